Source: an optimization exercise on an open RTL-to-GDS flow (aim: small area). Production flows keep margins and buffers that such runs may drop. Function was checked by simulation only, so behaviour that the tests miss may differ from the original. Runs are listed by start time; runs that overlapped did not see each other's results, and the first one shown may already differ from the original design. Not every run is shown, and edits may drop behaviour that the tests do not exercise. The clock port is modelled as an ideal driver; clocking choices that lean on that would not hold on a real chip.

**flow/design.v**
```verilog
`default_nettype none
module adc_row_col_decoder(
    input  wire[9:0] data_in,
    input  wire row_mode,
    input  wire col_mode,
    output wire[15:0] row_out_n,
    output wire[15:0] rowon_out_n,
    output wire[15:0] rowoff_out_n,
    output wire[31:0] col_out_n,
    output wire[31:0] col_out,
    output wire[2:0]  bincap_out_n,
    output wire       c0p_out_n,
    output wire       c0n_out_n
	);
genvar i;
wire[2:0] bincap_w = data_in[2:0];
wire[3:0] col_intermediate_w = data_in[6:3];
wire[2:0] row_intermediate_w = data_in[9:7];
wire row_direction_RL = row_intermediate_w[0] ;  
wire[15:0] row_bottotop_n = ~(16'h0001<<row_intermediate_w);
wire[15:0] rowon_bottotop_n = (16'hFFFF<<row_intermediate_w);
wire [15:0] row_midtoside_n;
wire [15:0] rowon_midtoside_n;
generate
  for (i=0;i<8;i=i+1) begin
    assign row_midtoside_n[8+i] = row_bottotop_n[2*i];
    assign row_midtoside_n[7-i] = row_bottotop_n[2*i+1];
    assign rowon_midtoside_n[8+i] = rowon_bottotop_n[2*i];
    assign rowon_midtoside_n[7-i] = rowon_bottotop_n[2*i+1];
  end
endgenerate
assign row_out_n = row_mode ? row_midtoside_n : row_bottotop_n ;
assign rowon_out_n = row_mode ? rowon_midtoside_n : rowon_bottotop_n ;
wire is_first_row = ~row_out_n[0];
wire[32:0] col_shift  = (33'h1FFFFFFFE)<<col_intermediate_w;
wire[32:0] col_shift_inv;
generate
  for (i=0;i<33;i=i+1) begin
    assign col_shift_inv[i] = col_shift[32-i];
  end
endgenerate
wire zeroes = row_mode == 1'b1 | (row_mode==1'b0 & col_mode==1'b1 & is_first_row );
wire[31:0] col_even_n = zeroes ? col_shift[32:1] : col_shift[31:0];
wire[31:0] col_odd_n  = zeroes ? col_shift_inv[31:0] :
                                 col_shift_inv[32:1] ;
wire[31:0] col_sidetoside_n = row_direction_RL ? col_odd_n : col_even_n;
wire[31:0] col_midtoside_n;
generate
  for (i=0;i<16;i=i+1) begin
    assign col_midtoside_n[16+i] = col_even_n[2*i];
    assign col_midtoside_n[15-i] = col_even_n[2*i+1];
  end
endgenerate
assign col_out_n = col_mode ? col_midtoside_n : col_sidetoside_n;
assign col_out = ~col_out_n;                            
assign bincap_out_n = ~bincap_w;
assign rowoff_out_n = ~(row_out_n&rowon_out_n);
assign c0p_out_n = 1'b0;
assign c0n_out_n = 1'b1;
endmodule
`default_nettype none
module adc_control_nonbinary #(
    parameter MATRIX_BITS = 10,
    parameter NONBINARY_REDUNDANCY = 3
)(
   input wire clk,
   input wire rst_n,
   input wire comparator_in,
   input wire [2:0] avg_control_in,
   output wire sample_out,
   output wire sample_out_n,
   output wire enable_loop_out,
   output wire conv_finished_strobe_out,
   output wire [MATRIX_BITS-1:0] pswitch_out,
   output wire [MATRIX_BITS-1:0] nswitch_out,
   output reg [MATRIX_BITS-1:0] result_out
);
   reg [MATRIX_BITS + NONBINARY_REDUNDANCY + 1 : 0] shift_register_r;
   reg [MATRIX_BITS-1:0] data_register_r;
   reg [4:0] average_counter_r;
   reg [4:0] average_sum_r;
   reg [2:0] sampled_avg_control_r;
   reg conv_finished_r;
   wire [MATRIX_BITS-1:0] next_result_w;
   wire [4:0] next_average_counter_w;
   wire [4:0] next_average_sum_w;
   wire [2:0] next_sampled_avg_control_w;
   wire [MATRIX_BITS + NONBINARY_REDUNDANCY + 1 : 0] next_shift_register_w;
   wire [MATRIX_BITS-1:0] next_data_register_w;
   wire lsb_region_w = (shift_register_r[2] | shift_register_r[3] | shift_register_r[4]);
   wire is_averaging_w = (lsb_region_w && (average_counter_r < average_count_limit_w));
   wire [4:0] average_count_limit_w;
   wire averaged_comparator_in_w;
   wire is_holding_result_w = shift_register_r[1];
   wire is_sampling_w       = shift_register_r[0];
   wire result_ready_w      = (shift_register_r[2] == 1'b1) && ~is_averaging_w;
   wire result_strobe_w     = (shift_register_r[1] == 1'b1) && ~is_averaging_w;
   always @(posedge clk or negedge rst_n) begin
      if (!rst_n) begin
         result_out            <= {MATRIX_BITS{1'b0}};
         shift_register_r      <= {{(MATRIX_BITS+NONBINARY_REDUNDANCY+1){1'b0}}, 1'b1};
         sampled_avg_control_r <= 3'b000;
         average_counter_r     <= 5'd1;
         average_sum_r         <= 5'd0;
         data_register_r       <= 10'd512;   
         conv_finished_r       <= 1'b0;
      end else begin
         result_out            <= next_result_w;
         shift_register_r      <= next_shift_register_w;
         sampled_avg_control_r <= next_sampled_avg_control_w;
         average_counter_r     <= next_average_counter_w;
         average_sum_r         <= next_average_sum_w;
         data_register_r       <= next_data_register_w;
         conv_finished_r       <= result_strobe_w;  
      end
   end
   assign sample_out               = is_sampling_w;
   assign sample_out_n             = ~is_sampling_w;
   assign enable_loop_out          = ~is_sampling_w;
   assign conv_finished_strobe_out = conv_finished_r;
   assign pswitch_out              = ~data_register_r;
   assign nswitch_out              = data_register_r;
   assign next_shift_register_w = is_averaging_w ? shift_register_r :
                                  {shift_register_r[0], shift_register_r[MATRIX_BITS+NONBINARY_REDUNDANCY+1:1]};
   assign next_sampled_avg_control_w = is_sampling_w ? avg_control_in : sampled_avg_control_r;
   wire [MATRIX_BITS-1:0] nonbinary_value_w;
   assign nonbinary_value_w =
        (shift_register_r == 15'd8192) ? 10'd201 :   
        (shift_register_r == 15'd4096) ? 10'd121 :   
        (shift_register_r == 15'd2048) ? 10'd74  :   
        (shift_register_r == 15'd1024) ? 10'd45  :   
        (shift_register_r == 15'd512 ) ? 10'd27  :   
        (shift_register_r == 15'd256 ) ? 10'd17  :   
        (shift_register_r == 15'd128 ) ? 10'd10  :   
        (shift_register_r == 15'd64  ) ? 10'd6   :   
        (shift_register_r == 15'd32  ) ? 10'd4   :   
        (shift_register_r == 15'd16  ) ? 10'd2   :   
        (shift_register_r == 15'd8   ) ? 10'd1   :   
        (shift_register_r == 15'd4   ) ? 10'd1   :   
        (shift_register_r == 15'd2   ) ? 10'd1   :   
        (shift_register_r == 15'd1   ) ? 10'd1   :   
        10'd0;
   wire [MATRIX_BITS-1:0] sar_up   = data_register_r + nonbinary_value_w;
   wire [MATRIX_BITS-1:0] sar_down = data_register_r - nonbinary_value_w;
   assign next_data_register_w = is_sampling_w | is_holding_result_w | result_ready_w ? 10'd512 :
                                 is_averaging_w ? data_register_r :
                                 averaged_comparator_in_w ? sar_up : sar_down;
   assign next_result_w = result_ready_w ?
                         (averaged_comparator_in_w ? data_register_r : data_register_r - 1) :
                         result_out;
   assign next_average_counter_w = is_averaging_w ? average_counter_r + 1 : 5'd1;
   assign next_average_sum_w     = is_averaging_w ? average_sum_r + {4'b0, comparator_in} : {4'b0, comparator_in};
   assign averaged_comparator_in_w = (~lsb_region_w) ? comparator_in :
                                     is_averaging_w ? 1'b0 :
                                     (average_count_limit_w == 5'd3)  ? average_sum_r[1] :
                                     (average_count_limit_w == 5'd7)  ? average_sum_r[2] :
                                     (average_count_limit_w == 5'd15) ? average_sum_r[3] :
                                     (average_count_limit_w == 5'd31) ? average_sum_r[4] :
                                     comparator_in;
   assign average_count_limit_w = (sampled_avg_control_r == 3'b001) ? 5'd3  :
                                  (sampled_avg_control_r == 3'b010) ? 5'd7  :
                                  (sampled_avg_control_r == 3'b011) ? 5'd15 :
                                  (sampled_avg_control_r == 3'b100) ? 5'd31 :
                                  5'd1;
endmodule   
`default_nettype none
module adc_osr (
   input wire clk,
   input wire rst_n,
   input wire data_valid_strobe,
   input wire [2:0] osr_mode_in,
   input wire [9:0] data_in,
   output wire [15:0] data_out,
   output wire conversion_finished_osr_out
   );
   reg  [19:0] result_r;
   reg  [2:0]  osr_mode_r;
   reg  [8:0]  sample_count_r;
   reg  [15:0] output_r;
   reg         osr_valid_r;
   wire [19:0] next_result_w;
   wire [2:0]  next_osr_mode_w;
   wire [8:0]  next_sample_count_w;
   wire [15:0] next_output_w;
   assign conversion_finished_osr_out = osr_valid_r;
   always @(posedge clk, negedge rst_n) begin
      if (rst_n == 1'b0) begin
         result_r          <= 20'd0;
         osr_mode_r        <=  3'd0;
         sample_count_r    <=  9'd1;
         output_r          <=  16'd0;
         osr_valid_r       <=  1'b0;
      end
      else begin
         osr_valid_r     <= data_valid_strobe & is_last_sample;
         if (data_valid_strobe) begin
            result_r        <= next_result_w;
            osr_mode_r      <= next_osr_mode_w;
            sample_count_r  <= next_sample_count_w;
            output_r        <= next_output_w;
         end
      end
   end
   wire bypass_oversampling = ~(osr_mode_in[0] | osr_mode_in[1] | osr_mode_in==3'b100);
   wire is_first_sample = bypass_oversampling | (sample_count_r == 9'd1);
   wire is_last_sample  = bypass_oversampling | ((sample_count_r == osr_count_limit_w)&&(~is_first_sample));
   assign next_result_w        = is_first_sample ? {10'd0,data_in} : 
                                                   {10'd0,data_in} + result_r;
   assign next_osr_mode_w      = is_first_sample ? osr_mode_in : osr_mode_r;
   assign next_sample_count_w  = is_last_sample ? 1 : sample_count_r + 1;
    assign data_out = output_r;
    assign next_output_w = bypass_oversampling    ? {next_result_w[9:0],6'b0} :
                       ~is_last_sample        ? output_r :
                       (osr_mode_r == 3'b001) ? {next_result_w[11:1],5'b0} :
                       (osr_mode_r == 3'b010) ? {next_result_w[13:2],4'b0} :
                       (osr_mode_r == 3'b011) ? {next_result_w[15:3],3'b0} :
                       (osr_mode_r == 3'b100) ? {next_result_w[17:4],2'b0} :
                       16'd0;
    wire [8:0] osr_count_limit_w = (osr_mode_r == 3'b001) ? 9'd4   :
                                   (osr_mode_r == 3'b010) ? 9'd16  :
                                   (osr_mode_r == 3'b011) ? 9'd64  :
                                   (osr_mode_r == 3'b100) ? 9'd256 :
                                   9'd1;
endmodule
`default_nettype none
module adc_core_digital(
    input  wire        a_rst_n,              
    input  wire [9:0]  a_config_1_in,        
    input  wire [9:0]  a_config_2_in,        
    input  wire        a_comparator_in,      
    input  wire        a_clk_dig_in,         
    output wire [15:0] a_result_out,         
    output wire        a_conv_finished_osr_out,
    output wire        a_enable_loop_out,    
    output wire        a_sample_matrix_out,      
    output wire        a_sample_matrix_out_n,    
    output wire        a_sample_switch_out,      
    output wire        a_sample_switch_out_n,    
    output wire [9:0]  a_pmatrix_row_out_n,      
    output wire [9:0]  a_pmatrix_rowon_out_n,    
    output wire [9:0]  a_pmatrix_rowoff_out_n,   
    output wire [12:0] a_pmatrix_col_out_n,      
    output wire [12:0] a_pmatrix_col_out,        
    output wire [2:0]  a_pmatrix_bincap_out_n,   
    output wire        a_pmatrix_c0_out_n,       
    output wire [9:0]  a_nmatrix_row_out_n,      
    output wire [9:0]  a_nmatrix_rowon_out_n,    
    output wire [9:0]  a_nmatrix_rowoff_out_n,   
    output wire [12:0] a_nmatrix_col_out_n,      
    output wire [12:0] a_nmatrix_col_out,        
    output wire [2:0]  a_nmatrix_bincap_out_n,   
    output wire        a_nmatrix_c0_out_n        
);
wire [9:0] result_cnb;
wire [9:0] pswitch_cnb;
wire [9:0] nswitch_cnb;
wire       conv_finished_cnb_n;
wire       a_sample_cnb_n;
wire       a_sample_cnb;
wire       _unused_ok_pin1, _unused_ok_pin2;     
wire [2:0] avg_control_w = a_config_1_in[2:0];      
wire [2:0] osr_mode_w    = a_config_1_in[5:3];      
wire       row_mode_w    = a_config_1_in[6];        
wire       col_mode_w    = a_config_1_in[7];        
assign a_sample_switch_out   = a_sample_cnb;
assign a_sample_switch_out_n = a_sample_cnb_n;
assign a_sample_matrix_out   = a_sample_cnb;
assign a_sample_matrix_out_n = a_sample_cnb_n;
adc_control_nonbinary cnb (
   .clk(a_clk_dig_in),
   .rst_n(a_rst_n),
   .comparator_in(a_comparator_in),
   .avg_control_in(avg_control_w),
   .sample_out(a_sample_cnb),
   .sample_out_n(a_sample_cnb_n),
   .enable_loop_out(a_enable_loop_out),
   .conv_finished_strobe_out(conv_finished_cnb_n),
   .pswitch_out(pswitch_cnb),
   .nswitch_out(nswitch_cnb),
   .result_out(result_cnb)
);
adc_row_col_decoder pdc (
   .data_in(pswitch_cnb),
   .row_mode(row_mode_w),
   .col_mode(col_mode_w),
   .row_out_n(a_pmatrix_row_out_n),
   .rowon_out_n(a_pmatrix_rowon_out_n),
   .rowoff_out_n(a_pmatrix_rowoff_out_n),
   .col_out_n(a_pmatrix_col_out_n),
   .col_out(a_pmatrix_col_out),
   .bincap_out_n(a_pmatrix_bincap_out_n),
   .c0p_out_n(a_pmatrix_c0_out_n),
   .c0n_out_n(_unused_ok_pin1)
);
adc_row_col_decoder ndc (
   .data_in(nswitch_cnb),
   .row_mode(row_mode_w),
   .col_mode(col_mode_w),
   .row_out_n(a_nmatrix_row_out_n),
   .rowon_out_n(a_nmatrix_rowon_out_n),
   .rowoff_out_n(a_nmatrix_rowoff_out_n),
   .col_out_n(a_nmatrix_col_out_n),
   .col_out(a_nmatrix_col_out),
   .bincap_out_n(a_nmatrix_bincap_out_n),
   .c0p_out_n(_unused_ok_pin2),
   .c0n_out_n(a_nmatrix_c0_out_n)
);
adc_osr osr (
   .clk(a_clk_dig_in),
   .rst_n(a_rst_n),
   .data_valid_strobe(conv_finished_cnb_n),
   .osr_mode_in(osr_mode_w),
   .data_in(result_cnb),
   .data_out(a_result_out),
   .conversion_finished_osr_out(a_conv_finished_osr_out)
);
wire [1:0]  _unused_ok_1 = a_config_1_in[9:8];    
wire [9:0]  _unused_ok_2 = a_config_2_in[9:0];    
endmodule
```
**flow/run.sh**
```bash
#!/bin/bash
# synth_recipe.tcl (not shown) runs the flow's synth.tcl, then flattens the netlist and writes it again
# the make line also repeats each setting of config.mk as NAME=value (left out here)
make -C /OpenROAD-flow-scripts/flow DESIGN_CONFIG=/design/flow/config.mk WORK_HOME=/design/flow/orfs CLKGATE_MAP_FILE= SYNTH_SCRIPT=/design/flow/synth_recipe.tcl finish
```
**flow/config.mk**
```make
export PLATFORM = sky130hd
export DESIGN_NAME = adc_core_digital
export DESIGN_NICKNAME = adc_core_digital
export VERILOG_FILES = /design/flow/design.v
export SDC_FILE = /design/flow/constraint.sdc
export NUM_CORES = 4
export LEC_CHECK = 0
export CAP_MARGIN = 20
export CORE_MARGIN = 2
export CORE_UTILIZATION = 40
export SLEW_MARGIN = 20
```
**flow/constraint.sdc**
```tcl
create_clock -name core_clock -period 10.0 [get_ports {a_clk_dig_in}]
set_input_delay 2.0000 -clock core_clock [delete_from_list [all_inputs] [get_ports {a_clk_dig_in}]]
set_output_delay 2.0000 -clock core_clock [all_outputs]
set_load 0.01 [all_outputs]
```
==> impl_results.md, run 1 <==
* CTS tree: built
* Main synth FF type: dfrtp_1
* Detail Placement HPWL at between 15000 and 20000 µm
* Root Driver: clkbuf_16
* Critical Path Source: a_config_1_in[7]
* # diodes at 0
* Final RePlAce weighted congestion at 0.892
* Most Crowded Layer GR: met2
* Drt first pass iters at 5
* Yosys reg bits at 94
* WL final at between 20000 and 25000 µm
* Worst Skew at roughly 0.012 ns
* H-Tree Level Count at 3
* Via count at approximately 7500
* Slowest stage delay, CP at about 0.71 ns
* First-pass GRT wire length at between 30000 and 40000 µm
* Share of cells above drive strength 1 at just under 7%
* Warnings, synthesis at 12
* Min-delay src: cnb.average_counter_r[0]
* Largest family of logic cells by synthesized area: simple AND/OR/NAND/NOR gates
* Fin. max-slew vios at 0
* Area grow syn2layout at 22.0%
* Syn avg cell area at roughly 7.8 µm²
* Compound-Gate Fraction of Synth Area at around 20%
* Die height at around 140 µm
* # hold bufs at CTS at 0
* Setup bufs post-CTS at 0
* Worst reg-to-reg setup slack at around 5.2 ns
* Grt met2 use at around 36%
* Commonest non-fill, non-tap cell in the layout: clkdlybuf4s50_1
* Clock Pin Slew Worst Setup and Hold Paths at about 0.07 ns
* Crit path launch type: primary input
* Synthesized area at about 0.008 mm²
* Critical path type: in -> out
* Crit path required time at roughly 8.0 ns
* Status: complete, no violations
* Sink Count at 94
* CP arrival at ~4.6 ns
* Largest net degree at the start of global routing at 64
* Adder-cell share of the synthesized area at 5.34%
* Max-cap viol count at 0
* Maximum fanout along the worst path at 19
* Post-route minimum period at about 6.5 ns
* Full die area at roughly 0.021 mm²
* RSZ-0062 raised after global routing: no
* CTS Buf Count at 9
* Sequential share of the synthesized area at a little under a third
* Initial antenna violation count at 0
* Crit-path cells: clkdlybuf4s50_1 -> a21o_1 -> or3_1 -> nand2_1 -> a21oi_1 -> a311o_1 -> inv_1 -> clkdlybuf4s50_1
* Clock Latency Late Sink at roughly 0.36 ns
* Port bufs at roughly 150
* Hold Path Class: reg -> reg
* Critical path's most frequent cell: clkdlybuf4s50_1
* Worst-Margin Slew at slightly below 1 ns
* Crit path max-delay cell type: clkdlybuf4s50_1
* Post-Synth XOR/XNOR Area at 5.07%
* Synth Area in Simple Gates at approximately a quarter
* Crit path capture type: output port
* DIE WIDTH at between 100 and 150 µm
* Synth Instances at 1002
* Initial drt markers at between 400 and 500
* Slew headroom at a little over a third
* GR Util met3 at just over 4%
* Post-CTS resize count at 0
* Max clock buf depth at 2
* Core outline area at about 0.019 mm²
* Synth cell types at 83
* Ys async rst share at 100%
* R2r startpoint: cnb.shift_register_r[2]
* Avg WL per Cell at 16.2 µm
* Setup-failing EPs final at 0
* Final setup TNS at 0 ns
* Post-route ant nets at 0
* GRT Resource Usage Total at a little over a fifth
* Fin crit share at between 60% and 70%
* I/O pins at 165
* Vias in the first global route at between 6000 and 7000
* M1 GR Usage at between 20% and 30%
* Hold Violations, Final at 0
* Drt via density at about 5.5
* Mux cell area share after synthesis at just over 3%
* Achievable clock frequency at between 0.15 and 0.2 GHz
* GRT overflow at 0
* Fin nets at 1146
* FP Rows at 51
* Commonest cells after routing, fill and taps aside: 147 x clkdlybuf4s50_1, 131 x nand2_1, 111 x nor2_1
* Residual DRC count at 0
* Initial core utilization at about two fifths
* Number of flops mapped to enable cells by yosys at 0
registers in the layout, summed over array words and instances, names as in the netlist:
name,flops
cnb.average_counter_r,5
cnb.average_sum_r,5
cnb.conv_finished_r,1
cnb.data_register_r,10
cnb.result_out,10
cnb.sampled_avg_control_r,3
cnb.shift_register_r,15
osr.osr_mode_r,3
osr.osr_valid_r,1
osr.output_r,14
osr.result_r,18
osr.sample_count_r,9
cell families after synthesis:
logic type | Yosys count
other | 2
xor gates and xnor gates | 45
muxes | 21
buffers and inverters | 141
adders and majority gates | 32
DFF | 94
and+or+nand+nor | 422
AOI/OAI and AO/OA | 245
routing by layer:
layer  vias up  share of wire (%)
met5         -                  0
met3        25                5.9
met1      3496                 45
met2       226                 47
met4         0                1.5
li1       3711                  -
path summary, 6_finish.rpt:
kind                                       endpoint  cells after the start
setup / recovery              a_pmatrix_col_out[11]                      8
hold / removal             cnb.average_counter_r[0]                      1
setup reg to reg             cnb.data_register_r[9]                     17
hold reg to reg            cnb.average_counter_r[0]                      1
max in group asynchronous   cnb.shift_register_r[3]                      2
min in group asynchronous          osr.result_r[14]                      1
worst max-delay path, delay by kind of cell:
| kind | cells | cell delay (ns) |
|---|---|---|
| compound gates | 3 | 0.81 |
| buf+inv | 3 | 1.29 |
| simple gates | 2 | 0.44 |
through the flow:
stage | cell area, µm² | util (%) | hold slack [ns] | cells | setup WS (ns)
2_1_floorplan | 7790 | - | 0.438 | 1004 | 4.68
6_report | 9490 | 49.3 | 0.468 | 1361 | 3.45
4_1_cts | 9490 | 49.3 | 0.469 | 1361 | 3.46
3_5_place_dp | 9190 | 47.7 | 0.452 | 1345 | 3.47
3_3_place_gp | 9190 | 47.7 | 0.449 | 1345 | 3.42
5_1_grt | 9490 | 49.3 | 0.484 | 1361 | 3.30
cells in the mapped netlist, types with 14 or more instances:
library cell  count  area, µm²
and3_1           14       87.6
nor2_1          111        417
nor3_1           24        120
a21oi_1          52        260
nand2_1         131        492
o21ai_0          69        345
xor2_1           28        245
dfrtp_1          90       2250
ha_1             30        375
clkbuf_1         48        180
inv_1            56        210
xnor2_1          17        149
nand3_1          29        145
final cells by class:
cell class / count / area [µm²]
Timing Repair Buffer: 158 / 1550
Multi-Input combinational cell: 769 / 4720
Inverter: 59 / 221
Sequential cell: 94 / 2360
Clock buffer: 9 / 225
Clock inverter: 7 / 81.3
Tap cell: 265 / 332
Fill cell: 1947 / 9780
Power of run 1 is not shown: the default activity estimate is doubtful for this run.
==> inputs of run 2 (changes only) <==
==> flow/design.v (replaced) <==
`default_nettype none
module adc_row_col_decoder (
   input  wire [9:0]  data_in,
   input  wire        row_mode,
   input  wire        col_mode,
   output wire [9:0]  row_out_n,
   output wire [9:0]  rowon_out_n,
   output wire [9:0]  rowoff_out_n,
   output wire [12:0] col_out_n,
   output wire [12:0] col_out,
   output wire [2:0]  bincap_out_n
);
   wire [2:0] r = data_in[9:7];
   wire [3:0] c = data_in[6:3];
   wire rm = row_mode;
   wire cm = col_mode;
   genvar k;
   generate
      for (k = 0; k < 4; k = k + 1) begin : g_row_lo
         assign row_out_n[k]    = rm | (r != k);
         assign rowon_out_n[k]  = rm | (r <= k);
         assign rowoff_out_n[k] = ~rm & (r >= k);
      end
      for (k = 4; k < 8; k = k + 1) begin : g_row_hi
         assign row_out_n[k]    = rm ? (r != 15 - 2*k) : (r != k);
         assign rowon_out_n[k]  = rm ? (r <= 15 - 2*k) : (r <= k);
         assign rowoff_out_n[k] = rm ? (r >= 15 - 2*k) : (r >= k);
      end
   endgenerate
   assign row_out_n[8]    = ~rm | (r != 3'd0);
   assign row_out_n[9]    = ~rm | (r != 3'd2);
   assign rowon_out_n[8]  = ~rm | (r == 3'd0);
   assign rowon_out_n[9]  = ~rm | (r <= 3'd2);
   assign rowoff_out_n[8] = rm;
   assign rowoff_out_n[9] = rm & (r >= 3'd2);
   wire zeroes = rm | (cm & (r == 3'd0));
   generate
      for (k = 0; k < 13; k = k + 1) begin : g_col
         if (k < 8) begin : g_side
            assign col_out_n[k] = cm | data_in[7] | (c < k) | (zeroes & (c == k));
         end else begin : g_mid
            assign col_out_n[k] = cm ? ((c < 31 - 2*k) | (zeroes & (c == 31 - 2*k)))
                                     : (data_in[7] | (c < k) | (zeroes & (c == k)));
         end
      end
   endgenerate
   assign col_out      = ~col_out_n;
   assign bincap_out_n = ~data_in[2:0];
endmodule
`default_nettype none
module adc_control_nonbinary (
   input  wire       clk,
   input  wire       rst_n,
   input  wire       comparator_in,
   input  wire [2:0] avg_control_in,
   output wire       sample_out,
   output wire       sample_out_n,
   output wire       enable_loop_out,
   output reg        conv_finished_strobe_out,
   output reg  [9:0] data_out,
   output reg  [9:0] result_out
);
   function [3:0] enc;
      input integer step;
      reg [3:0] s;
      integer i;
      begin
         s = 4'b0001;
         if (step != 0)
            for (i = 0; i < 15 - step; i = i + 1)
               s = {s[2:0], s[3] ^ s[2]};
         enc = s;
      end
   endfunction
   reg [3:0] state_r;
   reg [4:0] avg_cnt_r;
   reg [4:0] avg_sum_r;
   reg [2:0] avg_ctl_r;
   wire s_sample = (state_r == enc(0));
   wire s_hold   = (state_r == enc(1));
   wire s_ready  = (state_r == enc(2));
   wire s_lsb    = s_ready | (state_r == enc(3)) | (state_r == enc(4));
   wire m1 = (avg_ctl_r == 3'd1) | (avg_ctl_r == 3'd2) | (avg_ctl_r == 3'd3) | (avg_ctl_r == 3'd4);
   wire m2 = (avg_ctl_r == 3'd2) | (avg_ctl_r == 3'd3) | (avg_ctl_r == 3'd4);
   wire m3 = (avg_ctl_r == 3'd3) | (avg_ctl_r == 3'd4);
   wire m4 = (avg_ctl_r == 3'd4);
   wire avg_done = avg_cnt_r[0] & (avg_cnt_r[1] | ~m1) & (avg_cnt_r[2] | ~m2) &
                   (avg_cnt_r[3] | ~m3) & (avg_cnt_r[4] | ~m4);
   wire averaging = s_lsb & ~avg_done;
   wire majority = m4 ? avg_sum_r[4] : m3 ? avg_sum_r[3] : m2 ? avg_sum_r[2] :
                   m1 ? avg_sum_r[1] : comparator_in;
   wire decision = s_lsb ? majority : comparator_in;
   reg [7:0] w_up, w_dn;
   always @(*) begin
      w_up = 8'd0;
      w_dn = 8'd0;
      case (state_r)
         enc(13): begin w_up = 8'd201; w_dn = 8'd201; end
         enc(12): begin w_up = 8'd121; w_dn = 8'd121; end
         enc(11): begin w_up = 8'd74;  w_dn = 8'd74;  end
         enc(10): begin w_up = 8'd45;  w_dn = 8'd45;  end
         enc(9):  begin w_up = 8'd27;  w_dn = 8'd27;  end
         enc(8):  begin w_up = 8'd17;  w_dn = 8'd17;  end
         enc(7):  begin w_up = 8'd10;  w_dn = 8'd10;  end
         enc(6):  begin w_up = 8'd6;   w_dn = 8'd6;   end
         enc(5):  begin w_up = 8'd4;   w_dn = 8'd4;   end
         enc(4):  begin w_up = 8'd2;   w_dn = 8'd2;   end
         enc(3):  begin w_up = 8'd1;   w_dn = 8'd1;   end
         enc(2):  begin w_up = 8'd0;   w_dn = 8'd1;   end
         default: begin w_up = 8'd0;   w_dn = 8'd0;   end
      endcase
   end
   wire [9:0]  addend = decision ? {2'b00, w_up} : {2'b11, ~w_dn};
   wire [10:0] sum_w  = {data_out, 1'b1} + {addend, ~decision};
   wire [9:0]  step_w = sum_w[10:1];
   assign sample_out      = s_sample;
   assign sample_out_n    = ~s_sample;
   assign enable_loop_out = ~s_sample;
   always @(posedge clk or negedge rst_n) begin
      if (!rst_n) begin
         state_r                  <= enc(0);
         data_out                 <= 10'd512;
         conv_finished_strobe_out <= 1'b0;
      end else begin
         conv_finished_strobe_out <= s_hold;
         if (!averaging) begin
            state_r  <= {state_r[2:0], state_r[3] ^ state_r[2]};
            data_out <= (s_sample | s_hold | s_ready) ? 10'd512 : step_w;
         end
      end
   end
   always @(posedge clk) begin
      if (s_ready & ~averaging)
         result_out <= step_w;
      if (s_sample)
         avg_ctl_r <= avg_control_in;
      avg_cnt_r <= averaging ? avg_cnt_r + 5'd1 : 5'd1;
      avg_sum_r <= averaging ? avg_sum_r + {4'b0, comparator_in} : {4'b0, comparator_in};
   end
endmodule
`default_nettype none
module adc_osr (
   input  wire        clk,
   input  wire        rst_n,
   input  wire        data_valid_strobe,
   input  wire [2:0]  osr_mode_in,
   input  wire [9:0]  data_in,
   output wire [15:0] data_out,
   output reg         conversion_finished_osr_out
);
   reg [17:0] acc_r;
   reg [2:0]  mode_r;
   reg [8:0]  cnt_r;      
   reg [15:2] out_r;
   wire bypass = (osr_mode_in == 3'd0);
   wire first  = (cnt_r == 9'd0);
   wire hit    = ((mode_r == 3'd1) & (cnt_r == 9'd3)) |
                 ((mode_r == 3'd2) & (cnt_r == 9'd15)) |
                 ((mode_r == 3'd3) & (cnt_r == 9'd63)) |
                 ((mode_r == 3'd4) & (cnt_r == 9'd255));
   wire last   = bypass | hit;
   wire [17:0] sum_w = (first ? 18'd0 : acc_r) + {8'd0, data_in};
   reg [15:2] osr_w;
   always @(*) begin
      case (mode_r[1:0])
         2'b01:   osr_w = {sum_w[11:1], 3'b0};
         2'b10:   osr_w = {sum_w[13:2], 2'b0};
         2'b11:   osr_w = {sum_w[15:3], 1'b0};
         default: osr_w = sum_w[17:4];
      endcase
   end
   assign data_out = {out_r, 2'b00};
   always @(posedge clk or negedge rst_n) begin
      if (!rst_n) begin
         cnt_r                       <= 9'd0;
         out_r                       <= 14'd0;
         conversion_finished_osr_out <= 1'b0;
      end else begin
         conversion_finished_osr_out <= data_valid_strobe & last;
         if (data_valid_strobe) begin
            cnt_r <= last ? 9'd0 : cnt_r + 9'd1;
            if (bypass)
               out_r <= {data_in, 4'b0};
            else if (hit)
               out_r <= osr_w;
         end
      end
   end
   always @(posedge clk) begin
      if (data_valid_strobe) begin
         acc_r <= sum_w;
         if (first)
            mode_r <= osr_mode_in;
      end
   end
endmodule
`default_nettype none
module adc_core_digital(
    input  wire        a_rst_n,
    input  wire [9:0]  a_config_1_in,
    input  wire [9:0]  a_config_2_in,
    input  wire        a_comparator_in,
    input  wire        a_clk_dig_in,
    output wire [15:0] a_result_out,
    output wire        a_conv_finished_osr_out,
    output wire        a_enable_loop_out,
    output wire        a_sample_matrix_out,
    output wire        a_sample_matrix_out_n,
    output wire        a_sample_switch_out,
    output wire        a_sample_switch_out_n,
    output wire [9:0]  a_pmatrix_row_out_n,
    output wire [9:0]  a_pmatrix_rowon_out_n,
    output wire [9:0]  a_pmatrix_rowoff_out_n,
    output wire [12:0] a_pmatrix_col_out_n,
    output wire [12:0] a_pmatrix_col_out,
    output wire [2:0]  a_pmatrix_bincap_out_n,
    output wire        a_pmatrix_c0_out_n,
    output wire [9:0]  a_nmatrix_row_out_n,
    output wire [9:0]  a_nmatrix_rowon_out_n,
    output wire [9:0]  a_nmatrix_rowoff_out_n,
    output wire [12:0] a_nmatrix_col_out_n,
    output wire [12:0] a_nmatrix_col_out,
    output wire [2:0]  a_nmatrix_bincap_out_n,
    output wire        a_nmatrix_c0_out_n
);
wire [9:0] result_cnb;
wire [9:0] dac_code;
wire       conv_finished_cnb;
wire       sample_cnb;
wire       sample_cnb_n;
assign a_sample_switch_out   = sample_cnb;
assign a_sample_switch_out_n = sample_cnb_n;
assign a_sample_matrix_out   = sample_cnb;
assign a_sample_matrix_out_n = sample_cnb_n;
adc_control_nonbinary cnb (
   .clk(a_clk_dig_in),
   .rst_n(a_rst_n),
   .comparator_in(a_comparator_in),
   .avg_control_in(a_config_1_in[2:0]),
   .sample_out(sample_cnb),
   .sample_out_n(sample_cnb_n),
   .enable_loop_out(a_enable_loop_out),
   .conv_finished_strobe_out(conv_finished_cnb),
   .data_out(dac_code),
   .result_out(result_cnb)
);
adc_row_col_decoder pdc (
   .data_in(~dac_code),
   .row_mode(a_config_1_in[6]),
   .col_mode(a_config_1_in[7]),
   .row_out_n(a_pmatrix_row_out_n),
   .rowon_out_n(a_pmatrix_rowon_out_n),
   .rowoff_out_n(a_pmatrix_rowoff_out_n),
   .col_out_n(a_pmatrix_col_out_n),
   .col_out(a_pmatrix_col_out),
   .bincap_out_n(a_pmatrix_bincap_out_n)
);
adc_row_col_decoder ndc (
   .data_in(dac_code),
   .row_mode(a_config_1_in[6]),
   .col_mode(a_config_1_in[7]),
   .row_out_n(a_nmatrix_row_out_n),
   .rowon_out_n(a_nmatrix_rowon_out_n),
   .rowoff_out_n(a_nmatrix_rowoff_out_n),
   .col_out_n(a_nmatrix_col_out_n),
   .col_out(a_nmatrix_col_out),
   .bincap_out_n(a_nmatrix_bincap_out_n)
);
assign a_pmatrix_c0_out_n = 1'b0;
assign a_nmatrix_c0_out_n = 1'b1;
adc_osr osr (
   .clk(a_clk_dig_in),
   .rst_n(a_rst_n),
   .data_valid_strobe(conv_finished_cnb),
   .osr_mode_in(a_config_1_in[5:3]),
   .data_in(result_cnb),
   .data_out(a_result_out),
   .conversion_finished_osr_out(a_conv_finished_osr_out)
);
wire [1:0] _unused_ok_1 = a_config_1_in[9:8];
wire [9:0] _unused_ok_2 = a_config_2_in[9:0];
endmodule
==> impl_results.md, run 2 <==
* Status: complete, no violations (unchanged)
* Commonest cells after routing, fill and taps aside: 147 x clkdlybuf4s50_1, 110 x nand2_1, 70 x inv_1 (was 147 x clkdlybuf4s50_1, 131 x nand2_1, 111 x nor2_1)
* Yosys reg bits at 83 (was 94)
* Detail Placement HPWL at 13800 µm (was 16100 µm)
* Max reg flops at 18 (unchanged)
* Fin crit share at 67.6% (was 65.5%)
* Post-synth top cells: 110 x nand2_1, 70 x inv_1, 67 x nor2_1, 60 x o21ai_0, 39 x a21oi_1 (was 131 x nand2_1, 111 x nor2_1, 90 x dfrtp_1, 69 x o21ai_0, 56 x inv_1)
* # hold bufs at CTS at 0 (unchanged)
* Initial antenna violation count at 0 (unchanged)
* Post-CTS resize count at 0 (unchanged)
* Worst Skew at 0.00914 ns (was 0.0116 ns)
* Clock Latency Late Sink at 0.35 ns (was 0.36 ns)
* Crit path required time at 8.00 ns (about the same)
* RSZ-0062 raised after global routing: no (unchanged)
* Largest reg by FF count: osr.acc_r (was osr.result_r)
* Avg WL per Cell at 16.9 µm (was 16.2 µm)
* DIE WIDTH at 129 µm (was 143 µm)
* Die height at 129 µm (was 143 µm)
* Crit-path cells: clkdlybuf4s50_1 -> inv_1 -> o21ai_0 -> o21a_1 -> nand2_1 -> a32oi_1 -> clkdlybuf4s50_1 (was clkdlybuf4s50_1 -> a21o_1 -> or3_1 -> nand2_1 -> a21oi_1 -> a311o_1 -> inv_1 -> clkdlybuf4s50_1)
* Syn avg cell area at 8.07 µm² (was 7.76 µm²)
* Fin. max-slew vios at 0 (unchanged)
* Final setup TNS at 0 ns (unchanged)
* Crit path max-delay cell type: clkdlybuf4s50_1 (unchanged)
* # diodes at 0 (unchanged)
* Hold Violations, Final at 0 (unchanged)
* Largest net degree at the start of global routing at 40 (was 64)
* CP delay by family, top: buffers and inverters (unchanged)
* Critical path type: in -> out (unchanged)
* GRT overflow at 0 (unchanged)
* Yosys top cell by area: edfxtp_1 (was dfrtp_1)
* Setup bufs post-CTS at 0 (unchanged)
* Slew headroom at 45.8% (was 35.5%)
* Initial drt markers at 364 (was 475)
* Setup-failing EPs final at 0 (unchanged)
* CTS Buf Count at 9 (unchanged)
* Crit path capture type: output port (unchanged)
* Full die area at 0.0166 mm² (was 0.0206 mm²)
* Sequential share of the synthesized area at 35.4% (was 30.3%)
* Post-synth top area share at 16.4% (was 28.9%)
* Clock Pin Slew Worst Setup and Hold Paths at 0.06 ns (was 0.07 ns)
* Via count at 5957 (was 7458)
* Core outline area at 0.0152 mm² (was 0.0193 mm²)
* Initial core utilization at 40.9% (was 40.4%)
* Main synth FF type: dfrtp_1 (unchanged)
* Most common cell in the netlist: nand2_1 (unchanged)
* Root Driver: clkbuf_16 (unchanged)
* Final core utilization at 53.1% (was 49.3%)
* Commonest non-fill, non-tap cell in the layout: clkdlybuf4s50_1 (unchanged)
* Worst-Margin Slew at 0.813 ns (was 0.967 ns)
* Residual DRC count at 0 (unchanged)
* Drt first pass iters at 5 (unchanged)
* FF+latch area at 0.00220 mm² (was 0.00236 mm²)
* I/O pins at 165 (unchanged)
* GRT Resource Usage Total at 22.3% (was 21.4%)
* FP Rows at 45 (was 51)
* Fin nets at 950 (was 1146)
* Synth Instances at 771 (was 1002)
* CTS tree: built (unchanged)
* Filler cells at 1454 (was 1947)
* Ys async rst share at 47.0% (was 100%)
* Synthesized area at 0.00622 mm² (was 0.00778 mm²)
* GR Util met3 at 4.57% (was 4.13%)
* Max clock buf depth at 2 (unchanged)
* Multi-input logic area at 0.00353 mm² (was 0.00472 mm²)
* M1 GR Usage at 27.4% (was 28.4%)
* Sink Count at 83 (was 94)
* CP arrival at 4.76 ns (was 4.55 ns)
* Critical path's most frequent cell: clkdlybuf4s50_1 (unchanged)
* First-pass GRT wire length at 29400 µm (was 35600 µm)
* Grt met2 use at 38.5% (was 35.5%)
* Area grow syn2layout at 29.7% (was 22.0%)
* Number of flops mapped to enable cells by yosys at 34 (was 0)
* Post-route ant nets at 0 (unchanged)
* Final RePlAce weighted congestion at 0.861 (was 0.892)
* Bufs and invs on worst path at 3 (unchanged)
* Synth cell types at 71 (was 83)
* H-Tree Level Count at 3 (unchanged)
* Drt via density at 5.50 (was 5.48)
* Warnings, synthesis at 2 (was 12)
* WL final at 18400 µm (was 22100 µm)
* Post-route minimum period at 6.76 ns (was 6.55 ns)
* Dominant cells by area after synthesis: edfxtp_1 16%, dfrtp_1 15%, ha_1 6.8% (was dfrtp_1 29%, nand2_1 6.3%, nor2_1 5.4%)
* Most Crowded Layer GR: met2 (unchanged)
* Hold Path Class: reg -> reg (unchanged)
* Slowest stage delay, CP at 0.78 ns (was 0.71 ns)
* Achievable clock frequency at 0.148 GHz (was 0.153 GHz)
* Maximum fanout along the worst path at 14 (was 19)
* Port bufs at 148 (unchanged)
* Top flop regs: osr.acc_r: 18 flops, osr.out_r: 14 flops (was osr.result_r: 18 flops, cnb.shift_register_r: 15 flops, osr.output_r: 14 flops)
* Max-cap viol count at 0 (unchanged)
* Share of cells above drive strength 1 at 4.58% (was 6.84%)
* Vias in the first global route at 5816 (was 6938)
* Crit path launch type: primary input (unchanged)
## run 2: changes by cell type after synthesis, moves of 13 or more
cell      previous run  this run
xor2_1              28        15
dfrtp_1             90        37
nor2_1             111        67
clkbuf_1            48        31
edfxtp_1             0        34
a21oi_1             52        39
inv_1               56        70
nand2_1            131       110
## run 2: path summary, 6_finish.rpt
check	depth (start not counted)	end	start	slack [ns]
worst max-delay path	7	a_pmatrix_col_out_n[11]	a_config_1_in[7]	3.24
worst min-delay path	1	cnb.avg_cnt_r[0]	cnb.avg_cnt_r[0]	0.43
worst max register to register	13	osr.out_r[13]	osr.cnt_r[4]	5.41
worst min register to register	1	cnb.avg_cnt_r[0]	cnb.avg_cnt_r[0]	0.43
max in group asynchronous	1	cnb.data_out[7]	a_rst_n	7.95
min in group asynchronous	1	cnb.state_r[3]	a_rst_n	1.65
## run 2: kinds of logic (layout without fill, tap and decap cells)
group / count (synthesis) / after routing / synth area share, %
simple gates: 306 / 306 / 23.4
buf+inv: 120 / 243 / 8.07
xor+xnor: 36 / 36 / 5.07
compound gates: 179 / 179 / 19.0
flops: 83 / 83 / 35.4
other cells: 2 / 4 / 0.121
mux: 9 / 9 / 1.49
fa+ha+maj: 36 / 36 / 7.48
## run 2: layout make-up
class | count | share of cell area, %
multi-input combinational | 570 | 43.7
sequential | 83 | 27.3
timing repair buffer | 154 | 18.9
inverter | 73 | 3.40
tap | 188 | 2.92
clock buffer | 11 | 2.88
clock inverter | 5 | 0.961
## run 2: per-layer routing
layer,part of all wire (%),wire (µm)
met1,43,7850
met2,50,9110
met3,5.0,924
met4,2.6,469
met5,0,0
## run 2: metrics by stage
stage | std cells | setup slack, ns | hold slack (ns) | instance area, µm²
detailed placement | 1068 | 3.34 | 0.417 | 7760
finish | 1084 | 3.24 | 0.430 | 8070
CTS | 1084 | 3.34 | 0.431 | 8070
global placement | 1068 | 3.39 | 0.406 | 7760
floorplan | 773 | 4.83 | 0.389 | 6230
global route | 1084 | 3.07 | 0.443 | 8070
Power of run 2 is not shown: the default activity estimate is doubtful for this run.
==> inputs of run 3 (changes only) <==
==> flow/flow/run.sh (new file) <==
#!/bin/bash
# The standard layout (standard.sh) with these changes:
#  - synthesis: synth_recipe.tcl unchanged, except that ABC maps the logic with an
#    area-oriented script (flow/area.abc); registers are mapped before ABC as usual,
#  - port buffers made of the smallest buffer cell,
#  - a small clock tree without dummy loads,
#  - area recovery (downsizing) on paths with slack after CTS (then legalized again).
set -e
HERE=$(pwd)
{
  echo 'proc abc {args} { set i [lsearch $args -script]; if {$i >= 0} { lset args [expr {$i + 1}] $::env(MY_ABC_SCRIPT) }; yosys abc {*}$args }'
  cat synth_recipe.tcl
} > my_synth.tcl
sed "s#SYNTH_SCRIPT=[^ ]*#SYNTH_SCRIPT=$HERE/my_synth.tcl#" standard.sh > my_standard.sh
grep -q "SYNTH_SCRIPT=$HERE/my_synth.tcl" my_standard.sh
export MY_ABC_SCRIPT=$HERE/flow/area.abc
export BUFFER_PORTS_ARGS="-buffer_cell sky130_fd_sc_hd__buf_1"
export CTS_ARGS="-sink_clustering_enable -repair_clock_nets -dont_use_dummy_load -buf_list sky130_fd_sc_hd__clkbuf_8"
export POST_CTS_TCL=$HERE/flow/recover.tcl
bash my_standard.sh > standard.log 2>&1
==> flow/flow/area.abc (new file) <==
&get -n
&st
&dch
&nf -R 1000
&put
==> flow/flow/recover.tcl (new file) <==
# downsize cells on paths with slack to recover area, fix any slew/cap this
# caused, and legalize the placement again
estimate_parasitics -placement
repair_timing -recover_power 100
repair_design
detailed_placement
check_placement -verbose
==> flow/standard.sh (new file) <==
#!/bin/bash
# synth_recipe.tcl (not shown) runs the flow's synth.tcl, then flattens the netlist and writes it again
# the make line also repeats each setting of config.mk as NAME=value (left out here)
make -C /OpenROAD-flow-scripts/flow DESIGN_CONFIG=/design/flow/config.mk WORK_HOME=/design/flow/orfs CLKGATE_MAP_FILE= SYNTH_SCRIPT=/design/flow/synth_recipe.tcl "${@:-finish}"
removed: flow/run.sh
==> impl_results.md, run 3 <==
* CTS tree: built (unchanged)
* Yosys reg bits at 83 (unchanged)
* Hold Violations, Final at 0 (unchanged)
* Main synth FF type: dfrtp_1 (unchanged)
* GR Util met3 at 3.65% (was 4.57%)
* Fin crit share at 63.3% (was 67.6%)
* Setup-failing EPs final at 0 (unchanged)
* WL final at 14100 µm (was 18400 µm)
* # diodes at 0 (unchanged)
* Sequential share of the synthesized area at 39.5% (was 35.4%)
* Dominant cells by area after synthesis: edfxtp_1 18%, dfrtp_1 17%, ha_1 7.6% (was edfxtp_1 16%, dfrtp_1 15%, ha_1 6.8%)
* Synth Area in Simple Gates at 20.3% (was 23.4%)
* Largest family of logic cells by synthesized area: simple AND/OR/NAND/NOR gates (unchanged)
* Crit path capture type: output port (unchanged)
* Initial antenna violation count at 0 (unchanged)
* Port bufs at 148 (unchanged)
* Crit path launch type: primary input (unchanged)
* Adder-cell share of the synthesized area at 8.36% (was 7.48%)
* Sink Count at 83 (unchanged)
* Status: complete, no violations (unchanged)
* Worst Reg-to-Reg Cells at 19 (was 13)
* Hold Path Class: reg -> reg (unchanged)
* Min-delay src: cnb.avg_cnt_r[0] (unchanged)
* Worst Skew at 0.0233 ns (was 0.00914 ns)
* Vias in the first global route at 4993 (was 5816)
* Initial drt markers at 519 (was 364)
* FP Rows at 43 (was 45)
* Critical path's most frequent cell: buf_1 (was clkdlybuf4s50_1)
* Syn avg cell area at 8.45 µm² (was 8.07 µm²)
* Fin nets at 872 (was 950)
* Worst reg-to-reg setup slack at 4.85 ns (was 5.41 ns)
* Achievable clock frequency at 0.158 GHz (was 0.148 GHz)
* Post-Synth XOR/XNOR Area at 7.08% (was 5.07%)
* Hold Path Sink: cnb.avg_cnt_r[0] (unchanged)
* Hold path cells at 1 (unchanged)
* Post-synth top cells: 107 x nand2_1, 64 x clkinv_1, 60 x nor2_1, 46 x o21ai_0, 43 x a21oi_1 (was 110 x nand2_1, 70 x inv_1, 67 x nor2_1, 60 x o21ai_0, 39 x a21oi_1)
* Clock Pin Slew Worst Setup and Hold Paths at 0.07 ns (was 0.06 ns)
* Mux cell area share after synthesis at 0.180% (was 1.49%)
* Synthesized area at 0.00557 mm² (was 0.00622 mm²)
* Ys async rst share at 47.0% (unchanged)
* M1 GR Usage at 24.7% (was 27.4%)
* Max-cap viol count at 0 (unchanged)
* Initial core utilization at 40.6% (was 40.9%)
* Fin. max-slew vios at 0 (unchanged)
* Commonest non-fill, non-tap cell in the layout: buf_1 (was clkdlybuf4s50_1)
* Share of cells above drive strength 1 at 1.60% (was 4.58%)
* First-pass GRT wire length at 23100 µm (was 29400 µm)
* Drt first pass iters at 6 (was 5)
* Reg2reg end: osr.out_r[13] (unchanged)
* Via count at 5315 (was 5957)
* Crit-path cells: buf_1 -> clkbuf_1 -> a21oi_1 -> nor2_1 -> o21ai_0 -> a32oi_1 -> clkinv_1 -> buf_1 (was clkdlybuf4s50_1 -> inv_1 -> o21ai_0 -> o21a_1 -> nand2_1 -> a32oi_1 -> clkdlybuf4s50_1)
* GRT overflow at 0 (unchanged)
* Yosys top cell by area: edfxtp_1 (unchanged)
* RSZ-0062 raised after global routing: no (unchanged)
* Post-route ant nets at 0 (unchanged)
* Slowest stage delay, CP at 0.64 ns (was 0.78 ns)
* I/O pins at 165 (unchanged)
* Number of flops mapped to enable cells by yosys at 34 (unchanged)
* Maximum fanout along the worst path at 22 (was 14)
* Largest reg by FF count: osr.acc_r (unchanged)
* Detail Placement HPWL at 10700 µm (was 13800 µm)
* Clock Latency Late Sink at 0.36 ns (was 0.35 ns)
* R2r startpoint: osr.cnt_r[4] (unchanged)
* GRT Resource Usage Total at 19.3% (was 22.3%)
* Synth cell types at 45 (was 71)
* Area grow syn2layout at 15.5% (was 29.7%)
* Most Crowded Layer GR: met2 (unchanged)
* Residual DRC count at 0 (unchanged)
* Grt met2 use at 33.2% (was 38.5%)
* CP arrival at 4.33 ns (was 4.76 ns)
* Synth Instances at 659 (was 771)
* Die height at 122 µm (was 129 µm)
* Largest net degree at the start of global routing at 34 (was 40)
* Compound-Gate Fraction of Synth Area at 18.3% (was 19.0%)
* Post-route minimum period at 6.33 ns (was 6.76 ns)
* Crit path max-delay cell type: clkbuf_1 (was clkdlybuf4s50_1)
* Most common cell in the netlist: nand2_1 (unchanged)
* Post-synth top area share at 18.3% (was 16.4%)
* Commonest cells after routing, fill and taps aside: 147 x buf_1, 107 x nand2_1, 64 x clkinv_1 (was 147 x clkdlybuf4s50_1, 110 x nand2_1, 70 x inv_1)
* Top flop regs: osr.acc_r: 18 flops, osr.out_r: 14 flops (unchanged)
* Drt via density at 5.36 (was 5.50)
* Max reg flops at 18 (unchanged)
* Warnings, synthesis at 2 (unchanged)
* DIE WIDTH at 122 µm (was 129 µm)
* Crit path required time at 8.00 ns (about the same)
* Avg WL per Cell at 14.3 µm (was 16.9 µm)
* Critical path type: in -> out (unchanged)
* Final setup TNS at 0 ns (unchanged)
* Worst-Margin Slew at 0.918 ns (was 0.813 ns)
* Core outline area at 0.0137 mm² (was 0.0152 mm²)
* Full die area at 0.0149 mm² (was 0.0166 mm²)
* Slew headroom at 38.8% (was 45.8%)
* Final RePlAce weighted congestion at 0.917 (was 0.861)
run 3: cell types whose count changed in the layout (fill, tap and decap cells not counted), sizes merged, moves of 9 or more:
| cell | change |
|---|---|
| nand2b | -13 |
| xor2 | +11 |
| buf | +141 |
| a222oi | +9 |
| clkinv | +60 |
| o21ai | -16 |
| inv | -72 |
| clkdlybuf4s50 | -147 |
run 3: how the worst max path moves through the flow:
stage,end,slack (ns),startpoint,depth (start not counted)
6_report,a_pmatrix_col_out[12],3.67,a_config_1_in[6],8
5_1_grt,a_pmatrix_col_out[11],3.32,a_config_1_in[6],8
3_5_place_dp,a_pmatrix_col_out[11],4.03,a_config_1_in[7],7
3_3_place_gp,a_nmatrix_col_out[10],4.00,a_config_1_in[7],7
2_1_floorplan,cnb.data_out[9],4.63,a_comparator_in,16
run 3: cell type report:
| type | count | area (µm²) |
|---|---|---|
| repair buffers | 154 | 597 |
| flip-flops and latches | 83 | 2200 |
| multi-input cells | 501 | 3040 |
| fillers | 1345 | 7290 |
| well taps | 180 | 225 |
| inverters | 64 | 240 |
| clock buffers | 9 | 124 |
run 3: per-stage QoR:
stage	utilization, %	cell area (µm²)	worst slack, ns	hold WS (ns)	std cells
6_report	46.8	6430	3.67	0.426	991
5_1_grt	46.8	6430	3.32	0.441	991
2_1_floorplan	-	5570	4.63	0.388	661
3_5_place_dp	45.9	6300	4.03	0.409	981
3_3_place_gp	45.9	6300	4.00	0.407	981
run 3: logic make-up after synthesis:
kind of cell | Yosys count
DFF | 83
xor gates and xnor gates | 45
and+or+nand+nor | 254
muxes | 1
AOI/OAI and AO/OA | 161
adders and majority gates | 36
other | 2
buffers and inverters | 77
run 3: routing by layer:
metal,wire (µm),up-vias
li1,-,2611
met1,6170,2485
met2,6930,204
met3,840,15
met4,189,0
met5,0,-
run 3: worst max-delay path, delay by kind of cell:
family          cells  cell delay, ns
simple gates        1            0.63
buf+inv             4            0.93
compound gates      3            0.75
Power of run 3 is not shown: the default activity estimate is doubtful for this run.
==> inputs of run 4 (changes only) <==
--- a/flow/design.v
+++ b/flow/design.v
@@ -110,9 +110,17 @@
          default: begin w_up = 8'd0;   w_dn = 8'd0;   end
       endcase
    end
-   wire [9:0]  addend = decision ? {2'b00, w_up} : {2'b11, ~w_dn};
-   wire [10:0] sum_w  = {data_out, 1'b1} + {addend, ~decision};
-   wire [9:0]  step_w = sum_w[10:1];
+   wire        add_up = decision | averaging;
+   wire [7:0]  w_add  = averaging ? 8'd0 : w_up;
+   wire [9:0]  addend = add_up ? {2'b00, w_add} : {2'b11, ~w_dn};
+   wire [9:0]  step_w;
+   adc_ripple_add #(.W(10)) step_add (
+      .a(data_out), .b(addend), .ci(~add_up), .s(step_w), .co());
+   wire [4:0] cnt_inc, sum_inc;
+   adc_ripple_add #(.W(5)) cnt_add (
+      .a(averaging ? avg_cnt_r : 5'd0), .b(5'd0), .ci(1'b1), .s(cnt_inc), .co());
+   adc_ripple_add #(.W(5)) sum_add (
+      .a(averaging ? avg_sum_r : 5'd0), .b(5'd0), .ci(comparator_in), .s(sum_inc), .co());
    assign sample_out      = s_sample;
    assign sample_out_n    = ~s_sample;
    assign enable_loop_out = ~s_sample;
@@ -123,10 +131,9 @@
          conv_finished_strobe_out <= 1'b0;
       end else begin
          conv_finished_strobe_out <= s_hold;
-         if (!averaging) begin
-            state_r  <= {state_r[2:0], state_r[3] ^ state_r[2]};
-            data_out <= (s_sample | s_hold | s_ready) ? 10'd512 : step_w;
-         end
+         if (!averaging)
+            state_r <= {state_r[2:0], state_r[3] ^ state_r[2]};
+         data_out <= (s_sample | s_hold | (s_ready & ~averaging)) ? 10'd512 : step_w;
       end
    end
    always @(posedge clk) begin
@@ -134,8 +141,8 @@
          result_out <= step_w;
       if (s_sample)
          avg_ctl_r <= avg_control_in;
-      avg_cnt_r <= averaging ? avg_cnt_r + 5'd1 : 5'd1;
-      avg_sum_r <= averaging ? avg_sum_r + {4'b0, comparator_in} : {4'b0, comparator_in};
+      avg_cnt_r <= cnt_inc;
+      avg_sum_r <= sum_inc;
    end
 endmodule
 `default_nettype none
@@ -159,7 +166,17 @@
                  ((mode_r == 3'd3) & (cnt_r == 9'd63)) |
                  ((mode_r == 3'd4) & (cnt_r == 9'd255));
    wire last   = bypass | hit;
-   wire [17:0] sum_w = (first ? 18'd0 : acc_r) + {8'd0, data_in};
+   wire [9:0]  add_w = data_valid_strobe ? data_in : 10'd0;
+   wire [17:0] acc_w = (data_valid_strobe & first) ? 18'd0 : acc_r;
+   wire [17:0] sum_w;
+   wire        sum_c;
+   adc_ripple_add #(.W(10)) acc_lo (
+      .a(acc_w[9:0]), .b(add_w), .ci(1'b0), .s(sum_w[9:0]), .co(sum_c));
+   adc_ripple_add #(.W(8)) acc_hi (
+      .a(acc_w[17:10]), .b(8'd0), .ci(sum_c), .s(sum_w[17:10]), .co());
+   wire [8:0] cnt_inc;
+   adc_ripple_add #(.W(9)) cnt_add (
+      .a(cnt_r), .b(9'd0), .ci(data_valid_strobe), .s(cnt_inc), .co());
    reg [15:2] osr_w;
    always @(*) begin
       case (mode_r[1:0])
@@ -177,8 +194,8 @@
          conversion_finished_osr_out <= 1'b0;
       end else begin
          conversion_finished_osr_out <= data_valid_strobe & last;
+         cnt_r <= (data_valid_strobe & last) ? 9'd0 : cnt_inc;
          if (data_valid_strobe) begin
-            cnt_r <= last ? 9'd0 : cnt_r + 9'd1;
             if (bypass)
                out_r <= {data_in, 4'b0};
             else if (hit)
@@ -187,11 +204,9 @@
       end
    end
    always @(posedge clk) begin
-      if (data_valid_strobe) begin
-         acc_r <= sum_w;
-         if (first)
-            mode_r <= osr_mode_in;
-      end
+      acc_r <= sum_w;
+      if (data_valid_strobe & first)
+         mode_r <= osr_mode_in;
    end
 endmodule
 `default_nettype none
@@ -280,3 +295,24 @@
 wire [1:0] _unused_ok_1 = a_config_1_in[9:8];
 wire [9:0] _unused_ok_2 = a_config_2_in[9:0];
 endmodule
+module adc_ripple_add #(
+   parameter W = 8
+)(
+   input  wire [W-1:0] a,
+   input  wire [W-1:0] b,
+   input  wire         ci,
+   output wire [W-1:0] s,
+   output wire         co
+);
+   wire [W:0] c;
+   assign c[0] = ci;
+   genvar i;
+   generate
+      for (i = 0; i < W; i = i + 1) begin : g_bit
+         wire p = a[i] ^ b[i];
+         assign s[i]   = p ^ c[i];
+         assign c[i+1] = (a[i] & b[i]) | (p & c[i]);
+      end
+   endgenerate
+   assign co = c[W];
+endmodule
==> impl_results.md, run 4 <==
* Residual DRC count at 0 (unchanged)
* Synth Instances at 579 (was 659)
* Synthesized area at 0.00514 mm² (was 0.00557 mm²)
* Avg WL per Cell at 13.6 µm (was 14.3 µm)
* Ys async rst share at 47.0% (unchanged)
* Syn avg cell area at 8.87 µm² (was 8.45 µm²)
* Hold Violations, Final at 0 (unchanged)
* Compound-Gate Fraction of Synth Area at 14.9% (was 18.3%)
* Top flop regs: osr.acc_r: 18 flops, osr.out_r: 14 flops (unchanged)
* Crit path required time at 10.27 ns (was 8.00 ns)
* Pre-CTS setup slack at 2.12 ns (was 4.03 ns)
* Crit path capture type: flop (was output port)
* Fin crit share at 74.8% (was 63.3%)
* DIE WIDTH at 117 µm (was 122 µm)
* Post-route minimum period at 7.48 ns (was 6.33 ns)
* Mux cell area share after synthesis at 1.17% (was 0.180%)
* Commonest non-fill, non-tap cell in the layout: buf_1 (unchanged)
* Critical path type: in -> reg (was in -> out)
* Post-synth top cells: 93 x nand2_1, 62 x clkinv_1, 48 x and2_0, 42 x nor2_1, 37 x dfrtp_1 (was 107 x nand2_1, 64 x clkinv_1, 60 x nor2_1, 46 x o21ai_0, 43 x a21oi_1)
* Sequential share of the synthesized area at 39.3% (was 39.5%)
* Hold Path Class: reg -> reg (unchanged)
* Reg2reg end: cnb.data_out[9] (was osr.out_r[13])
* Via count at 4671 (was 5315)
* R2r startpoint: cnb.state_r[0] (was osr.cnt_r[4])
* RSZ-0062 raised after global routing: no (unchanged)
* Placed Cells at 891 (was 981)
* Largest reg by FF count: osr.acc_r (unchanged)
* Status: complete, no violations (unchanged)
* WL final at 12300 µm (was 14100 µm)
* Worst-Margin Slew at 1.09 ns (was 0.918 ns)
* Maximum fanout along the worst path at 10 (was 22)
* Warnings, synthesis at 2 (unchanged)
* Full die area at 0.0138 mm² (was 0.0149 mm²)
* Setup-failing EPs final at 0 (unchanged)
* Clock Latency Late Sink at 0.35 ns (was 0.36 ns)
* PnR worst setup slack at 2.52 ns (was 3.67 ns)
* Detail Placement HPWL at 9220 µm (was 10700 µm)
* CP arrival at 7.75 ns (was 4.33 ns)
* Sink Count at 83 (unchanged)
* Post-route ant nets at 0 (unchanged)
* Number of flops mapped to enable cells by yosys at 16 (was 34)
* # diodes at 0 (unchanged)
* Initial core utilization at 40.9% (was 40.6%)
* Yosys top cell by area: dfrtp_1 (was edfxtp_1)
* Area grow syn2layout at 16.5% (was 15.5%)
* Fin. max-slew vios at 0 (unchanged)
* Clock Pin Slew Worst Setup and Hold Paths at 0.08 ns (was 0.07 ns)
* Drt first pass iters at 7 (was 6)
* Largest family of logic cells by synthesized area: simple AND/OR/NAND/NOR gates (unchanged)
* Initial drt markers at 359 (was 519)
* Worst Skew at 0.0219 ns (was 0.0233 ns)
* Slew headroom at 27.5% (was 38.8%)
* Final setup TNS at 0 ns (unchanged)
* Synth cell types at 49 (was 45)
* Hold path cells at 1 (unchanged)
* Adder-cell share of the synthesized area at 14.8% (was 8.36%)
* Commonest cells after routing, fill and taps aside: 145 x buf_1, 93 x nand2_1, 62 x clkinv_1 (was 147 x buf_1, 107 x nand2_1, 64 x clkinv_1)
* Die height at 117 µm (was 122 µm)
* Placed inst area at 0.00585 mm² (was 0.00630 mm²)
* Synth Area in Simple Gates at 22.0% (was 20.3%)
* Max reg flops at 18 (unchanged)
* Min-delay src: cnb.avg_cnt_r[0] (unchanged)
* Share of cells above drive strength 1 at 1.78% (was 1.60%)
* Most common cell in the netlist: nand2_1 (unchanged)
* GRT overflow at 0 (unchanged)
* Worst reg-to-reg setup slack at 3.05 ns (was 4.85 ns)
* Core outline area at 0.0126 mm² (was 0.0137 mm²)
* Post-synth top area share at 18.0% (was 18.3%)
* Hold Path Sink: cnb.avg_cnt_r[0] (unchanged)
* GRT Resource Usage Total at 18.5% (was 19.3%)
* Initial antenna violation count at 0 (unchanged)
* Main synth FF type: dfrtp_1 (unchanged)
* CTS tree: built (unchanged)
* First-pass GRT wire length at 21100 µm (was 23100 µm)
* Vias in the first global route at 4479 (was 4993)
* Final Cell Area at 0.00599 mm² (was 0.00643 mm²)
* Worst Reg-to-Reg Cells at 21 (was 19)
* Drt via density at 5.18 (was 5.36)
* Layout Cells excl Fill at 902 (was 991)
* Largest net degree at the start of global routing at 26 (was 34)
* I/O pins at 165 (unchanged)
* Yosys reg bits at 83 (unchanged)
* Final RePlAce weighted congestion at 0.916 (was 0.917)
* Dominant cells by area after synthesis: dfrtp_1 18%, dfxtp_1 11%, edfxtp_1 9.4% (was edfxtp_1 18%, dfrtp_1 17%, ha_1 7.6%)
* Achievable clock frequency at 0.134 GHz (was 0.158 GHz)
* Max-cap viol count at 0 (unchanged)
* Post-Synth XOR/XNOR Area at 1.19% (was 7.08%)
* Fin nets at 805 (was 872)
* FP Rows at 41 (was 43)
* Port bufs at 148 (unchanged)
* Crit path launch type: primary input (unchanged)
run 4: changes by cell type in the layout (fill, tap and decap cells not counted), sizes merged, moves of 14 or more:
cell	change
xnor2	-14
xor2	-24
fa	+16
nor2	-18
dfxtp	+18
edfxtp	-18
and2	+30
nand2	-14
run 4: worst max-delay path by stage:
stage	startpoint	endpoint	slack (ns)
2_1_floorplan	a_comparator_in	cnb.data_out[9]	2.61
3_3_place_gp	a_comparator_in	cnb.data_out[9]	2.19
3_5_place_dp	a_comparator_in	cnb.data_out[9]	2.12
5_1_grt	a_comparator_in	cnb.data_out[9]	2.20
6_report	a_comparator_in	cnb.data_out[9]	2.52
run 4: kinds of logic after synthesis:
family,after synthesis
AO/OA/AOI/OAI,120
XOR/XNOR,7
adder cells (fa/ha/maj),50
buffers and inverters,75
flip-flops,83
multiplexers,6
other,2
AND/OR/NAND/NOR,236
run 4: worst max-delay path, stage by stage:
cell and delay (ns):
buf_1 0.10, nand2b_1 0.14, o221ai_1 0.07, nand3_1 0.09, a211o_1 0.40, nand2b_1 0.26, a21oi_1 0.07, a31oi_1 0.22
fa_1 0.23, clkinv_1 0.08, fa_1 0.39, fa_1 0.40, fa_1 0.43, fa_1 0.43, fa_1 0.42, fa_1 0.42
fa_1 0.42, fa_1 0.41, xor2_1 0.18, xnor2_1 0.16, or4_1 0.42
run 4: layout make-up:
| cell class | count | area, µm² |
|---|---|---|
| Clock buffer | 9 | 124 |
| Fill cell | 1224 | 6580 |
| Inverter | 62 | 233 |
| Multi-Input combinational cell | 423 | 2800 |
| Sequential cell | 83 | 2020 |
| Tap cell | 172 | 215 |
| Timing Repair Buffer | 153 | 596 |
run 4: per-layer routing:
metal | routed length (µm) | part of all wire, % | GRT usage, %
met1 | 5320 | 43 | 23.3
met2 | 6040 | 49 | 31.9
met3 | 711 | 5.8 | 4.09
met4 | 211 | 1.7 | 5.42
met5 | 0 | 0 | 0
run 4: per-stage QoR:
step	utilization [%]	hold slack, ns
after global routing	47.6	0.435
after detailed placement	46.5	0.407
final	47.6	0.425
after global placement	46.5	0.401
after floorplan	-	0.385
Power of run 4 is not shown: the default activity estimate is doubtful for this run.
==> inputs of run 5 (changes only) <==
--- a/flow/design.v
+++ b/flow/design.v
@@ -56,16 +56,16 @@
    output wire       sample_out,
    output wire       sample_out_n,
    output wire       enable_loop_out,
-   output reg        conv_finished_strobe_out,
+   output wire       conv_finished_strobe_out,
    output reg  [9:0] data_out,
-   output reg  [9:0] result_out
+   output wire [9:0] result_out
 );
    function [3:0] enc;
       input integer step;
       reg [3:0] s;
       integer i;
       begin
-         s = 4'b0001;
+         s = 4'b1000;
          if (step != 0)
             for (i = 0; i < 15 - step; i = i + 1)
                s = {s[2:0], s[3] ^ s[2]};
@@ -76,7 +76,7 @@
    reg [4:0] avg_cnt_r;
    reg [4:0] avg_sum_r;
    reg [2:0] avg_ctl_r;
-   wire s_sample = (state_r == enc(0));
+   wire s_sample = (state_r[2:0] == 3'b000);    
    wire s_hold   = (state_r == enc(1));
    wire s_ready  = (state_r == enc(2));
    wire s_lsb    = s_ready | (state_r == enc(3)) | (state_r == enc(4));
@@ -90,6 +90,7 @@
    wire majority = m4 ? avg_sum_r[4] : m3 ? avg_sum_r[3] : m2 ? avg_sum_r[2] :
                    m1 ? avg_sum_r[1] : comparator_in;
    wire decision = s_lsb ? majority : comparator_in;
+   wire finish   = s_ready & ~averaging;
    reg [7:0] w_up, w_dn;
    always @(*) begin
       w_up = 8'd0;
@@ -121,28 +122,28 @@
       .a(averaging ? avg_cnt_r : 5'd0), .b(5'd0), .ci(1'b1), .s(cnt_inc), .co());
    adc_ripple_add #(.W(5)) sum_add (
       .a(averaging ? avg_sum_r : 5'd0), .b(5'd0), .ci(comparator_in), .s(sum_inc), .co());
-   assign sample_out      = s_sample;
-   assign sample_out_n    = ~s_sample;
-   assign enable_loop_out = ~s_sample;
+   assign sample_out               = s_sample;
+   assign sample_out_n             = ~s_sample;
+   assign enable_loop_out          = ~s_sample;
+   assign conv_finished_strobe_out = (state_r == enc(0));
+   assign result_out               = {avg_cnt_r, avg_sum_r};
    always @(posedge clk or negedge rst_n) begin
       if (!rst_n) begin
-         state_r                  <= enc(0);
-         data_out                 <= 10'd512;
-         conv_finished_strobe_out <= 1'b0;
+         state_r  <= 4'b0000;
+         data_out <= 10'd512;
       end else begin
-         conv_finished_strobe_out <= s_hold;
          if (!averaging)
-            state_r <= {state_r[2:0], state_r[3] ^ state_r[2]};
-         data_out <= (s_sample | s_hold | (s_ready & ~averaging)) ? 10'd512 : step_w;
+            state_r <= {state_r[2:0], (state_r[3] ^ state_r[2]) | (state_r == 4'b0000)};
+         data_out <= (s_sample | s_hold | finish) ? 10'd512 : step_w;
       end
    end
    always @(posedge clk) begin
-      if (s_ready & ~averaging)
-         result_out <= step_w;
       if (s_sample)
          avg_ctl_r <= avg_control_in;
-      avg_cnt_r <= cnt_inc;
-      avg_sum_r <= sum_inc;
+      if (finish)
+         {avg_cnt_r, avg_sum_r} <= step_w;
+      else if (!(s_hold | s_sample))
+         {avg_cnt_r, avg_sum_r} <= {cnt_inc, sum_inc};
    end
 endmodule
 `default_nettype none
==> flow/flow/area.abc (replaced) <==
strash
dch
amap
&get -n
&st
&dch
&nf -R 1000
&put
==> impl_results.md, run 5 <==
* Share of cells above drive strength 1 at 1.94% (was 1.78%)
* FF+latch area at 0.00179 mm² (was 0.00202 mm²)
* Crit path launch type: flop (was primary input)
* Filler cells at 1197 (was 1224)
* Met2 routed WL at 6570 µm (was 6040 µm)
* Largest net degree at the start of global routing at 27 (was 26)
* Bufs and invs on worst path at 4 (was 2)
* CP arrival at 7.72 ns (was 7.75 ns)
* Min-delay src: osr.out_r[10] (was cnb.avg_cnt_r[0])
* CTS tree: built (unchanged)
* Post-route minimum period at 7.66 ns (was 7.48 ns)
* First-pass GRT wire length at 20700 µm (was 21100 µm)
* Crit path max-delay cell type: nor2_1 (was fa_1)
* Yosys reg bits at 72 (was 83)
* Slowest stage delay, CP at 0.78 ns (was 0.43 ns)
* Detail Placement HPWL at 9860 µm (was 9220 µm)
* Final RePlAce weighted congestion at 0.942 (was 0.916)
* Via count at 4697 (was 4671)
* I/O pins at 165 (unchanged)
* Residual DRC count at 0 (unchanged)
* Status: complete, no violations (unchanged)
* Synthesized area at 0.00498 mm² (was 0.00514 mm²)
* Commonest non-fill, non-tap cell in the layout: buf_1 (unchanged)
* Synth cell types at 49 (unchanged)
* Initial drt markers at 414 (was 359)
* Avg WL per Cell at 14.6 µm (was 13.6 µm)
* Multi-input logic area at 0.00288 mm² (was 0.00280 mm²)
* WL final at 13000 µm (was 12300 µm)
* Max reg flops at 18 (unchanged)
* R2r startpoint: cnb.avg_ctl_r[2] (was cnb.state_r[0])
* Fin. max-slew vios at 0 (unchanged)
* Drt via density at 5.27 (was 5.18)
* Sequential share of the synthesized area at 36.0% (was 39.3%)
* Warnings, synthesis at 2 (unchanged)
* Drt first pass iters at 8 (was 7)
* Largest reg by FF count: osr.acc_r (unchanged)
* Hold Path Class: reg -> reg (unchanged)
* RSZ-0062 raised after global routing: no (unchanged)
* Crit path capture type: flop (unchanged)
* Fin nets at 798 (was 805)
* Commonest cells after routing, fill and taps aside: 145 x buf_1, 81 x nand2_1, 59 x clkinv_1 (was 145 x buf_1, 93 x nand2_1, 62 x clkinv_1)
* Number of flops mapped to enable cells by yosys at 16 (unchanged)
* Fin crit share at 76.6% (was 74.8%)
* Vias in the first global route at 4266 (was 4479)
* Post-synth top cells: 81 x nand2_1, 59 x clkinv_1, 42 x and2_0, 42 x nor2_1, 38 x o21ai_0 (was 93 x nand2_1, 62 x clkinv_1, 48 x and2_0, 42 x nor2_1, 37 x dfrtp_1)
* Clock Pin Slew Worst Setup and Hold Paths at 0.08 ns (about the same)
* Full die area at 0.0134 mm² (was 0.0138 mm²)
* FP Rows at 40 (was 41)
* Yosys top cell by area: dfrtp_1 (unchanged)
* Post-synth top area share at 18.6% (was 18.0%)
* Synth Instances at 571 (was 579)
* Max-cap viol count at 0 (unchanged)
* GRT overflow at 0 (unchanged)
* Met1 WL at 5450 µm (was 5320 µm)
* Hold Violations, Final at 0 (unchanged)
* DR top layer: met4 (unchanged)
* Hold path cells at 2 (was 1)
* Reg2reg end: cnb.avg_cnt_r[4] (was cnb.data_out[9])
* Initial antenna violation count at 0 (unchanged)
* Crit path required time at 10.05 ns (was 10.27 ns)
* Met3 wire length at 791 µm (was 711 µm)
* Worst-Margin Slew at 1.03 ns (was 1.09 ns)
* Achievable clock frequency at 0.130 GHz (was 0.134 GHz)
* Critical path type: reg -> reg (was in -> reg)
* GRT Resource Usage Total at 19.5% (was 18.5%)
* Worst reg-to-reg setup slack at 2.34 ns (was 3.05 ns)
* Syn avg cell area at 8.73 µm² (was 8.87 µm²)
* Worst hold slack at 0.483 ns (was 0.425 ns)
* CP delay by family, top: adder cells (unchanged)
* Most common cell in the netlist: nand2_1 (unchanged)
* DIE WIDTH at 116 µm (was 117 µm)
* Sink Count at 72 (was 83)
* Final setup TNS at 0 ns (unchanged)
* # diodes at 0 (unchanged)
* Main synth FF type: dfrtp_1 (unchanged)
* Post-route ant nets at 0 (unchanged)
* Worst Reg-to-Reg Cells at 25 (was 21)
* Die height at 116 µm (was 117 µm)
* Area grow syn2layout at 17.1% (was 16.5%)
* Top flop regs: osr.acc_r: 18 flops, osr.out_r: 14 flops, cnb.data_out: 10 flops (was osr.acc_r: 18 flops, osr.out_r: 14 flops)
* Initial core utilization at 41.3% (was 40.9%)
* Clock Latency Late Sink at 0.34 ns (was 0.35 ns)
* Hold Path Sink: osr.out_r[10] (was cnb.avg_cnt_r[0])
* Critical path's most frequent cell: fa_1 (unchanged)
* Maximum fanout along the worst path at 19 (was 10)
* Slew headroom at 31.3% (was 27.5%)
* Ys async rst share at 52.8% (was 47.0%)
* Core outline area at 0.0121 mm² (was 0.0126 mm²)
* Port bufs at 148 (unchanged)
* Worst Skew at 0.0240 ns (was 0.0219 ns)
* Setup-failing EPs final at 0 (unchanged)
* Dominant cells by area after synthesis: dfrtp_1 19%, edfxtp_1 9.6%, ha_1 8.0% (was dfrtp_1 18%, dfxtp_1 11%, edfxtp_1 9.4%)
-- run 5: logic make-up (layout without fill, tap and decap cells) --
group           Yosys count  in the layout  synth area share, %
compound gates          118            118                 15.2
fa+ha+maj                50             50                 15.3
other cells               2              4                0.151
buf+inv                  72            222                 6.40
flops                    72             72                 36.0
xor+xnor                  6              6                 1.05
mux                      15             15                 3.16
simple gates            236            236                 22.8
-- run 5: per-stage QoR --
stage,std cells,util (%),area (µm²),worst slack [ns]
detailed placement,880,47.2,5690,2.26
finish,891,48.4,5830,2.34
global route,891,48.4,5830,1.68
global placement,880,47.2,5690,2.29
floorplan,573,-,4990,2.24
-- run 5: metal layers --
metal / GRT usage, % / up-vias
li1: - / 2258
met2: 34.4 / 200
met5: 0 / -
met4: 5.86 / 0
met1: 25.0 / 2214
met3: 2.41 / 25
-- run 5: cell type report --
class | count | share of cell area, %
inverters | 59 | 3.80
repair buffers | 154 | 10.3
well taps | 168 | 3.60
flip-flops and latches | 72 | 30.7
multi-input cells | 429 | 49.4
clock buffers | 9 | 2.12
-- run 5: worst register-to-register path: stages, from the launching register on --
cell and delay, ns:
edfxtp_1 0.37, clkinv_1 0.11, nor3_1 0.45, nor2_1 0.11, o21a_1 0.19, o22ai_1 0.15, nor2_1 0.09, nor2_1 0.78
a21oi_1 0.08, o31ai_1 0.11, clkbuf_1 0.42, clkinv_1 0.24, a31oi_1 0.21, fa_1 0.20, clkinv_1 0.07, fa_1 0.38
fa_1 0.42, fa_1 0.44, fa_1 0.43, fa_1 0.42, fa_1 0.43, fa_1 0.42, fa_1 0.42, xnor2_1 0.15
xnor2_1 0.22, o21ai_0 0.10
-- run 5: worst max path at each step --
stage	start	end	slack (ns)	cells after the start
finish	cnb.avg_ctl_r[2]	cnb.avg_cnt_r[4]	2.34	25
global route	cnb.avg_ctl_r[2]	cnb.avg_cnt_r[4]	1.68	25
detailed placement	a_comparator_in	cnb.avg_cnt_r[4]	2.26	22
global placement	a_comparator_in	cnb.avg_cnt_r[4]	2.29	22
floorplan	a_comparator_in	cnb.avg_cnt_r[4]	2.24	19
Power of run 5 is not shown: the default activity estimate is doubtful for this run.

[separate check: timing with driven ports]
How much do the figures lean on ideal ports? The routed layouts below were timed once more, with nothing changed but the port constraints.
Step 1: set_driving_cell puts a clkbuf_16 on a_clk_dig_in and a buf_2 on each other input, an assumption about the parent block.
Step 2 also shifts input and output timing later by t, the mid clock arrival at the registers, as if the neighbouring blocks saw the same clock.
Slacks: ideal ports / drivers / drivers and shift; pairs: ideal ports / drivers.
run	t (ns)	setup WS [ns]	slew at the worst register clock pin (ns)
run 1	0.399	3.454 / 3.399 / 3.399	0.08 / 0.08
run 2	0.385	3.243 / 3.206 / 3.206	0.06 / 0.06
run 3	0.384	3.671 / 3.647 / 3.647	0.08 / 0.08
run 4	0.374	2.522 / 2.534 / 2.160	0.08 / 0.08
run 5	0.365	2.336 / 2.336 / 2.037	0.09 / 0.09
After both steps every run listed still meets setup and hold. For run 4, which loses most, drivers alone change the setup slack by +0.012 ns; drivers and shift together by -0.362 ns.
